Context: an optimization exercise on an open-source flow, tuned for a short achievable clock period and few clock cycles. The choices shown serve that exercise and are no tape-out recipe. RTL that was checked went through simulation tests only; none was proved equivalent to the original. The runs stand in the order in which they began. Some may have run side by side, so a run need not build on the results above it, and the first need not be the original design. Some runs may be left out. An edit can pass the tests and still lose a function that they never use. Function not checked in run 2: the RTL went through the layout flow alone. Power and IR drop assume default switching activity.

<file path="design/flow/config.mk">
export PLATFORM = sky130hd
export DESIGN_NAME = dawn_cpu
export DESIGN_NICKNAME = dawn_cpu
export VERILOG_FILES = /design/flow/design.v
export SDC_FILE = /design/flow/constraint.sdc
export NUM_CORES = 4
export LEC_CHECK = 0
export CAP_MARGIN = 20
export CORE_MARGIN = 2
export CORE_UTILIZATION = 30
export SLEW_MARGIN = 20
</file>
<file path="design/flow/constraint.sdc">
create_clock -name core_clock -period 10.0 [get_ports {clk_i}]
set_input_delay 2.0000 -clock core_clock [delete_from_list [all_inputs] [get_ports {clk_i}]]
set_output_delay 2.0000 -clock core_clock [all_outputs]
set_load 0.01 [all_outputs]
</file>
<file path="design/flow/design.v">
module F_pipe_reg(
    input wire clk_i,
    input wire rst_n_i,
    input wire F_stall_i,
    input wire F_bubble_i,
    input wire[63:0] f_predPC_i,
    output wire[63:0] F_predPC_o
);
reg[63:0]predPC;
always@(posedge clk_i)begin 
    if(~rst_n_i)begin 
        predPC<=64'b0;
    end
    else if(F_bubble_i)begin 
        predPC<=64'b0;
    end
    else if(~F_stall_i)begin 
        predPC<=f_predPC_i;
    end
end
assign F_predPC_o=predPC;
endmodule
module select_pc(
    input wire[63:0] F_predPC_i,
    input wire[3:0] M_icode_i,
    input wire[3:0] W_icode_i,
    input wire[63:0] M_valA_i,
    input wire[63:0] W_valM_i,
    input wire M_cnd_i,
    output reg[63:0] f_pc_o
);
always@(*)begin 
    if(M_icode_i==4'H7 && ~M_cnd_i)
        f_pc_o=M_valA_i;
    else if(W_icode_i==4'H9)
        f_pc_o=W_valM_i;
    else
        f_pc_o=F_predPC_i;
end
endmodule
module fetch(
    input wire[63:0] PC_i,
    input wire[79:0] imem_data_i, 
    output wire[3:0] icode_o,
    output wire[3:0] ifun_o,
    output wire[3:0] rA_o,
    output wire[3:0] rB_o,
    output wire[63:0] valC_o,
    output wire[63:0] valP_o,
    output wire[63:0] predPC_o, 
    output wire[2:0] stat_o     
);
wire[79:0] instr;
wire need_regids;
wire need_valC;
wire imem_error;
wire instr_valid;
assign imem_error=(PC_i>1023);
assign instr=imem_error==0?imem_data_i:80'b0;
assign icode_o=instr[7:4];
assign ifun_o=instr[3:0];
assign instr_valid=(icode_o<4'hC);
assign need_regids=(icode_o==4'H2)||(icode_o==4'H3)||(icode_o==4'H4)||
(icode_o==4'H5)||(icode_o==4'H6)||(icode_o==4'HA)||(icode_o==4'HB);
assign need_valC=(icode_o==4'H3)||(icode_o==4'H4)||
        (icode_o==4'H5)||(icode_o==4'H7)||(icode_o==4'H8);
assign rA_o=need_regids?{instr[15:12]}:4'hf;
assign rB_o=need_regids?{instr[11:8]}:4'hf;
assign valC_o=need_valC?(need_regids?instr[79:16]:instr[71:8]):64'b0;
assign valP_o=PC_i+1+8*need_valC+need_regids;
assign stat_o=imem_error?{1'b0,2'H2}:
                (!instr_valid)?{1'b0,2'H3}:
                (icode_o==4'H0)?{1'b0,2'H1}:{1'b0,2'H0};
assign predPC_o=(icode_o==4'H7||icode_o==4'H8)?valC_o:valP_o;
endmodule
module fetch_D_pipe_reg(
    input wire clk_i,
    input wire rst_n_i,
    input wire D_stall_i,
    input wire D_bubble_i,
    input wire[2:0] f_stat_i,
    input wire[63:0] f_pc_i,
    input wire[3:0] f_icode_i,
    input wire[3:0] f_ifun_i,
    input wire[3:0] f_rA_i,
    input wire[3:0] f_rB_i,
    input wire[63:0] f_valC_i,
    input wire[63:0] f_valP_i,
    output reg[2:0] D_stat_o,
    output reg[63:0] D_pc_o,
    output reg[3:0] D_icode_o,
    output reg[3:0] D_ifun_o,
    output reg[3:0] D_rA_o,
    output reg[3:0] D_rB_o,
    output reg[63:0] D_valC_o,
    output reg[63:0] D_valP_o
);
always@(posedge clk_i)begin 
    if(~rst_n_i)begin 
        D_stat_o<=2'H0;
        D_pc_o<=64'b0;
        D_icode_o<=4'H1;
        D_ifun_o<=4'b0;
        D_rA_o<=4'HF;
        D_rB_o<=4'HF;
        D_valC_o<=64'b0;
        D_valP_o<=64'b0;
    end
    else if(D_bubble_i)begin 
        D_stat_o<=2'H0;
        D_pc_o<=64'b0;
        D_icode_o<=4'H1;
        D_ifun_o<=4'b0;
        D_rA_o<=4'HF;
        D_rB_o<=4'HF;
        D_valC_o<=64'b0;
        D_valP_o<=64'b0;
    end
    else if(~D_stall_i)begin 
        D_stat_o<=f_stat_i;
        D_pc_o<=f_pc_i;
        D_icode_o<=f_icode_i;
        D_ifun_o<=f_ifun_i;
        D_rA_o<=f_rA_i;
        D_rB_o<=f_rB_i;
        D_valC_o<=f_valC_i;
        D_valP_o<=f_valP_i;
    end
end
endmodule
module decode(
    input wire clk_i,
    input wire rst_n_i,
    input wire decode_stall_i,
    input wire decode_bubble_i,
    input [3:0] D_icode_i,
    input [3:0] D_rA_i,
    input [3:0] D_rB_i,
    input [63:0] D_valP_i,
    input [2:0] D_stat_i,
    input wire[3:0] e_dstE_i,
    input wire[63:0] e_valE_i,
    input wire[3:0] M_dstM_i,
    input wire[63:0] m_valM_i,
    input wire[3:0] M_dstE_i,
    input wire[63:0] M_valE_i,
    input wire[3:0] W_dstM_i,
    input wire[63:0] W_valM_i,
    input wire[3:0] W_dstE_i,
    input wire[63:0] W_valE_i,
    output wire[63:0] d_valA_o,
    output wire[63:0] d_valB_o,
    output wire[3:0] d_dstE_o,
    output wire[3:0] d_dstM_o,
    output wire[3:0] d_srcA_o,
    output wire[3:0] d_srcB_o,
    output wire[2:0] d_stat_o
);
wire[63:0]d_rvalA;
wire[63:0]d_rvalB;
wire[63:0]fwdA_valA_o;
wire[63:0]fwdA_valB_o;
reg [63:0] regfile[14:0];
assign d_srcA_o=(D_icode_i==4'H2 || D_icode_i==4'H4 ||
                D_icode_i==4'H6 ||D_icode_i==4'HA )?D_rA_i:
                (D_icode_i==4'HB || D_icode_i==4'H9)?4'H4:4'HF;
assign d_srcB_o=(D_icode_i==4'H6 ||D_icode_i==4'H4 ||D_icode_i==4'H5)?D_rB_i:
                (D_icode_i==4'H8||D_icode_i==4'HA||D_icode_i==4'HB||D_icode_i==4'H9)?4'H4:4'HF;
assign d_dstE_o=(D_icode_i==4'H2||D_icode_i==4'H3||D_icode_i==4'H6)?D_rB_i:
                (D_icode_i==4'HA||D_icode_i==4'HB||
                D_icode_i==4'H8||D_icode_i==4'H9)?4'H4:4'HF;
assign d_dstM_o=(D_icode_i==4'H5||D_icode_i==4'HB)?D_rA_i:4'HF;
assign d_rvalA=(d_srcA_o==4'HF)?64'b0:regfile[d_srcA_o];
assign d_rvalB=(d_srcB_o==4'HF)?64'b0:regfile[d_srcB_o];
assign fwdA_valA_o=((D_icode_i==4'H8 || D_icode_i==4'H7)?D_valP_i:
                    (d_srcA_o==e_dstE_i)?e_valE_i:
                    (d_srcA_o==M_dstM_i)?m_valM_i:
                    (d_srcA_o==M_dstE_i)?M_valE_i:
                    (d_srcA_o==W_dstM_i)?W_valM_i:
                    (d_srcA_o==W_dstE_i)?W_valE_i:d_rvalA);
assign fwdA_valB_o=(d_srcB_o==e_dstE_i)?e_valE_i:
                    (d_srcB_o==M_dstM_i)?m_valM_i:
                    (d_srcB_o==M_dstE_i)?M_valE_i:
                    (d_srcB_o==W_dstM_i)?W_valM_i:
                    (d_srcB_o==W_dstE_i)?W_valE_i:d_rvalB;
assign d_valA_o=fwdA_valA_o;
assign d_valB_o=fwdA_valB_o;
assign d_stat_o=D_stat_i;
integer i;
always@(posedge clk_i)begin 
    if(~rst_n_i)begin 
        for(i=0;i<15;i=i+1)begin 
            regfile[i]<=64'b0;
        end
    end else begin 
        if(W_dstE_i!=4'HF)begin 
            regfile[W_dstE_i]<=W_valE_i;
        end 
        if(W_dstM_i!=4'HF)begin 
            regfile[W_dstM_i]<=W_valM_i;
        end
    end
end
endmodule
module decode_E_pipe_reg(
    input wire clk_i,
    input wire rst_n_i,
    input wire E_stall_i,
    input wire E_bubble_i,
    input wire[2:0]d_stat_i,
    input wire[63:0]d_pc_i,
    input wire[3:0]d_icode_i,
    input wire[3:0]d_ifun_i,
    input wire[63:0]d_valC_i,
    input wire[63:0]d_valA_i,
    input wire[63:0]d_valB_i,
    input wire[3:0]d_dstE_i,
    input wire[3:0]d_dstM_i,
    input wire[3:0]d_srcA_i,
    input wire[3:0]d_srcB_i,
    output reg[2:0]E_stat_o,
    output reg[63:0]E_pc_o,
    output reg[3:0]E_icode_o,
    output reg[3:0]E_ifun_o,
    output reg[63:0]E_valA_o,
    output reg[63:0]E_valB_o,
    output reg[63:0]E_valC_o,
    output reg[3:0]E_dstE_o,
    output reg[3:0]E_dstM_o,
    output reg[3:0]E_srcA_o,
    output reg[3:0]E_srcB_o
);
always@(posedge clk_i)begin 
    if(~rst_n_i)begin 
        E_stat_o<=3'b0;
        E_pc_o<=64'b0;
        E_icode_o<=4'H1;
        E_ifun_o<=4'b0;
        E_valA_o<=64'b0;
        E_valB_o<=64'b0;
        E_valC_o<=64'b0;
        E_dstE_o<=4'HF;
        E_dstM_o<=4'HF;
        E_srcA_o<=4'HF;
        E_srcB_o<=4'HF;
    end
    else if(E_bubble_i)begin
        E_stat_o<={1'b0,2'H0};
        E_pc_o<=64'b0;
        E_icode_o<=4'H1;
        E_ifun_o<=4'b0;
        E_valA_o<=64'b0;
        E_valB_o<=64'b0;
        E_valC_o<=64'b0;
        E_dstE_o<=4'HF;
        E_dstM_o<=4'HF;
        E_srcA_o<=4'HF;
        E_srcB_o<=4'HF;
    end
    else if(~E_stall_i)begin 
        E_stat_o<=d_stat_i;
        E_pc_o<=d_pc_i;
        E_icode_o<=d_icode_i;
        E_ifun_o<=d_ifun_i;
        E_valA_o<=d_valA_i;
        E_valB_o<=d_valB_i;
        E_valC_o<=d_valC_i;
        E_dstE_o<=d_dstE_i;
        E_dstM_o<=d_dstM_i;
        E_srcA_o<=d_srcA_i;
        E_srcB_o<=d_srcB_i;
    end
end
endmodule
module execute(
    input wire clk_i,
    input wire rst_n_i,
    input wire execute_stall_i,
    input wire execute_bubble_i,
    input wire[3:0] icode_i,
    input wire [3:0] ifun_i,
    input wire[2:0] stat_i,
    input wire[3:0] E_dstE_i,
    input wire signed[63:0]valA_i,
    input wire signed[63:0]valB_i,
    input wire signed[63:0]valC_i,
    input wire[2:0]m_stat_i,
    input wire[2:0]W_stat_i,
    output wire signed[63:0] valE_o,
    output wire[3:0]dstE_o,
    output wire e_cnd_o,
    output wire[2:0] stat_o,
    output wire [2:0]cc_debug
);
wire [63:0] aluA;
wire[63:0] aluB;
wire [3:0] alu_fun;
reg[2:0]new_cc;
reg[2:0]cc;
wire of=cc[0];
wire sf=cc[1];
wire zf=cc[2];
assign aluA=(icode_i==4'H2||icode_i==4'H6)?valA_i:
            (icode_i==4'H3||icode_i==4'H4||icode_i==4'H5)?valC_i: 
            (icode_i==4'H8||icode_i==4'HA)?-8:
            (icode_i==4'H9||icode_i==4'HB)?8:0;
assign aluB=(icode_i==4'H4||icode_i==4'H5||
            icode_i==4'H6||icode_i==4'H8||
            icode_i==4'HA||icode_i==4'H9||
            icode_i==4'HB)?valB_i:
            (icode_i==4'H2||icode_i==4'H3)?0:0;
assign alu_fun=(icode_i==4'H6)?ifun_i:4'H0;
assign valE_o=(alu_fun==4'H1)?(aluB-aluA):
              (alu_fun==4'H2)?(aluB & aluA):
              (alu_fun==4'H3)?(aluB ^ aluA):(aluB+aluA);
always@(*)begin 
    new_cc[2]=(valE_o==0)?1'b1:1'b0;
    new_cc[1]=valE_o[63];
    new_cc[0]=(alu_fun==4'H0)?
                (aluA[63]==aluB[63])&(aluA[63]!=valE_o[63]):
                (alu_fun==4'H1)?
                (~aluA[63]==aluB[63])&(aluB[63]!=valE_o[63]):1'b0;
end
wire set_cc;
assign set_cc=(icode_i==4'H6)&&(m_stat_i==2'H0)&&(W_stat_i==2'H0);
always@(posedge clk_i)begin 
    if(~rst_n_i)
        cc<=3'b100; 
    else if( (~execute_stall_i) && set_cc)
    begin 
        cc<=new_cc;
    end
end
assign e_cnd_o= 
    ((ifun_i==4'h0)||
    (ifun_i==4'h1 && ((sf^of)||zf))||
    (ifun_i==4'h2 &&(sf^of))||
    (ifun_i==4'h3 && zf)||
    (ifun_i==4'h4 && ~zf)||
    (ifun_i==4'h5 && ~(sf ^ of))||
    (ifun_i==4'h6 && (~(sf ^ of)&&~zf)));
assign dstE_o=((icode_i==4'H2)&&!e_cnd_o)?4'HF:E_dstE_i;
assign stat_o=stat_i;
assign cc_debug=cc;
endmodule
module execute_M_pipe_reg(
    input wire clk_i,
    input wire rst_n_i,
    input wire M_stall_i,
    input wire M_bubble_i,
    input wire[2:0]e_stat_i,
    input wire[63:0]e_pc_i,
    input wire[3:0]e_icode_i,
    input wire[3:0]e_ifun_i,
    input wire      e_cnd_i,
    input wire[63:0]e_valE_i,
    input wire[63:0]e_valA_i,
    input wire[3:0]e_dstE_i,
    input wire[3:0]e_dstM_i,
    output reg[2:0]M_stat_o,
    output reg[63:0]M_pc_o, 
    output reg[3:0]M_icode_o,
    output reg[3:0]M_ifun_o,
    output reg      M_cnd_o,
    output reg[63:0]M_valE_o,
    output reg[63:0]M_valA_o,
    output reg[3:0]M_dstE_o,
    output reg[3:0]M_dstM_o
);
always@(posedge clk_i)begin
    if(~rst_n_i)begin 
        M_stat_o<=2'b0;
        M_pc_o<=64'b0;
        M_icode_o<=4'H1;
        M_ifun_o<=4'b0;
        M_cnd_o<=1'b0;
        M_valE_o<=64'b0;
        M_valA_o<=64'b0;
        M_dstE_o<=4'HF;
        M_dstM_o<=4'HF;
    end
    else if(M_bubble_i)begin 
        M_stat_o<=2'H0; 
        M_pc_o<=64'b0;
        M_icode_o<=4'H1;
        M_ifun_o<=4'b0;
        M_cnd_o<=1'b0;
        M_valE_o<=64'b0;
        M_valA_o<=64'b0;
        M_dstE_o<=4'HF;
        M_dstM_o<=4'HF;
    end 
    else if(~M_stall_i)begin 
        M_stat_o<=e_stat_i; 
        M_pc_o<=e_pc_i;
        M_icode_o<=e_icode_i;
        M_ifun_o<=e_ifun_i;
        M_cnd_o<=e_cnd_i;
        M_valE_o<=e_valE_i;
        M_valA_o<=e_valA_i;
        M_dstE_o<=e_dstE_i;
        M_dstM_o<=e_dstM_i;
    end
end
endmodule
module  memory_access(
    input wire[3:0]icode_i,
    input wire[2:0]stat_i,
    input wire[63:0] valA_i,
    input wire[63:0] valE_i,
    input wire[3:0] dstE_i,
    input wire[3:0] dstM_i,
    input wire cnd_i,
    output wire[9:0] dmem_addr_o,
    output wire[63:0] dmem_wdata_o,
    output wire dmem_we_o,
    input wire[63:0] dmem_rdata_i,
    output wire[3:0]icode_o,
    output wire[2:0]stat_o,
    output wire [63:0] valM_o,
    output wire [63:0] valE_o,
    output wire[3:0]dstE_o,
    output wire[3:0]dstM_o,
    output wire[63:0]M_valA_o
);
reg r_en;
reg w_en;
reg[63:0] mem_addr;
wire dmem_error;
always@(*)begin 
    case(icode_i)
        4'H4,4'HA,4'H8:begin 
            r_en=1'b0;w_en=1'b1;mem_addr=valE_i;
            end
        4'H5:begin 
            r_en=1'b1;w_en=1'b0;mem_addr=valE_i;
            end
        4'HB,4'H9:begin 
            r_en=1'b1;w_en=1'b0;mem_addr=valA_i;
            end
        default:begin 
            r_en=1'b0;w_en=1'b0;mem_addr=valE_i;
            end
    endcase
end
assign dmem_error=(r_en|w_en)&&(mem_addr>=1023);
assign dmem_addr_o=mem_addr[9:0];
assign dmem_wdata_o=valA_i;
assign dmem_we_o=w_en&&!dmem_error;
assign icode_o=icode_i;
assign stat_o=(stat_i=={1'b0,2'H3})?{1'b0,2'H3}:
                (stat_i=={1'b0,2'H2})?{1'b0,2'H2}:
                (stat_i=={1'b0,2'H1})?{1'b0,2'H1}:
                dmem_error?{1'b0,2'H2}:{1'b0,2'H0};
assign valE_o=valE_i;
assign valM_o=(r_en&&!dmem_error)?dmem_rdata_i:64'b0;
assign dstE_o=dstE_i;
assign dstM_o=dstM_i;
assign M_valA_o=valA_i;
endmodule
module writeback(
    input wire clk_i,
    input wire rst_n_i,
    input wire stall_i,
    input wire bubble_i,
    input wire [3:0] icode_i,
    input wire [63:0] valE_i,
    input wire [63:0] valM_i,
    input wire [3:0] dstE_i,
    input wire [3:0] dstM_i,
    input wire [2:0] stat_i,
    output wire [63:0] valM_o,
    output wire [63:0] valE_o,
    output wire [3:0] dstE_o,
    output wire [3:0] dstM_o,
    output wire [3:0] icode_o,
    output wire [2:0] stat_o
);
reg[2:0]stat;
reg[3:0]icode;
reg[63:0]valE;
reg[63:0]valM;
reg[3:0]dstE;
reg[3:0]dstM;
always@(posedge clk_i)begin 
    if(~rst_n_i)begin
        stat<=2'H0;
        icode<=4'H1;
        valE<=0;
        valM<=0;
        dstE<=4'HF;
        dstM<=4'HF;
    end else if(bubble_i)begin 
        stat<=2'H0;
        icode<=4'H1;
        valE<=0;
        valM<=0;
        dstE<=4'HF;
        dstM<=4'HF;
    end else if(~stall_i) begin 
        stat<=stat_i;
        icode<=icode_i;
        valE<=valE_i;
        valM<=valM_i;
        dstE<=dstE_i;
        dstM<=dstM_i;
    end
end
assign valE_o=valE;
assign valM_o=valM;
assign dstE_o=dstE;
assign dstM_o=dstM;
assign icode_o=icode;
assign stat_o=stat;
endmodule
module controller(
    input wire[3:0]D_icode_i,
    input wire[3:0]d_srcA_i,
    input wire[3:0]d_srcB_i,
    input wire[3:0]E_icode_i,
    input wire[3:0]E_dstM_i,
    input wire e_Cnd_i,
    input wire[3:0]M_icode_i,
    input wire[2:0]m_stat_i,
    input wire[2:0]W_stat_i,
    output wire F_stall_o,
    output wire D_bubble_o,
    output wire D_stall_o,
    output wire E_bubble_o,
    output wire M_bubble_o,
    output wire W_stall_o  
);
assign F_stall_o=(((E_icode_i==4'H5 || E_icode_i==4'HB)&&
    (E_dstM_i==d_srcA_i || E_dstM_i==d_srcB_i)) ||
    (D_icode_i==4'H9 || E_icode_i==4'H9 || M_icode_i==4'H9));
assign D_stall_o=(E_icode_i==4'H5 || E_icode_i == 4'HB) &&
                    (E_dstM_i==d_srcA_i ||E_dstM_i==d_srcB_i);
assign D_bubble_o=((E_icode_i==4'H7)&&(~e_Cnd_i)) ||
                    ((~((E_icode_i==4'H5 || E_icode_i==4'HB)&& 
                    (E_dstM_i==d_srcA_i || E_dstM_i ==d_srcB_i)) &&
                    (D_icode_i==4'H9 || E_icode_i==4'H9 || M_icode_i==4'H9)));
assign E_bubble_o=(((E_icode_i==4'H7)&& (~e_Cnd_i)) ||
                    ((E_icode_i==4'H5 || E_icode_i==4'HB)&&
                    (E_dstM_i==d_srcA_i || E_dstM_i==d_srcB_i)));
assign M_bubble_o=((m_stat_i==2'H2 || m_stat_i==2'H3 || m_stat_i==2'H1) |
                    (W_stat_i==2'H2 || W_stat_i==2'H3 || W_stat_i==2'H1));
assign W_stall_o=(W_stat_i==2'H2 || W_stat_i==2'H3 || W_stat_i == 2'H1);
endmodule
module dawn_cpu(
    input  wire        clk_i,
    input  wire        rst_n_i,
    output wire [9:0]  imem_addr_o,
    input  wire [79:0] imem_data_i,
    output wire [9:0]  dmem_addr_o,
    output wire [63:0] dmem_wdata_o,
    output wire        dmem_we_o,
    input  wire [63:0] dmem_rdata_i,
    output wire        halted_o,
    output wire [1:0]  stat_o
);
wire F_stall_i;
wire F_bubble_i;
assign F_bubble_i=0;
wire [63:0] F_predPC_o;
wire [63:0] f_predPC_o;
F_pipe_reg f_reg(
    .clk_i(clk_i),
    .rst_n_i(rst_n_i),
    .F_stall_i(F_stall_i),
    .F_bubble_i(F_bubble_i),
    .f_predPC_i(f_predPC_o),
    .F_predPC_o(F_predPC_o)
);
wire [3:0] M_icode_o;
wire [3:0] W_icode_o;
wire [63:0] M_valA_o;
wire [63:0] W_valM_o;
wire [63:0] f_pc_o;
wire M_cnd_o;
select_pc select_pc_module  (
    .F_predPC_i(F_predPC_o),
    .M_icode_i(M_icode_o), 
    .W_icode_i(W_icode_o), 
    .M_valA_i(M_valA_o), 
    .W_valM_i(W_valM_o), 
    .M_cnd_i(M_cnd_o), 
    .f_pc_o(f_pc_o)
);
wire[3:0] f_icode_o;
wire[3:0] f_ifun_o;
wire[3:0] f_rA_o;
wire[3:0] f_rB_o;
wire[63:0] f_valC_o;
wire[63:0] f_valP_o;
wire[2:0] f_stat_o;
fetch fetch_module(
    .PC_i(f_pc_o),
    .imem_data_i(imem_data_i),
    .icode_o(f_icode_o),
    .ifun_o(f_ifun_o),
    .rA_o(f_rA_o),
    .rB_o(f_rB_o),
    .valC_o(f_valC_o),
    .valP_o(f_valP_o) ,
    .predPC_o(f_predPC_o),
    .stat_o(f_stat_o)
);
wire D_stall_i;
wire D_bubble_i;
wire[3:0]D_icode_o;
wire[3:0]D_ifun_o;
wire[63:0]D_valC_o;
wire[63:0]D_valP_o;
wire[63:0]D_pc_o;
wire[2:0]D_stat_o;
wire[3:0]D_rA_o;
wire[3:0]D_rB_o;
fetch_D_pipe_reg  D_reg (
    .clk_i(clk_i),
    .rst_n_i(rst_n_i),
    .D_stall_i(D_stall_i),
    .D_bubble_i(D_bubble_i),
    .f_stat_i(f_stat_o),
    .f_pc_i(f_pc_o),
    .f_icode_i(f_icode_o),
    .f_ifun_i(f_ifun_o),
    .f_rA_i(f_rA_o),
    .f_rB_i(f_rB_o),
    .f_valC_i(f_valC_o),
    .f_valP_i(f_valP_o),
    .D_stat_o(D_stat_o),
    .D_pc_o(D_pc_o),
    .D_icode_o(D_icode_o),
    .D_ifun_o(D_ifun_o),
    .D_rA_o(D_rA_o),
    .D_rB_o(D_rB_o),
    .D_valC_o(D_valC_o),
    .D_valP_o(D_valP_o)
);
wire[3:0] e_dstE_o;
wire[63:0] e_valE_o;
wire[3:0] M_dstM_o;
wire[63:0] m_valM_o;
wire[3:0] M_dstE_o;
wire[63:0] M_valE_o;
wire[3:0] W_dstM_o;
wire[3:0] W_dstE_o;
wire[63:0] W_valE_o;
wire[63:0] d_valA_o;
wire[63:0] d_valB_o;
wire[3:0] d_dstE_o;
wire[3:0] d_dstM_o;
wire[3:0] d_srcA_o;
wire[3:0] d_srcB_o;
wire[2:0] d_stat_o;
decode decode_module(
    .clk_i(clk_i),
    .rst_n_i(rst_n_i),
    .decode_stall_i(D_stall_i),
    .decode_bubble_i(D_bubble_i),
    .D_icode_i(D_icode_o),
    .D_rA_i(D_rA_o),
    .D_rB_i(D_rB_o),
    .D_valP_i(D_valP_o),
    .D_stat_i(D_stat_o),
    .e_dstE_i(e_dstE_o),
    .e_valE_i(e_valE_o),
    .M_dstM_i(M_dstM_o),
    .m_valM_i(m_valM_o),
    .M_dstE_i(M_dstE_o),
    .M_valE_i(M_valE_o),
    .W_dstM_i(W_dstM_o),
    .W_valM_i(W_valM_o),
    .W_dstE_i(W_dstE_o),
    .W_valE_i(W_valE_o),
    .d_valA_o(d_valA_o),
    .d_valB_o(d_valB_o),
    .d_dstE_o(d_dstE_o),
    .d_dstM_o(d_dstM_o),
    .d_srcA_o(d_srcA_o),
    .d_srcB_o(d_srcB_o),
    .d_stat_o(d_stat_o)
);
wire E_stall_i;
assign E_stall_i=0;
wire E_bubble_i;
wire[2:0]E_stat_o;
wire[63:0]E_pc_o;
wire[3:0]E_icode_o;
wire[3:0]E_ifun_o;
wire[63:0]E_valA_o;
wire[63:0]E_valB_o;
wire[63:0]E_valC_o;
wire[3:0]E_dstE_o;
wire[3:0]E_dstM_o;
wire[3:0]E_srcA_o;
wire[3:0]E_srcB_o;
decode_E_pipe_reg  E_reg (
    .clk_i(clk_i),
    .rst_n_i(rst_n_i),
    .E_stall_i(E_stall_i),
    .E_bubble_i(E_bubble_i),
    .d_stat_i(D_stat_o),
    .d_pc_i(D_pc_o),
    .d_icode_i(D_icode_o),
    .d_ifun_i(D_ifun_o),
    .d_valC_i(D_valC_o),
    .d_valA_i(d_valA_o),
    .d_valB_i(d_valB_o),
    .d_dstE_i(d_dstE_o),
    .d_dstM_i(d_dstM_o),
    .d_srcA_i(d_srcA_o),
    .d_srcB_i(d_srcB_o),
    .E_stat_o(E_stat_o),
    .E_pc_o(E_pc_o),
    .E_icode_o(E_icode_o),
    .E_ifun_o(E_ifun_o),
    .E_valA_o(E_valA_o),
    .E_valB_o(E_valB_o),
    .E_valC_o(E_valC_o),
    .E_dstE_o(E_dstE_o),
    .E_dstM_o(E_dstM_o),
    .E_srcA_o(E_srcA_o),
    .E_srcB_o(E_srcB_o)
);
wire[2:0]m_stat_o;
wire[2:0]W_stat_o;
wire[2:0]e_stat_o;
wire e_cnd_o;
wire [2:0]cc_debug_o;
execute execute_module(
    .clk_i(clk_i),
    .rst_n_i(rst_n_i),
    .execute_stall_i(E_stall_i),
    .execute_bubble_i(E_bubble_i),
    .icode_i(E_icode_o),
    .ifun_i(E_ifun_o),
    .stat_i(E_stat_o),
    .E_dstE_i(E_dstE_o),
    .valA_i(E_valA_o),
    .valB_i(E_valB_o),
    .valC_i(E_valC_o),
    .m_stat_i(m_stat_o),
    .W_stat_i(W_stat_o),
    .valE_o(e_valE_o),
    .dstE_o(e_dstE_o),
    .e_cnd_o(e_cnd_o),
    .stat_o(e_stat_o),
    .cc_debug(cc_debug_o)
);
wire   M_stall_i;
assign M_stall_i=0;
wire   M_bubble_i;
wire [2:0]M_stat_o;
wire [63:0]M_pc_o;
wire [3:0]M_ifun_o;
execute_M_pipe_reg  M_reg (
    .clk_i( clk_i),
    .rst_n_i( rst_n_i),
    .M_stall_i( M_stall_i),
    .M_bubble_i( M_bubble_i),
    .e_stat_i(E_stat_o),
    .e_pc_i(E_pc_o),
    .e_icode_i(E_icode_o),
    .e_ifun_i(E_ifun_o),
    .e_cnd_i(e_cnd_o),
    .e_valE_i(e_valE_o),
    .e_valA_i(E_valA_o),
    .e_dstE_i(e_dstE_o),
    .e_dstM_i(E_dstM_o),
    .M_stat_o(M_stat_o),
    .M_pc_o(M_pc_o),
    .M_icode_o(M_icode_o),
    .M_ifun_o(M_ifun_o),
    .M_cnd_o(M_cnd_o),
    .M_valE_o(M_valE_o),
    .M_valA_o(M_valA_o),
    .M_dstE_o(M_dstE_o),
    .M_dstM_o(M_dstM_o)
);
wire [3:0]   m_icode_o;
wire [63:0]   m_valE_o;
wire [63:0]   m_valA_o;
wire [3:0]   m_dstE_o;
wire [3:0]   m_dstM_o;
memory_access memory_module(
    .icode_i(M_icode_o),
    .stat_i(M_stat_o),
    .valA_i(M_valA_o),
    .valE_i(M_valE_o),
    .dstE_i(M_dstE_o),
    .dstM_i(M_dstM_o),
    .cnd_i(M_cnd_o),
    .dmem_addr_o(dmem_addr_o),
    .dmem_wdata_o(dmem_wdata_o),
    .dmem_we_o(dmem_we_o),
    .dmem_rdata_i(dmem_rdata_i),
    .icode_o(m_icode_o),
    .stat_o(m_stat_o),
    .valM_o(m_valM_o),
    .valE_o(m_valE_o),
    .dstE_o(m_dstE_o),
    .dstM_o(m_dstM_o),
    .M_valA_o(m_valA_o)
);
wire W_stall_i;
wire W_bubble_i;
assign W_bubble_i=0;
writeback writeback_module(
    .clk_i(clk_i),
    .rst_n_i(rst_n_i),
    .stall_i(W_stall_i),
    .bubble_i(W_bubble_i),
    .icode_i(m_icode_o),
    .valE_i(m_valE_o),
    .valM_i(m_valM_o),
    .dstE_i(m_dstE_o),
    .dstM_i(m_dstM_o),
    .stat_i(m_stat_o),
    .valM_o(W_valM_o),
    .valE_o(W_valE_o),
    .dstE_o(W_dstE_o),
    .dstM_o(W_dstM_o),
    .icode_o(W_icode_o),
    .stat_o(W_stat_o)
);
controller controller_module(
    .D_icode_i(D_icode_o),
    .d_srcA_i(d_srcA_o),
    .d_srcB_i(d_srcB_o),
    .E_icode_i(E_icode_o),
    .E_dstM_i(E_dstM_o),
    .e_Cnd_i(e_cnd_o),
    .M_icode_i(M_icode_o),
    .m_stat_i(m_stat_o),
    .W_stat_i(W_stat_o),
    .F_stall_o(F_stall_i),
    .D_bubble_o(D_bubble_i),
    .D_stall_o(D_stall_i),
    .E_bubble_o(E_bubble_i),
    .M_bubble_o(M_bubble_i),
    .W_stall_o(W_stall_i)
);
assign imem_addr_o=f_pc_o[9:0];
assign halted_o=(W_stat_o!={1'b0,2'H0});
assign stat_o=W_stat_o[1:0];
endmodule
</file>
<file path="design/flow/run.sh">
#!/bin/bash
# synth_recipe.tcl (not shown) runs the flow's synth.tcl, then flattens the netlist and writes it again
# the make line also repeats each setting of config.mk as NAME=value (left out here)
make -C /OpenROAD-flow-scripts/flow DESIGN_CONFIG=/design/flow/config.mk WORK_HOME=/design/flow/orfs CLKGATE_MAP_FILE= SYNTH_SCRIPT=/design/flow/synth_recipe.tcl finish
</file>
==> impl_metrics.yaml, run 1 <==
outcome:
  status: "timing/DRC/antenna clean"
final_layout:
  syn_to_final_growth_pct: 12.0
  final_common_cell: "nand2_1"
  drive_gt1_frac: 0.0721
  stdcell_count: 16000
  mostFrequentLayoutCells: "1679 x nand2_1, 1024 x edfxtp_1, 978 x a21oi_1, 974 x a22o_1, 864 x nor2_1"
  multi_input_area_um2: 53400
  final_nets: 11500
  nFillCells: 35200
  fin_util: 0.338
  register_area_um2: 44900
power_and_ir_drop:
  power_uw: 23600
  leakage_uw: 0.0409
  vdd_ir_drop_max_v: 0.000257
  power_density_nw_per_um2: 204
route:
  wl_um: 541000
  routedWlPerCell_um: 33.8
  drt_iter0_drc: 16700
  ant_nets: 0
  vias: 104000
  wl_met1_um: 203000
  met3WireLength_um: 71200
  top_layer: "met5"
  drc_errors: 0
  avgViaCountPerCell: 6.50
  dr_wl_met2_um: 225000
  drtPass1Iterations: 9
synth:
  avgSynthCellArea_um2: 8.72
  synthArstFlopShare: 0
  ys_types: 113
  synth_top_family_by_area: "compound AO/OA/AOI/OAI gates"
  seq_area_frac_synth: 0.433
  synth-warning-count: 9
  synth-seq-cells: 1732
  synth_simple_gate_area_frac: 0.178
  synth_xor_area_frac: 0.0102
  synth_fa_ha_area_frac: 0.0161
  syn_area_um2: 104000
  syn_inst: 11900
  ys.flop_type: "edfxtp_1"
  synth-edff-count: 1024
  synth_mux_area_frac: 0.0314
  synth_compound_area_frac: 0.270
floorplanning:
  num_rows: 215
  initial_core_util: 0.302
  io_pins: 234
  die_h_um: 592
  core-area_um2: 344000
  fp.dieW_um: 592
  dieArea_um2: 350000
sta:
  fin_tns_setup_ps: 0
  finalHoldViolations: 0
  period_share: 0.822
  fin_skew_ps: 127
  slew_violations: 0
  slew_headroom: 0.122
  finalCriticalPeriod_ps: 8220
  setup_viol: 0
  rsz0062_at_grt: "no"
  max_freq_mhz: 122
  worst_pin_slew_ps: 1310
critical_path:
  critPathKind: "reg2reg"
  worstSetupStartpointType: "flop"
  critical_path_required_ps: 10810
  crit_arrival_ps: 9030
  cp-end-kind: "flop"
  cp_max_fo: 45
grt:
  grt_usage: 0.294
  grt_max_degree: 206
  grt_pass1_vias: 95400
  grt_first_pass_wirelength_um: 746000
  antenna_found_initial: 56
  grt_overflow_total: 0
run:
  drv_cap: 0
place:
  place_hpwl_um: 340000
  portBuffers: 233
  gp_congestion: 1.03
  dp.cells: 15600
cts:
  cts_resized: 0
  root_buffer: "clkbuf_16"
  hold_buffers: 0
  h-tree-depth: 4
  cts_buffers: 193
  clock_latency_ps: 960
  post_cts_buffers: 0
  clockBufferDepth: 4
  cts.sinks: 1732
  cts_tree: "done"
  clk_pin_slew_ps: 70
hold_path:
  hold_class: "reg2reg"
final timing paths:
check | start | to | slack (ps) | depth (start not counted)
worst max-delay path | E_reg.E_icode_o[3]$_SDFF_PP0_ | execute_module.cc[2]$_SDFFE_PN1P_ | 1780 | 20
worst min-delay path | D_reg.D_valC_o[44]$_SDFFE_PP0N_ | E_reg.E_valC_o[44]$_SDFF_PP0_ | 430 | 1
worst max register to register | E_reg.E_icode_o[3]$_SDFF_PP0_ | execute_module.cc[2]$_SDFFE_PN1P_ | 1780 | 20
worst min register to register | D_reg.D_valC_o[44]$_SDFFE_PP0N_ | E_reg.E_valC_o[44]$_SDFF_PP0_ | 430 | 1
state kept, by name (all words and copies together) (netlist names), 64 cells and up:
| signal | flops |
|---|---|
| decode_module.regfile | 1024 |
| f_reg.predPC | 64 |
| writeback_module.valM | 64 |
| writeback_module.valE | 64 |
| M_reg.M_valA_o | 64 |
| E_reg.E_valA_o | 64 |
| D_reg.D_valP_o | 64 |
| E_reg.E_valC_o | 64 |
| M_reg.M_valE_o | 64 |
| E_reg.E_valB_o | 64 |
| D_reg.D_valC_o | 64 |
synthesized netlist by cell type, types with 27 or more instances:
cell         n  share of area
o21ai_0    308          0.015
a221o_1     31         0.0030
a21o_1      39         0.0028
xor2_1      31         0.0026
nor2_1     899          0.033
mux2_2      27         0.0029
inv_1      156         0.0056
nor4_1      85         0.0051
a32oi_1     66         0.0056
o21bai_1    42         0.0030
and3_1     180          0.011
nand2b_1    41         0.0025
o221ai_1    91         0.0077
nand4_1     61         0.0037
a31oi_1    122         0.0074
or3_1       60         0.0036
o22ai_1     58         0.0035
and2_1      91         0.0055
a311oi_1    50         0.0042
dfxtp_1    708           0.14
buf_1      136         0.0049
clkbuf_1  1266          0.046
nor3_1     168         0.0081
ha_1       130          0.016
o311ai_0   151          0.013
nand2_1   1687          0.061
o31ai_1     28         0.0020
a21oi_1    981          0.047
nand3_1    615          0.030
mux2i_1    293          0.028
nor2b_1     94         0.0057
edfxtp_1  1024           0.30
a211oi_1   251          0.018
a221oi_1   308          0.026
o211ai_1   129         0.0093
a22o_1     974          0.082
o21ai_1     33         0.0016
xnor2_1     88         0.0074
power by group:
| part | internal (uW) | total (uW) | switching, uW |
|---|---|---|---|
| sequential | 8270 | 8960 | 686 |
| combinational | 2010 | 7280 | 5260 |
| clock | 4210 | 7400 | 3180 |
| total | 14500 | 23600 | 9140 |
critical path: stages, from the launching register on:
cell,delay [ps]
dfxtp_1,560
inv_1,200
nand2_1,130
a21oi_1,70
a21oi_4,600
buf_4,690
nor2b_1,160
ha_1,530
or4_1,640
or3_1,470
nor4_1,650
a21boi_0,820
o21ai_0,260
a2bb2oi_1,190
a31oi_1,260
o2111ai_1,150
nor4b_1,750
nand4_1,170
nor4_1,410
nand4_1,150
o21ai_1,170
per-layer routing:
metal | vias up | global-route usage
met3 | 2016 | 0.0854
met4 | 26 | 0.190
li1 | 43200 | -
met1 | 50400 | 0.375
met5 | - | 0.00419
met2 | 8308 | 0.433
logic make-up after synthesis:
family          Yosys count
buf+inv                1606
fa+ha+maj               132
xor+xnor                120
compound gates         3875
other cells               1
flops                  1732
simple gates           4102
mux                     321
cell type report:
cell class,instances,area share
multi-input cells,8614,0.460
flip-flops and latches,1732,0.387
well taps,4557,0.0491
clock buffers,263,0.0465
repair buffers,554,0.0436
clock inverters,86,0.00792
inverters,160,0.00528
diodes,34,0.000733
stage by stage:
stage	worst slack [ps]	instance area, um2	hold WS (ps)
after detailed placement	2140	110000	417
after floorplan	3680	104000	406
after global routing	1850	116000	449
after global placement	2280	110000	415
final	1780	116000	431
after CTS	2090	116000	431
Testbench counts, summed over its fixed seeds: cycles 37,551.
==> inputs of run 2 (changes only) <==
==> design/flow/design.v (replaced) <==
module dawn_cpu(
    input  wire        clk_i,
    input  wire        rst_n_i,
    output wire [9:0]  imem_addr_o,
    input  wire [79:0] imem_data_i,
    output wire [9:0]  dmem_addr_o,
    output wire [63:0] dmem_wdata_o,
    output wire        dmem_we_o,
    input  wire [63:0] dmem_rdata_i,
    output wire        halted_o,
    output wire [1:0]  stat_o
);
localparam [3:0] RNONE = 4'hF;
localparam [3:0] RRSP  = 4'h4;
function cond;
    input [3:0] fn;
    input [2:0] c;       
    begin
        case (fn)
            4'h0: cond = 1'b1;
            4'h1:  cond = (c[1] ^ c[0]) | c[2];
            4'h2:   cond = c[1] ^ c[0];
            4'h3:   cond = c[2];
            4'h4:  cond = ~c[2];
            4'h5:  cond = ~(c[1] ^ c[0]);
            4'h6:   cond = ~(c[1] ^ c[0]) & ~c[2];
            default: cond = 1'b0;
        endcase
    end
endfunction
reg  [9:0]  pc;
reg         pc_bad;              
reg  [10:0] ras [0:3];           
reg  [1:0]  ras_ptr;
reg         fix;                 
reg  [63:0] fix_pc;
reg  [1:0]  fix_rp;
reg         D_valid;
reg  [3:0]  D_icode, D_ifun;
reg  [3:0]  D_srcA, D_srcB, D_dstE, D_dstM;
reg  [63:0] D_valC;
reg  [10:0] D_valP;              
reg  [1:0]  D_stat;
reg         D_predT;
reg  [1:0]  D_rp;
reg  [10:0] D_rpred;
reg         E_valid;
reg  [63:0] E_a;                 
reg  [63:0] E_b;
reg         E_sub;
reg  [1:0]  E_op;                
reg         E_setcc, E_cmov, E_jmp, E_predT, E_mem, E_popret, E_store, E_ret;
reg  [3:0]  E_ifun, E_dstE, E_dstM;
reg  [63:0] E_sd;                
reg  [10:0] E_valP, E_rpred;
reg  [1:0]  E_stat, E_rp;
reg  [2:0]  cc;                  
reg         M_valid;
reg  [63:0] M_valE, M_sd;
reg  [9:0]  M_addr;
reg         M_we, M_ret;
reg  [3:0]  M_dstE, M_dstM;
reg  [10:0] M_rpred;
reg  [1:0]  M_rp;
reg         halted;
reg  [1:0]  stop_code;
reg  [63:0] rf [0:14];
wire [7:0]  b1 = imem_data_i[15:8];
wire [3:0]  f_icode = pc_bad ? 4'H0 : imem_data_i[7:4];
wire [3:0]  f_ifun  = pc_bad ? 4'h0  : imem_data_i[3:0];
wire [63:0] f_valC  = imem_data_i[79:16];
wire [63:0] f_dest  = imem_data_i[71:8];
wire [10:0] pc1  = {1'b0, pc} + 11'd1;
wire [10:0] pc2  = {1'b0, pc} + 11'd2;
wire [10:0] pc9  = {1'b0, pc} + 11'd9;
wire [10:0] pc10 = {1'b0, pc} + 11'd10;
wire [1:0] f_stat = pc_bad ? 2'H2 :
                    (f_icode >= 4'hC) ? 2'H3 :
                    (f_icode == 4'H0) ? 2'H1 : 2'H0;
reg [3:0] f_srcA, f_srcB, f_dstE, f_dstM;
always @(*) begin
    case (f_icode)
        4'H2, 4'H4, 4'H6, 4'HA: f_srcA = b1[7:4];
        4'HB, 4'H9:                      f_srcA = RRSP;
        default:                            f_srcA = RNONE;
    endcase
    case (f_icode)
        4'H4, 4'H5, 4'H6:          f_srcB = b1[3:0];
        4'H8, 4'H9, 4'HA, 4'HB:     f_srcB = RRSP;
        default:                            f_srcB = RNONE;
    endcase
    case (f_icode)
        4'H2, 4'H3, 4'H6:          f_dstE = b1[3:0];
        4'H8, 4'H9, 4'HA, 4'HB:     f_dstE = RRSP;
        default:                            f_dstE = RNONE;
    endcase
    case (f_icode)
        4'H5, 4'HB:                   f_dstM = b1[7:4];
        default:                            f_dstM = RNONE;
    endcase
end
wire D_isop = D_icode == 4'H6;
wire f_resolv = ~(D_valid & D_isop) & ~(E_valid & E_setcc);
wire f_predT  = f_resolv ? cond(f_ifun, cc) : 1'b1;
wire [10:0] ras_top = ras[ras_ptr];
wire [1:0]  f_rp = (f_icode == 4'H8) ? ras_ptr + 2'd1 :
                   (f_icode == 4'H9)  ? ras_ptr - 2'd1 : ras_ptr;
reg [9:0] f_npc;
reg       f_nbad;
always @(*) begin
    case (f_icode)
        4'H7: begin
            if (f_predT) begin f_nbad = |f_dest[63:10]; f_npc = f_dest[9:0]; end
            else         begin f_nbad = pc9[10];        f_npc = pc9[9:0];    end
        end
        4'H8:  begin f_nbad = |f_dest[63:10]; f_npc = f_dest[9:0]; end
        4'H9:   begin f_nbad = ras_top[10];    f_npc = ras_top[9:0]; end
        4'H2, 4'H6, 4'HA, 4'HB:
                 begin f_nbad = pc2[10];        f_npc = pc2[9:0];    end
        4'H3, 4'H4, 4'H5:
                 begin f_nbad = pc10[10];       f_npc = pc10[9:0];   end
        default: begin f_nbad = pc1[10];        f_npc = pc1[9:0];    end
    endcase
end
wire cnd_E = cond(E_ifun, cc);
wire cnd_D = cond(D_ifun, cc);
wire [3:0] E_dstE_eff = (E_cmov & ~cnd_E) ? RNONE : E_dstE;
wire e_redir = E_valid & E_jmp & E_predT & ~cnd_E & ~halted;
wire d_redir = D_valid & (D_icode == 4'H7) & D_predT & ~(E_valid & E_setcc) & ~cnd_D & ~halted;
wire stall   = D_valid & E_valid & (E_dstM != RNONE) &
               ((E_dstM == D_srcA) | (E_dstM == D_srcB));
wire m_retbad = M_valid & M_ret & (dmem_rdata_i != {53'b0, M_rpred});
wire kill_D = e_redir | m_retbad | halted;
wire kill_F = kill_D | d_redir | fix;
wire [63:0] sum;
wire [63:0] e_valE;
wire [63:0] rfA = (D_srcA == RNONE) ? 64'd0 : rf[D_srcA];
wire [63:0] rfB = (D_srcB == RNONE) ? 64'd0 : rf[D_srcB];
wire eA  = E_valid & (E_dstE_eff != RNONE) & (E_dstE_eff == D_srcA);
wire mMA = M_valid & (M_dstM != RNONE) & (M_dstM == D_srcA);
wire mEA = M_valid & (M_dstE != RNONE) & (M_dstE == D_srcA);
wire eB  = E_valid & (E_dstE_eff != RNONE) & (E_dstE_eff == D_srcB);
wire mMB = M_valid & (M_dstM != RNONE) & (M_dstM == D_srcB);
wire mEB = M_valid & (M_dstE != RNONE) & (M_dstE == D_srcB);
wire [63:0] valA = eA ? e_valE : mMA ? dmem_rdata_i : mEA ? M_valE : rfA;
wire [63:0] valB = eB ? e_valE : mMB ? dmem_rdata_i : mEB ? M_valE : rfB;
reg         d_useA, d_useB;
reg  [63:0] d_constA;
always @(*) begin
    d_useA = (D_icode == 4'H2) | (D_icode == 4'H6);
    case (D_icode)
        4'H4, 4'H5, 4'H6, 4'H8, 4'H9, 4'HA, 4'HB: d_useB = 1'b1;
        default: d_useB = 1'b0;
    endcase
    case (D_icode)
        4'H3, 4'H4, 4'H5: d_constA = D_valC;
        4'H8, 4'HA:              d_constA = -64'd8;
        4'H9, 4'HB:                d_constA = 64'd8;
        default:                      d_constA = 64'd0;
    endcase
end
wire        d_sub = D_isop & (D_ifun == 4'H1);
wire [63:0] d_a   = d_useA ? valA : d_constA;
assign sum    = E_b + E_a + {63'd0, E_sub};
assign e_valE = (E_op == 2'd2) ? (E_a & E_b) :
                (E_op == 2'd3) ? (E_a ^ E_b) : sum;
wire   e_zf = ~|e_valE;
wire   e_sf = e_valE[63];
wire   e_of = (E_op[1] == 1'b0) & (E_a[63] == E_b[63]) & (sum[63] != E_b[63]);
wire [63:0] e_addr   = E_popret ? E_b : sum;
wire        e_adrerr = E_mem & ((|e_addr[63:10]) | (&e_addr[9:0]));
wire        e_fault  = (E_stat != 2'H0) | e_adrerr;
wire [1:0]  e_scode  = (E_stat != 2'H0) ? E_stat : 2'H2;
wire        e_go     = E_valid & ~halted & ~m_retbad;
integer i;
always @(posedge clk_i) begin
    if (~rst_n_i) begin
        pc <= 10'd0;
        pc_bad <= 1'b0;
        ras_ptr <= 2'd0;
        for (i = 0; i < 4; i = i + 1) ras[i] <= 11'd0;
        fix <= 1'b0;
        D_valid <= 1'b0;
        E_valid <= 1'b0;
        M_valid <= 1'b0;
        M_we <= 1'b0;
        cc <= 3'b100;
        halted <= 1'b0;
        stop_code <= 2'H0;
        for (i = 0; i < 15; i = i + 1) rf[i] <= 64'd0;
    end else begin
        fix <= m_retbad;
        if (fix) begin
            pc <= fix_pc[9:0]; pc_bad <= |fix_pc[63:10]; ras_ptr <= fix_rp;
        end else if (e_redir) begin
            pc <= E_valP[9:0]; pc_bad <= E_valP[10]; ras_ptr <= E_rp;
        end else if (d_redir) begin
            pc <= D_valP[9:0]; pc_bad <= D_valP[10]; ras_ptr <= D_rp;
        end else if (~stall) begin
            pc <= f_npc; pc_bad <= f_nbad; ras_ptr <= f_rp;
            if (f_icode == 4'H8) ras[ras_ptr + 2'd1] <= pc9;
        end
        D_valid <= stall ? (D_valid & ~kill_D) : ~kill_F;
        E_valid <= D_valid & ~stall & ~kill_D;
        if (e_go & E_setcc) cc <= {e_zf, e_sf, e_of};
        M_valid <= e_go & ~e_fault;
        M_we <= e_go & ~e_fault & E_store;
        if (e_go & e_fault & ~halted) stop_code <= e_scode;
        if (e_go & e_fault) halted <= 1'b1;
        if (M_valid) begin
            if (M_dstE != RNONE) rf[M_dstE] <= M_valE;
            if (M_dstM != RNONE) rf[M_dstM] <= dmem_rdata_i;
        end
    end
end
always @(posedge clk_i) begin
    fix_pc <= dmem_rdata_i;
    fix_rp <= M_rp;
    if (~stall) begin
        D_icode <= f_icode;
        D_ifun  <= f_ifun;
        D_srcA  <= f_srcA;
        D_srcB  <= f_srcB;
        D_dstE  <= f_dstE;
        D_dstM  <= f_dstM;
        D_valC  <= f_valC;
        D_valP  <= pc9;
        D_stat  <= f_stat;
        D_predT <= f_predT;
        D_rp    <= f_rp;
        D_rpred <= ras_top;
    end
    E_a     <= d_sub ? ~d_a : d_a;
    E_b     <= d_useB ? valB : 64'd0;
    E_sub   <= d_sub;
    E_op    <= D_isop ? D_ifun[1:0] : 2'd0;
    E_setcc <= D_isop;
    E_cmov  <= D_icode == 4'H2;
    E_jmp   <= D_icode == 4'H7;
    E_predT <= D_predT;
    E_mem   <= (D_icode == 4'H4) | (D_icode == 4'H5) | (D_icode == 4'H8) |
               (D_icode == 4'H9) | (D_icode == 4'HA) | (D_icode == 4'HB);
    E_popret <= (D_icode == 4'H9) | (D_icode == 4'HB);
    E_store <= (D_icode == 4'H4) | (D_icode == 4'H8) | (D_icode == 4'HA);
    E_ret   <= D_icode == 4'H9;
    E_ifun  <= D_ifun;
    E_dstE  <= D_dstE;
    E_dstM  <= D_dstM;
    E_sd    <= (D_icode == 4'H8) ? {53'd0, D_valP} : valA;
    E_valP  <= D_valP;
    E_rpred <= D_rpred;
    E_stat  <= D_stat;
    E_rp    <= D_rp;
    M_valE  <= e_valE;
    M_sd    <= E_sd;
    M_addr  <= e_addr[9:0];
    M_ret   <= E_ret;
    M_dstE  <= E_dstE_eff;
    M_dstM  <= E_dstM;
    M_rpred <= E_rpred;
    M_rp    <= E_rp;
end
assign imem_addr_o  = pc;
assign dmem_addr_o  = M_addr;
assign dmem_wdata_o = M_sd;
assign dmem_we_o    = M_we;
assign halted_o     = halted;
assign stat_o       = stop_code;
endmodule
--- a/design/flow/config.mk
+++ b/design/flow/config.mk
@@ -5,7 +5,9 @@
 export SDC_FILE = /design/flow/constraint.sdc
 export NUM_CORES = 4
 export LEC_CHECK = 0
+export ABC_CLOCK_PERIOD_IN_PS = 2500
 export CAP_MARGIN = 20
 export CORE_MARGIN = 2
 export CORE_UTILIZATION = 30
+export SETUP_SLACK_MARGIN = 5
 export SLEW_MARGIN = 20
==> run 2 against run 1 <==
Worst hold slack got worse by 120 ps. Clock-buffer cell count down 8. Sequential power is 3.0% lower. Synthesized cell count shrank 42%. Highest routed layer unchanged. Combinational power fell by 52%. First-iteration DRC count shrank 36%. Sequential share of layout area increased by 6.3 points. Power shrank 19%. Non-clock buffer count down 81. Worst setup slack gained 2900 ps. Global-route usage is 5.6 points lower.
==> impl_metrics.yaml, run 2 <==
critical_path:
  critical_path_required_ps: 10460
  worstSetupStartpointType: "input port"
  cp_max_fo: 50
  cp-end-kind: "flop"
  r2r_slack_ps: 4830
  critPathMaxStageDelay_ps: 1010
  slowest_stage: "nor2_4"
  cp_common_cell: "buf_4"
  worst-path-buf-inv: 4
  crit_arrival_ps: 5740
  worst_path_dominant_cell_family: "buffers and inverters"
  crit_chain: "buf_2 > buf_4 > nand4_1 > nor2_4 > nand3b_1 > buf_4 > buf_4"
  critPathKind: "in2reg"
floorplanning:
  dieArea_um2: 299000
  die_h_um: 547
  num_rows: 199
  initial_core_util: 0.301
  io_pins: 234
  fp.dieW_um: 547
  core-area_um2: 294000
grt:
  grt_pass1_vias: 65700
  grt_overflow_total: 0
  grt_max_degree: 129
  grt_usage: 0.238
  antenna_found_initial: 29
  grt_first_pass_wirelength_um: 510000
cts:
  cts_tree: "done"
  cts_buffers: 186
  clockBufferDepth: 4
  root_buffer: "clkbuf_16"
  h-tree-depth: 4
  cts.sinks: 1684
  clock_latency_ps: 900
  clk_pin_slew_ps: 60
  hold_buffers: 0
synth:
  seq_area_frac_synth: 0.515
  ys.flop_type: "edfxtp_1"
  synthDominantCellAreaShare: 0.401
  avgSynthCellArea_um2: 12.8
  synth.most_common_cell: "edfxtp_1"
  synth_area_leaders: "edfxtp_1 40%, mux4_2 17%, dfxtp_1 11%"
  synth_top_area_cell: "edfxtp_1"
  synthTopCellsByCount: "1183 x edfxtp_1, 964 x a22o_1, 727 x clkbuf_1, 651 x mux4_2, 501 x dfxtp_1"
  synthArstFlopShare: 0
  synth-warning-count: 1
  synth-edff-count: 1183
  syn_area_um2: 88500
  ys_types: 98
  synth-seq-cells: 1684
  syn_inst: 6886
sta:
  slew_headroom: 0.0988
  period_share: 0.528
  fin_tns_setup_ps: 0
  fin_skew_ps: 57.4
  worst_pin_slew_ps: 1340
  slew_violations: 0
  setup_viol: 0
  finalHoldViolations: 0
  rsz0062_at_grt: "yes"
  final.setup.worst_slack_ps: 4720
  max_freq_mhz: 189
  finalCriticalPeriod_ps: 5280
route:
  drtPass1Iterations: 7
  ant_nets: 0
  drc_errors: 0
  avgViaCountPerCell: 6.24
  routedWlPerCell_um: 34.2
  wl_um: 370000
  drt_iter0_drc: 10600
  vias: 67300
final_layout:
  mostFrequentLayoutCells: "1183 x edfxtp_1, 964 x a22o_1, 651 x mux4_2, 491 x dfxtp_1, 369 x a21oi_1"
  final_nets: 6924
  drive_gt1_frac: 0.199
  largest_reg_flops: 1024
  final_common_cell: "edfxtp_1"
  stdcell_count: 10800
  syn_to_final_growth_pct: 14.6
  largest-register: "rf"
  nFillCells: 28300
place:
  dp.cells: 10400
  portBuffers: 233
  place_hpwl_um: 229000
  place_ws_ps: 2390
  gp_congestion: 0.976
run:
  drv_cap: 0
power_and_ir_drop:
  leakage_uw: 0.0353
  power_density_nw_per_um2: 189
  vdd_ir_drop_max_v: 0.000127
hold_path:
  hold_class: "reg2reg"
outcome:
  status: "timing/DRC/antenna clean"
run 2: stage by stage:
| stage | cell area (um2) | power [uW] | utilization | hold slack (ps) |
|---|---|---|---|---|
| finish | 101000 | 19100 | 0.345 | 309 |
| global route | 101000 | 19600 | 0.345 | 327 |
| CTS | 101000 | 19000 | 0.344 | 324 |
| detailed placement | 94800 | 12200 | 0.323 | 312 |
| global placement | 94800 | 12100 | 0.323 | 311 |
| floorplan | 88800 | 10600 | - | 310 |
run 2: logic make-up (layout without fill, tap and decap cells):
kind of cell,count (synthesis),in the layout,share of synthesized area
multiplexers,873,873,0.192
AND/OR/NAND/NOR,1215,1215,0.0669
flip-flops,1684,1684,0.515
XOR/XNOR,165,165,0.0163
adder cells (fa/ha/maj),71,71,0.0101
buffers and inverters,963,872,0.0414
other,1,81,0.0000424
AO/OA/AOI/OAI,1914,1914,0.159
run 2: power breakdown:
part / total [uW] / switching, uW / internal [uW] / leakage (uW)
sequential: 8690 / 687 / 8000 / 0.0164
clock: 6940 / 2990 / 3950 / 0.00295
combinational: 3480 / 2130 / 1350 / 0.0159
total: 19100 / 5810 / 13300 / 0.0353
run 2: cell type report:
| class | instances | area, um2 | share of cell area |
|---|---|---|---|
| Antenna cell | 17 | 42.5 | 0.000420 |
| Inverter | 63 | 236 | 0.00233 |
| Clock inverter | 81 | 729 | 0.00720 |
| Sequential cell | 1684 | 45600 | 0.450 |
| Timing Repair Buffer | 473 | 4370 | 0.0431 |
| Tap cell | 3919 | 4900 | 0.0484 |
| Clock buffer | 255 | 5270 | 0.0520 |
| Multi-Input combinational cell | 4302 | 40200 | 0.397 |
run 2: path summary, 6_finish.rpt:
kind | to | startpoint | cells past startpoint
hold reg to reg | M_sd[27]$_DFF_P_ | E_sd[27]$_SDFF_PP0_ | 0
setup / recovery | rf[13][38]$_DFFE_PP_ | rst_n_i | 7
setup reg to reg | E_a[30]$_DFF_P_ | D_srcA[1]$_DFFE_PN_ | 12
hold / removal | M_sd[27]$_DFF_P_ | E_sd[27]$_SDFF_PP0_ | 0
run 2: worst reg2reg max path: stages, from the launching register on:
cell and delay, ps:
edfxtp_1 560, xnor2_1 220, nand4_1 180, nor2_4 150, buf_12 450, a41o_4 600
buf_6 700, nor2b_1 160, a21oi_1 140, o21ai_0 350, mux2i_1 650, xnor2_1 180
o21ai_0 650
run 2: repair_timing:
item                       4_1_cts  5_1_grt
setup endpoints to repair       59      155
pin swaps                        3       10
resized for setup               41       54
setup buffers                    2       16
cloned                           0        1
run 2: layer usage:
metal,up-vias,share of wire,GRT usage
li1,26700,-,-
met1,34200,0.36,0.306
met2,5338,0.43,0.354
met3,1102,0.13,0.0621
met4,10,0.077,0.154
met5,-,0.00017,0
==> inputs of run 3 (changes only) <==
--- a/design/flow/design.v
+++ b/design/flow/design.v
@@ -46,12 +46,16 @@
 reg  [10:0] D_rpred;
 reg         E_valid;
 reg  [63:0] E_a;                 
-reg  [63:0] E_b;
-reg         E_sub;
+reg  [63:0] E_b;                 
+reg         E_fwdA, E_fwdB;      
+reg         E_sub;               
 reg  [1:0]  E_op;                
 reg         E_setcc, E_cmov, E_jmp, E_predT, E_mem, E_popret, E_store, E_ret;
 reg  [3:0]  E_ifun, E_dstE, E_dstM;
 reg  [63:0] E_sd;                
+reg         E_fwdS, E_ldS;       
+reg         E_ldA, E_ldB;        
+reg         E_logic;             
 reg  [10:0] E_valP, E_rpred;
 reg  [1:0]  E_stat, E_rp;
 reg  [2:0]  cc;                  
@@ -62,9 +66,17 @@
 reg  [3:0]  M_dstE, M_dstM;
 reg  [10:0] M_rpred;
 reg  [1:0]  M_rp;
+reg         M_ccp;               
+reg         M_add, M_sub;
+reg         M_a63, M_b63;        
+reg         M_zf;                
 reg         halted;
 reg  [1:0]  stop_code;
 reg  [63:0] rf [0:14];
+wire       m_sf = M_valE[63];
+wire       m_of = M_sub ? ((M_a63 != M_b63) & (M_valE[63] != M_b63)) :
+                  M_add ? ((M_a63 == M_b63) & (M_valE[63] != M_a63)) : 1'b0;
+wire [2:0] cc_base = (M_valid & M_ccp) ? {M_zf, m_sf, m_of} : cc;
 wire [7:0]  b1 = imem_data_i[15:8];
 wire [3:0]  f_icode = pc_bad ? 4'H0 : imem_data_i[7:4];
 wire [3:0]  f_ifun  = pc_bad ? 4'h0  : imem_data_i[3:0];
@@ -81,7 +93,6 @@
 always @(*) begin
     case (f_icode)
         4'H2, 4'H4, 4'H6, 4'HA: f_srcA = b1[7:4];
-        4'HB, 4'H9:                      f_srcA = RRSP;
         default:                            f_srcA = RNONE;
     endcase
     case (f_icode)
@@ -100,8 +111,9 @@
     endcase
 end
 wire D_isop = D_icode == 4'H6;
+wire D_jmp  = D_icode == 4'H7;
 wire f_resolv = ~(D_valid & D_isop) & ~(E_valid & E_setcc);
-wire f_predT  = f_resolv ? cond(f_ifun, cc) : 1'b1;
+wire f_predT  = f_resolv ? cond(f_ifun, cc_base) : 1'b1;
 wire [10:0] ras_top = ras[ras_ptr];
 wire [1:0]  f_rp = (f_icode == 4'H8) ? ras_ptr + 2'd1 :
                    (f_icode == 4'H9)  ? ras_ptr - 2'd1 : ras_ptr;
@@ -122,36 +134,39 @@
         default: begin f_nbad = pc1[10];        f_npc = pc1[9:0];    end
     endcase
 end
-wire cnd_E = cond(E_ifun, cc);
-wire cnd_D = cond(D_ifun, cc);
+wire cnd_E = cond(E_ifun, cc_base);
+wire cnd_D = cond(D_ifun, cc_base);
 wire [3:0] E_dstE_eff = (E_cmov & ~cnd_E) ? RNONE : E_dstE;
+wire d_aluA = (D_icode == 4'H2) | D_isop;
+wire d_stA  = (D_icode == 4'H4) | (D_icode == 4'HA);
+reg  d_useB;
+always @(*) begin
+    case (D_icode)
+        4'H4, 4'H5, 4'H6, 4'H8, 4'H9, 4'HA, 4'HB: d_useB = 1'b1;
+        default: d_useB = 1'b0;
+    endcase
+end
+wire eA = E_valid & (E_dstE_eff != RNONE) & (E_dstE_eff == D_srcA);
+wire eB = E_valid & (E_dstE_eff != RNONE) & (E_dstE_eff == D_srcB);
+wire lA = E_valid & (E_dstM != RNONE) & (E_dstM == D_srcA);
+wire lB = E_valid & (E_dstM != RNONE) & (E_dstM == D_srcB);
+wire d_logic = (D_icode == 4'H2) | (D_isop & D_ifun[1]);
+wire stall   = D_valid & ((lA & d_aluA & ~d_logic) | (lB & d_useB & ~(D_isop & D_ifun[1])));
 wire e_redir = E_valid & E_jmp & E_predT & ~cnd_E & ~halted;
-wire d_redir = D_valid & (D_icode == 4'H7) & D_predT & ~(E_valid & E_setcc) & ~cnd_D & ~halted;
-wire stall   = D_valid & E_valid & (E_dstM != RNONE) &
-               ((E_dstM == D_srcA) | (E_dstM == D_srcB));
+wire d_redir = D_valid & D_jmp & D_predT & ~(E_valid & E_setcc) & ~cnd_D & ~halted;
 wire m_retbad = M_valid & M_ret & (dmem_rdata_i != {53'b0, M_rpred});
 wire kill_D = e_redir | m_retbad | halted;
 wire kill_F = kill_D | d_redir | fix;
-wire [63:0] sum;
-wire [63:0] e_valE;
 wire [63:0] rfA = (D_srcA == RNONE) ? 64'd0 : rf[D_srcA];
 wire [63:0] rfB = (D_srcB == RNONE) ? 64'd0 : rf[D_srcB];
-wire eA  = E_valid & (E_dstE_eff != RNONE) & (E_dstE_eff == D_srcA);
 wire mMA = M_valid & (M_dstM != RNONE) & (M_dstM == D_srcA);
 wire mEA = M_valid & (M_dstE != RNONE) & (M_dstE == D_srcA);
-wire eB  = E_valid & (E_dstE_eff != RNONE) & (E_dstE_eff == D_srcB);
 wire mMB = M_valid & (M_dstM != RNONE) & (M_dstM == D_srcB);
 wire mEB = M_valid & (M_dstE != RNONE) & (M_dstE == D_srcB);
-wire [63:0] valA = eA ? e_valE : mMA ? dmem_rdata_i : mEA ? M_valE : rfA;
-wire [63:0] valB = eB ? e_valE : mMB ? dmem_rdata_i : mEB ? M_valE : rfB;
-reg         d_useA, d_useB;
+wire [63:0] valA = mMA ? dmem_rdata_i : mEA ? M_valE : rfA;
+wire [63:0] valB = mMB ? dmem_rdata_i : mEB ? M_valE : rfB;
 reg  [63:0] d_constA;
 always @(*) begin
-    d_useA = (D_icode == 4'H2) | (D_icode == 4'H6);
-    case (D_icode)
-        4'H4, 4'H5, 4'H6, 4'H8, 4'H9, 4'HA, 4'HB: d_useB = 1'b1;
-        default: d_useB = 1'b0;
-    endcase
     case (D_icode)
         4'H3, 4'H4, 4'H5: d_constA = D_valC;
         4'H8, 4'HA:              d_constA = -64'd8;
@@ -159,19 +174,41 @@
         default:                      d_constA = 64'd0;
     endcase
 end
-wire        d_sub = D_isop & (D_ifun == 4'H1);
-wire [63:0] d_a   = d_useA ? valA : d_constA;
-assign sum    = E_b + E_a + {63'd0, E_sub};
-assign e_valE = (E_op == 2'd2) ? (E_a & E_b) :
-                (E_op == 2'd3) ? (E_a ^ E_b) : sum;
-wire   e_zf = ~|e_valE;
-wire   e_sf = e_valE[63];
-wire   e_of = (E_op[1] == 1'b0) & (E_a[63] == E_b[63]) & (sum[63] != E_b[63]);
-wire [63:0] e_addr   = E_popret ? E_b : sum;
-wire        e_adrerr = E_mem & ((|e_addr[63:10]) | (&e_addr[9:0]));
+wire d_sub = D_isop & (D_ifun == 4'H1);
+wire [63:0] opA = E_fwdA ? M_valE : E_a;
+wire [63:0] opB = E_fwdB ? (M_valE ^ {64{E_sub}}) : E_b;
+wire [63:0] sum = opA + opB;
+wire [63:0] lgA = E_ldA ? dmem_rdata_i : opA;
+wire [63:0] lgB = E_ldB ? dmem_rdata_i : opB;
+wire [63:0] e_lg = (E_op == 2'd2) ? (lgA & lgB) : (E_op == 2'd3) ? (lgA ^ lgB) : lgA;
+wire [63:0] e_valE = E_logic ? e_lg : (sum ^ {64{E_sub}});
+wire [63:0] zx = lgA ^ lgB;
+wire        zf_add = (&(zx[63:1] ~^ (lgA[62:0] | lgB[62:0]))) & ~zx[0];
+wire        e_zf = (E_op == 2'd0) ? zf_add : (E_op == 2'd1) ? &zx :
+                   (E_op == 2'd2) ? ~|(lgA & lgB) : ~|zx;
+function adr_fault;
+    input [63:0] a;
+    input [63:0] b;
+    reg   [10:0] lo;
+    reg   [53:0] hp, ho;
+    begin
+        lo = {1'b0, a[9:0]} + {1'b0, b[9:0]};
+        hp = a[63:10] ^ b[63:10];
+        ho = a[63:10] | b[63:10];
+        adr_fault = ~(&(hp[53:1] ~^ ho[52:0]) & (hp[0] == lo[10])) | (&lo[9:0]);
+    end
+endfunction
+wire        f_add_r = adr_fault(E_a, E_b);
+wire        f_add_m = adr_fault(E_a, M_valE);
+wire        f_pop_r = (|E_b[63:10]) | (&E_b[9:0]);
+wire        f_pop_m = (|M_valE[63:10]) | (&M_valE[9:0]);
+wire        f_add = E_fwdB ? f_add_m : f_add_r;
+wire        f_pop = E_fwdB ? f_pop_m : f_pop_r;
+wire        e_adrerr = E_mem & (E_popret ? f_pop : f_add);
 wire        e_fault  = (E_stat != 2'H0) | e_adrerr;
 wire [1:0]  e_scode  = (E_stat != 2'H0) ? E_stat : 2'H2;
 wire        e_go     = E_valid & ~halted & ~m_retbad;
+wire [63:0] e_sd     = E_ldS ? dmem_rdata_i : E_fwdS ? M_valE : E_sd;
 integer i;
 always @(posedge clk_i) begin
     if (~rst_n_i) begin
@@ -198,15 +235,15 @@
             pc <= D_valP[9:0]; pc_bad <= D_valP[10]; ras_ptr <= D_rp;
         end else if (~stall) begin
             pc <= f_npc; pc_bad <= f_nbad; ras_ptr <= f_rp;
-            if (f_icode == 4'H8) ras[ras_ptr + 2'd1] <= pc9;
         end
+        if (~stall & (f_icode == 4'H8)) ras[ras_ptr + 2'd1] <= pc9;
         D_valid <= stall ? (D_valid & ~kill_D) : ~kill_F;
         E_valid <= D_valid & ~stall & ~kill_D;
-        if (e_go & E_setcc) cc <= {e_zf, e_sf, e_of};
         M_valid <= e_go & ~e_fault;
         M_we <= e_go & ~e_fault & E_store;
         if (e_go & e_fault & ~halted) stop_code <= e_scode;
         if (e_go & e_fault) halted <= 1'b1;
+        if (M_valid & M_ccp) cc <= {M_zf, m_sf, m_of};
         if (M_valid) begin
             if (M_dstE != RNONE) rf[M_dstE] <= M_valE;
             if (M_dstM != RNONE) rf[M_dstM] <= dmem_rdata_i;
@@ -230,13 +267,20 @@
         D_rp    <= f_rp;
         D_rpred <= ras_top;
     end
-    E_a     <= d_sub ? ~d_a : d_a;
-    E_b     <= d_useB ? valB : 64'd0;
+    E_a     <= d_aluA ? valA : d_constA;
+    E_b     <= d_useB ? (valB ^ {64{d_sub}}) : 64'd0;
+    E_fwdA  <= eA & d_aluA;
+    E_ldA   <= lA & d_aluA;
+    E_ldB   <= lB & d_useB;
+    E_logic <= d_logic;
+    E_fwdB  <= eB & ~lB & d_useB;
+    E_fwdS  <= eA & ~lA & d_stA;
+    E_ldS   <= lA & d_stA;
     E_sub   <= d_sub;
     E_op    <= D_isop ? D_ifun[1:0] : 2'd0;
     E_setcc <= D_isop;
     E_cmov  <= D_icode == 4'H2;
-    E_jmp   <= D_icode == 4'H7;
+    E_jmp   <= D_jmp;
     E_predT <= D_predT;
     E_mem   <= (D_icode == 4'H4) | (D_icode == 4'H5) | (D_icode == 4'H8) |
                (D_icode == 4'H9) | (D_icode == 4'HA) | (D_icode == 4'HB);
@@ -252,13 +296,19 @@
     E_stat  <= D_stat;
     E_rp    <= D_rp;
     M_valE  <= e_valE;
-    M_sd    <= E_sd;
-    M_addr  <= e_addr[9:0];
+    M_sd    <= e_sd;
+    M_addr  <= E_popret ? opB[9:0] : sum[9:0];
     M_ret   <= E_ret;
     M_dstE  <= E_dstE_eff;
     M_dstM  <= E_dstM;
     M_rpred <= E_rpred;
     M_rp    <= E_rp;
+    M_ccp   <= E_setcc;
+    M_zf    <= e_zf;
+    M_add   <= E_setcc & (E_op == 2'd0) & ~E_sub;
+    M_sub   <= E_setcc & E_sub;
+    M_a63   <= opA[63];
+    M_b63   <= opB[63] ^ E_sub;    
 end
 assign imem_addr_o  = pc;
 assign dmem_addr_o  = M_addr;
==> design/flow/flow/run.sh (new file) <==
#!/bin/bash
# Standard layout (standard.sh), with timing repair aiming well
# below the clock period and sized port buffers. Each tool's output goes
# to standard.log.
export SETUP_SLACK_MARGIN=7
export BUFFER_PORTS_ARGS="-buffer_cell sky130_fd_sc_hd__buf_4"
bash standard.sh > standard.log 2>&1
==> design/flow/standard.sh (new file) <==
#!/bin/bash
# synth_recipe.tcl (not shown) runs the flow's synth.tcl, then flattens the netlist and writes it again
# the make line also repeats each setting of config.mk as NAME=value (left out here)
make -C /OpenROAD-flow-scripts/flow DESIGN_CONFIG=/design/flow/config.mk WORK_HOME=/design/flow/orfs CLKGATE_MAP_FILE= SYNTH_SCRIPT=/design/flow/synth_recipe.tcl "${@:-finish}"
==> design/flow/config.mk (replaced) <==
export PLATFORM = sky130hd
export DESIGN_NAME = dawn_cpu
export DESIGN_NICKNAME = dawn_cpu
export VERILOG_FILES = /design/flow/design.v
export SDC_FILE = /design/flow/constraint.sdc
export NUM_CORES = 4
export LEC_CHECK = 0
export ABC_CLOCK_PERIOD_IN_PS = 1000
export CAP_MARGIN = 20
export CORE_MARGIN = 2
export CORE_UTILIZATION = 40
export SLEW_MARGIN = 20
export TNS_END_PERCENT = 10
removed: design/flow/run.sh
==> run 3 against run 2 <==
Final area grew 18%. Worst setup slack gained 1400 ps. Global-route usage grew 12 points. First-iteration DRC count grew 32%. Non-clock buffer count grew 332. Routed wire length grew 28%. Via count grew 21%. Cell count grew 11%. Combinational power grew 99%. Critical path type is now reg2reg. Critical endpoint is now M_valE[47]$_DFF_P_. Largest cell class is now multi-input combinational cells. Largest power group unchanged.
==> impl_metrics.yaml, run 3 <==
outcome:
  status: "timing/DRC/antenna clean"
floorplanning:
  die_h_um: 502
  num_rows: 182
  initial_core_util: 0.402
  core-area_um2: 246000
  io_pins: 234
  fp.dieW_um: 502
  dieArea_um2: 252000
place:
  gp_congestion: 1.01
  place_hpwl_um: 286000
  place_ws_ps: 4050
  portBuffers: 233
  post_dp_cell_area_um2: 104000
cts:
  clk_pin_slew_ps: 70
  cts_tree: "done"
  cts.sinks: 1697
  hold_buffers: 0
  h-tree-depth: 4
  cts_buffers: 190
  root_buffer: "clkbuf_16"
  clock_latency_ps: 920
  clockBufferDepth: 3
critical_path:
  worstSetupStartpointType: "flop"
  critPathLaunch: "E_fwdA$_DFF_P_"
  critPathKind: "reg2reg"
  cp_max_fo: 13
  worst_path_dominant_cell_family: "compound AO/OA/AOI/OAI gates"
  cp-end-kind: "flop"
  worst-path-buf-inv: 2
  crit_chain: "buf_8 > mux2_2 > ha_2 > nand2_1 > nor2_2 > nor4_4 > a211o_1 > a2111o_1 > a2111oi_4 > buf_6 > o21ai_4 > and3_4 > o31a_1"
  critical_path_required_ps: 10790
  r2r_start: "E_fwdA$_DFF_P_"
  endpoint: "M_valE[47]$_DFF_P_"
  r2r_slack_ps: 6080
  slowest_stage: "a2111o_1"
  critPathMaxStageDelay_ps: 570
  worst-path-stages: 13
  r2r_end: "M_valE[47]$_DFF_P_"
  worstRegToRegCells: 13
  crit_arrival_ps: 4710
sta:
  slew_headroom: 0.149
  fin_tns_setup_ps: 0
  final.setup.worst_slack_ps: 6080
  fin_skew_ps: 80.6
  finalHoldViolations: 0
  slew_violations: 0
  worst_pin_slew_ps: 1280
  rsz0062_at_grt: "yes"
  finalCriticalPeriod_ps: 3920
  setup_viol: 0
  max_freq_mhz: 255
  period_share: 0.392
grt:
  grt_max_degree: 105
  grt_usage: 0.358
  grt_first_pass_wirelength_um: 626000
  antenna_found_initial: 38
  grt_overflow_total: 0
  grt_pass1_vias: 77200
synth:
  ys.flop_type: "edfxtp_1"
  synth_top_area_cell: "edfxtp_1"
  synth.most_common_cell: "edfxtp_1"
  synth-warning-count: 1
  synthDominantCellAreaShare: 0.359
  syn_inst: 8351
  synth-seq-cells: 1697
  synthTopCellsByCount: "1183 x edfxtp_1, 964 x a22o_1, 838 x clkbuf_1, 651 x mux4_2, 571 x nand2_1"
  ys_types: 85
  synthArstFlopShare: 0
  avgSynthCellArea_um2: 11.9
  synth_area_leaders: "edfxtp_1 36%, mux4_2 15%, dfxtp_1 10%"
  seq_area_frac_synth: 0.462
  synth-edff-count: 1183
  syn_area_um2: 99100
route:
  vias: 81800
  ant_nets: 0
  drc_errors: 0
  drtPass1Iterations: 9
  wl_um: 471000
  routedWlPerCell_um: 39.4
  drt_iter0_drc: 14100
  avgViaCountPerCell: 6.84
final_layout:
  drive_gt1_frac: 0.274
  syn_to_final_growth_pct: 20.3
  final_area_um2: 119000
  mostFrequentLayoutCells: "1183 x edfxtp_1, 964 x a22o_1, 651 x mux4_2, 548 x nand2_1, 506 x buf_4"
  nFillCells: 21500
  multi_input_area_um2: 51800
  largest_reg_flops: 1024
  largest-register: "rf"
  fin_util: 0.484
  final_common_cell: "edfxtp_1"
  register_area_um2: 45900
  final_nets: 8916
power_and_ir_drop:
  power_uw: 22700
  leakage_uw: 0.0441
  power_density_nw_per_um2: 191
  vdd_ir_drop_max_v: 0.000166
hold_path:
  hold_class: "reg2reg"
run:
  drv_cap: 0
## run 3: cell types whose count changed after synthesis, moves of 67 or more
cell,delta
a221o_1,+67
inv_1,+334
xnor2_1,+250
ha_1,+252
nor4_1,+71
nand2_1,+232
clkbuf_1,+111
a21oi_1,-162
o21ai_0,+108
o21ai_1,+67
## run 3: per-stage QoR
stage          instances  hold slack [ps]
6_report           12000              327
5_1_grt            11900              331
3_3_place_gp       11200              313
4_1_cts            11800              326
2_1_floorplan       8414              310
3_5_place_dp       11200              312
## run 3: report_power, final
| group | leakage [uW] | switching [uW] | internal, uW |
|---|---|---|---|
| sequential | 0.0165 | 501 | 8090 |
| combinational | 0.0245 | 4380 | 2540 |
| clock | 0.00308 | 3190 | 4020 |
## run 3: cell type report
type,instances,share of cell area
multi-input cells,5359,0.434
flip-flops and latches,1697,0.385
repair buffers,805,0.0796
clock buffers,249,0.0441
well taps,3312,0.0348
inverters,395,0.0126
clock inverters,108,0.00872
diodes,24,0.000504
repair inverters,1,0.0000735
## run 3: timing repair
item,4_1_cts,5_1_grt
cloned,55,19
setup buffers,190,103
pin swaps,130,111
resized for setup,828,291
setup endpoints to repair,2447,2131
## run 3: worst register-to-register path: stages, from the launching register on
cell,delay (ps)
dfxtp_4,440
buf_8,180
mux2_2,400
ha_2,420
nand2_1,100
nor2_2,170
nor4_4,80
a211o_1,320
a2111o_1,570
a2111oi_4,410
buf_6,210
o21ai_4,80
and3_4,180
o31a_1,250
## run 3: worst min path at each step
stage | from | end | depth (start not counted)
floorplan | E_ret$_DFF_P_ | M_ret$_DFF_P_ | 0
global placement | M_rp[1]$_DFF_P_ | fix_rp[1]$_DFF_P_ | 0
detailed placement | E_rpred[7]$_DFF_P_ | M_rpred[7]$_DFF_P_ | 0
CTS | E_rpred[7]$_DFF_P_ | M_rpred[7]$_DFF_P_ | 0
global route | M_rp[1]$_DFF_P_ | fix_rp[1]$_DFF_P_ | 0
finish | E_rpred[8]$_DFF_P_ | M_rpred[8]$_DFF_P_ | 0
## run 3: cell families (layout without fill, tap and decap cells)
logic type               after synthesis  count (layout)  synth area share
AO/OA/AOI/OAI                       2105            2105             0.157
flip-flops                          1697            1697             0.462
AND/OR/NAND/NOR                     1495            1505            0.0719
buffers and inverters               1368            1558            0.0523
multiplexers                         905             905             0.175
XOR/XNOR                             458             458            0.0405
adder cells (fa/ha/maj)              322             322            0.0409
other                                  1              88         0.0000379
## run 3: routing by layer
layer / vias up / share of wire / global-route usage
li1: 32100 / - / -
met1: 40900 / 0.35 / 0.448
met2: 7053 / 0.42 / 0.514
met3: 1626 / 0.15 / 0.142
met4: 32 / 0.080 / 0.224
met5: - / 0.00070 / 0.00270
Testbench counts for the RTL of run 3, summed over its fixed seeds: cycles 30,644.
==> inputs of run 4 (changes only) <==
--- a/design/flow/design.v
+++ b/design/flow/design.v
@@ -61,6 +61,7 @@
 reg  [2:0]  cc;                  
 reg         M_valid;
 reg  [63:0] M_valE, M_sd;
+reg  [63:0] M_valEn;             
 reg  [9:0]  M_addr;
 reg         M_we, M_ret;
 reg  [3:0]  M_dstE, M_dstM;
@@ -176,7 +177,7 @@
 end
 wire d_sub = D_isop & (D_ifun == 4'H1);
 wire [63:0] opA = E_fwdA ? M_valE : E_a;
-wire [63:0] opB = E_fwdB ? (M_valE ^ {64{E_sub}}) : E_b;
+wire [63:0] opB = ~E_fwdB ? E_b : E_sub ? M_valEn : M_valE;
 wire [63:0] sum = opA + opB;
 wire [63:0] lgA = E_ldA ? dmem_rdata_i : opA;
 wire [63:0] lgB = E_ldB ? dmem_rdata_i : opB;
@@ -296,6 +297,7 @@
     E_stat  <= D_stat;
     E_rp    <= D_rp;
     M_valE  <= e_valE;
+    M_valEn <= ~e_valE;
     M_sd    <= e_sd;
     M_addr  <= E_popret ? opB[9:0] : sum[9:0];
     M_ret   <= E_ret;
==> run 4 against run 3 <==
Still clean on timing, DRC and antenna. Combinational power decreased by 18%. Routed wire length decreased by 1.0%. Power decreased by 3.3%. Largest cell class unchanged.
==> impl_metrics.yaml, run 4 <==
power_and_ir_drop:
  power_uw: 22000
  swShare: 0.337
  leakage_uw: 0.0452
  power_frac_seq: 0.403
  vdd_ir_drop_max_v: 0.000172
  p_sw_uw: 7390
  power_frac_comb: 0.260
  p_clk_frac: 0.337
  internal_power_uw: 14600
  power_density_nw_per_um2: 181
sta:
  rsz0062_at_grt: "yes"
  fin_skew_ps: 51.1
  slew_violations: 0
  finalHoldViolations: 0
  worst_pin_slew_ps: 1170
  slew_headroom: 0.219
  setup_viol: 0
  max_freq_mhz: 257
  fin_tns_setup_ps: 0
  finalCriticalPeriod_ps: 3890
  final.setup.worst_slack_ps: 6110
  period_share: 0.389
route:
  drtPass1Iterations: 8
  wl_um: 467000
  avgViaCountPerCell: 6.71
  drt_iter0_drc: 12800
  ant_nets: 0
  drc_errors: 0
  vias: 81800
  routedWlPerCell_um: 38.3
cts:
  cts.sinks: 1761
  clk_pin_slew_ps: 70
  hold_buffers: 0
  cts_buffers: 193
  clockBufferDepth: 3
  h-tree-depth: 4
  cts_tree: "done"
  clock_latency_ps: 900
  root_buffer: "clkbuf_16"
floorplanning:
  num_rows: 184
  dieArea_um2: 255000
  initial_core_util: 0.401
  io_pins: 234
  die_h_um: 505
  core-area_um2: 251000
  fp.dieW_um: 505
grt:
  antenna_found_initial: 38
  grt_usage: 0.340
  grt_max_degree: 115
  grt_first_pass_wirelength_um: 609000
  grt_pass1_vias: 76200
  grt_overflow_total: 0
synth:
  synth_area_leaders: "edfxtp_1 35%, mux4_2 15%, dfxtp_1 12%"
  ys_types: 82
  synthTopCellsByCount: "1183 x edfxtp_1, 961 x a22o_1, 834 x clkbuf_1, 651 x mux4_2, 621 x nand2_1"
  syn_area_um2: 101000
  ys.flop_type: "edfxtp_1"
  synth-edff-count: 1183
  synth_top_area_cell: "edfxtp_1"
  synthDominantCellAreaShare: 0.353
  synth-seq-cells: 1761
  synth-warning-count: 1
  seq_area_frac_synth: 0.469
  synth.most_common_cell: "edfxtp_1"
  synthArstFlopShare: 0
  avgSynthCellArea_um2: 11.8
  syn_inst: 8537
hold_path:
  hold_end: "M_rpred[7]$_DFF_P_"
  hp-start: "E_rpred[7]$_DFF_P_"
  whs_path_depth: 0
  hold_class: "reg2reg"
critical_path:
  cp-end-kind: "flop"
  critPathKind: "reg2reg"
  cp_max_fo: 13
  r2r_start: "E_sub$_DFF_P_"
  critical_path_required_ps: 10730
  worstRegToRegCells: 17
  r2r_slack_ps: 6110
  r2r_end: "M_valE[48]$_DFF_P_"
  crit_arrival_ps: 4620
  worstSetupStartpointType: "flop"
place:
  post_dp_cell_area_um2: 105000
  gp_congestion: 1.01
  place_hpwl_um: 284000
  portBuffers: 233
  place_ws_ps: 4170
final_layout:
  drive_gt1_frac: 0.268
  final_nets: 9126
  largest_reg_flops: 1024
  largest-register: "rf"
  final_area_um2: 121000
  syn_to_final_growth_pct: 20.5
  final_common_cell: "edfxtp_1"
  mostFrequentLayoutCells: "1183 x edfxtp_1, 961 x a22o_1, 651 x mux4_2, 598 x nand2_1, 531 x dfxtp_1"
outcome:
  status: "timing/DRC/antenna clean"
run:
  drv_cap: 0
-- run 4: metal layers --
metal,share of wire,vias up,global-route usage
met5,0.00018,-,0
met4,0.074,14,0.190
met3,0.15,1417,0.123
met2,0.42,6534,0.490
met1,0.36,41100,0.441
li1,-,32700,-
-- run 4: how the worst max path moves through the flow --
| stage | start | endpoint | cells after the start |
|---|---|---|---|
| 3_5_place_dp | rst_n_i | rf[12][56]$_DFFE_PP_ | 7 |
| 3_3_place_gp | rst_n_i | rf[12][56]$_DFFE_PP_ | 7 |
| 4_1_cts | dmem_rdata_i[42] | M_zf$_DFF_P_ | 11 |
| 5_1_grt | E_sub$_DFF_P_ | M_valE[48]$_DFF_P_ | 16 |
| 2_1_floorplan | rst_n_i | rf[10][0]$_DFFE_PP_ | 5 |
| 6_report | E_sub$_DFF_P_ | M_valE[48]$_DFF_P_ | 17 |
-- run 4: final cells by class --
| type | count | area (um2) |
|---|---|---|
| Antenna cell | 17 | 42.5 |
| Clock buffer | 261 | 5370 |
| Clock inverter | 106 | 1080 |
| Fill cell | 22000 | 130000 |
| Inverter | 441 | 1680 |
| Multi-Input combinational cell | 5447 | 51600 |
| Sequential cell | 1761 | 47200 |
| Tap cell | 3348 | 4190 |
| Timing Repair Buffer | 815 | 9930 |
-- run 4: kinds of logic after synthesis --
logic type / count (synthesis) / share of synthesized area
AOI/OAI and AO/OA: 2209 / 0.159
DFF: 1761 / 0.469
and+or+nand+nor: 1505 / 0.0693
buffers and inverters: 1404 / 0.0531
muxes: 935 / 0.175
xor gates and xnor gates: 397 / 0.0346
adders and majority gates: 325 / 0.0406
other: 1 / 0.0000373
-- run 4: worst max-delay path: stages, from the launching register on --
cell,delay (ps)
dfxtp_4,410
buf_8,160
buf_12,130
buf_16,150
nand2_1,60
o211ai_1,90
o21ai_2,140
inv_1,130
ha_4,310
nand2_2,90
a211oi_2,230
a21oi_4,100
a211o_4,370
a311o_2,520
a21boi_2,210
o21ai_2,100
and3_4,190
or3_1,310
-- run 4: what timing repair did --
action                                  4_1_cts  5_1_grt
setup buffers                               136      161
resized for setup                           531      562
pin swaps                                    79      160
gates cloned                                 62       39
endpoints found under the setup margin     2560     2250
-- run 4: power by group through the flow --
| stage | clock network [uW] | logic, uW | registers, uW |
|---|---|---|---|
| floorplan | 0 | 2870 | 8720 |
| global placement | 0 | 4690 | 8960 |
| detailed placement | 0 | 4700 | 8980 |
| CTS | 7400 | 4990 | 8830 |
| global route | 7680 | 5790 | 8890 |
| finish | 7400 | 5700 | 8850 |
-- run 4: stage by stage --
step,hold WS [ps],instances,utilization
2_1_floorplan,310,8600,-
3_3_place_gp,311,11400,0.419
3_5_place_dp,313,11400,0.419
4_1_cts,325,12000,0.465
5_1_grt,330,12200,0.483
6_report,326,12200,0.483
Testbench counts for the RTL of run 4, summed over its fixed seeds: cycles 30,644.
==> inputs of run 5 (changes only) <==
--- a/design/flow/design.v
+++ b/design/flow/design.v
@@ -40,6 +40,7 @@
 reg  [3:0]  D_srcA, D_srcB, D_dstE, D_dstM;
 reg  [63:0] D_valC;
 reg  [10:0] D_valP;              
+reg  [10:0] D_alt;               
 reg  [1:0]  D_stat;
 reg         D_predT;
 reg  [1:0]  D_rp;
@@ -56,7 +57,7 @@
 reg         E_fwdS, E_ldS;       
 reg         E_ldA, E_ldB;        
 reg         E_logic;             
-reg  [10:0] E_valP, E_rpred;
+reg  [10:0] E_valP, E_rpred, E_alt;
 reg  [1:0]  E_stat, E_rp;
 reg  [2:0]  cc;                  
 reg         M_valid;
@@ -114,7 +115,8 @@
 wire D_isop = D_icode == 4'H6;
 wire D_jmp  = D_icode == 4'H7;
 wire f_resolv = ~(D_valid & D_isop) & ~(E_valid & E_setcc);
-wire f_predT  = f_resolv ? cond(f_ifun, cc_base) : 1'b1;
+wire f_predT  = f_resolv ? cond(f_ifun, cc_base) : (f_ifun != 4'h3);
+wire [10:0] f_alt = f_predT ? pc9 : {|f_dest[63:10], f_dest[9:0]};
 wire [10:0] ras_top = ras[ras_ptr];
 wire [1:0]  f_rp = (f_icode == 4'H8) ? ras_ptr + 2'd1 :
                    (f_icode == 4'H9)  ? ras_ptr - 2'd1 : ras_ptr;
@@ -153,8 +155,8 @@
 wire lB = E_valid & (E_dstM != RNONE) & (E_dstM == D_srcB);
 wire d_logic = (D_icode == 4'H2) | (D_isop & D_ifun[1]);
 wire stall   = D_valid & ((lA & d_aluA & ~d_logic) | (lB & d_useB & ~(D_isop & D_ifun[1])));
-wire e_redir = E_valid & E_jmp & E_predT & ~cnd_E & ~halted;
-wire d_redir = D_valid & D_jmp & D_predT & ~(E_valid & E_setcc) & ~cnd_D & ~halted;
+wire e_redir = E_valid & E_jmp & (E_predT ^ cnd_E) & ~halted;
+wire d_redir = D_valid & D_jmp & ~(E_valid & E_setcc) & (D_predT ^ cnd_D) & ~halted;
 wire m_retbad = M_valid & M_ret & (dmem_rdata_i != {53'b0, M_rpred});
 wire kill_D = e_redir | m_retbad | halted;
 wire kill_F = kill_D | d_redir | fix;
@@ -231,9 +233,9 @@
         if (fix) begin
             pc <= fix_pc[9:0]; pc_bad <= |fix_pc[63:10]; ras_ptr <= fix_rp;
         end else if (e_redir) begin
-            pc <= E_valP[9:0]; pc_bad <= E_valP[10]; ras_ptr <= E_rp;
+            pc <= E_alt[9:0]; pc_bad <= E_alt[10]; ras_ptr <= E_rp;
         end else if (d_redir) begin
-            pc <= D_valP[9:0]; pc_bad <= D_valP[10]; ras_ptr <= D_rp;
+            pc <= D_alt[9:0]; pc_bad <= D_alt[10]; ras_ptr <= D_rp;
         end else if (~stall) begin
             pc <= f_npc; pc_bad <= f_nbad; ras_ptr <= f_rp;
         end
@@ -263,6 +265,7 @@
         D_dstM  <= f_dstM;
         D_valC  <= f_valC;
         D_valP  <= pc9;
+        D_alt   <= f_alt;
         D_stat  <= f_stat;
         D_predT <= f_predT;
         D_rp    <= f_rp;
@@ -282,7 +285,7 @@
     E_setcc <= D_isop;
     E_cmov  <= D_icode == 4'H2;
     E_jmp   <= D_jmp;
-    E_predT <= D_predT;
+    E_predT <= D_predT ^ d_redir;    
     E_mem   <= (D_icode == 4'H4) | (D_icode == 4'H5) | (D_icode == 4'H8) |
                (D_icode == 4'H9) | (D_icode == 4'HA) | (D_icode == 4'HB);
     E_popret <= (D_icode == 4'H9) | (D_icode == 4'HB);
@@ -293,6 +296,7 @@
     E_dstM  <= D_dstM;
     E_sd    <= (D_icode == 4'H8) ? {53'd0, D_valP} : valA;
     E_valP  <= D_valP;
+    E_alt   <= D_alt;
     E_rpred <= D_rpred;
     E_stat  <= D_stat;
     E_rp    <= D_rp;
==> run 5 against run 4 <==
Clock skew grew 25 ps. Area after synthesis rose by 0.53%. Largest cell class unchanged. Global-route usage is 0.26 points lower. Final area rose by 0.54%. Sequential power is 4.0% higher. Via count is 1.1% higher. Non-clock buffer count grew 24. Highest routed layer unchanged. Flip-flop and latch count is 11 higher. Sequential share of layout area barely moved. Still clean on timing, DRC and antenna. Critical endpoint is now M_valE[60]$_DFF_P_. Combinational power up 28%.
==> impl_metrics.yaml, run 5 <==
outcome:
  status: "timing/DRC/antenna clean"
critical_path:
  critical_path_required_ps: 10780
  r2r_start: "E_sub$_DFF_P_"
  cp_max_fo: 14
  critPathKind: "reg2reg"
  critPathLaunch: "E_sub$_DFF_P_"
  slowest_stage: "or4_4"
  worstRegToRegCells: 15
  worst-path-stages: 15
  crit_arrival_ps: 4850
  crit_chain: "buf_12 > buf_16 > o211ai_1 > o21ai_0 > inv_1 > ha_4 > nand4_1 > or4_4 > or4_1 > o32a_1 > and3_4 > o21ai_4 > a31oi_4 > mux2_4 > or2_1"
  r2r_slack_ps: 5930
  worstSetupStartpointType: "flop"
  worst_path_dominant_cell_family: "simple AND/OR/NAND/NOR gates"
  cp-end-kind: "flop"
  critPathMaxStageDelay_ps: 490
  worst-path-buf-inv: 3
route:
  drtPass1Iterations: 9
  wl_um: 475000
  vias: 82700
  routedWlPerCell_um: 38.7
  drt_iter0_drc: 13300
  drc_errors: 0
  ant_nets: 0
  avgViaCountPerCell: 6.74
run:
  drv_cap: 0
grt:
  grt_max_degree: 98
  grt_overflow_total: 0
  grt_pass1_vias: 76400
  antenna_found_initial: 45
  grt_first_pass_wirelength_um: 608000
  grt_usage: 0.337
final_layout:
  final_area_um2: 122000
  final_common_cell: "edfxtp_1"
  final_nets: 9204
  mostFrequentLayoutCells: "1194 x edfxtp_1, 961 x a22o_1, 651 x mux4_2, 570 x nand2_1, 550 x buf_4"
  syn_to_final_growth_pct: 20.5
  drive_gt1_frac: 0.265
  fin_util: 0.484
  largest_reg_flops: 1024
  largest-register: "rf"
  stdcell_count: 12300
cts:
  h-tree-depth: 4
  root_buffer: "clkbuf_16"
  cts_tree: "done"
  clock_latency_ps: 910
  clk_pin_slew_ps: 60
  hold_buffers: 0
  clockBufferDepth: 3
  cts.sinks: 1772
  cts_buffers: 197
sta:
  period_share: 0.407
  setup_viol: 0
  max_freq_mhz: 246
  slew_headroom: 0.0840
  finalCriticalPeriod_ps: 4070
  fin_tns_setup_ps: 0
  final.setup.worst_slack_ps: 5930
  slew_violations: 0
  finalHoldViolations: 0
  fin_skew_ps: 76.3
  rsz0062_at_grt: "yes"
  worst_pin_slew_ps: 1370
place:
  gp_congestion: 1.02
  post_dp_cell_area_um2: 106000
  portBuffers: 233
  dp.cells: 11500
  place_hpwl_um: 290000
  place_ws_ps: 4190
synth:
  synthArstFlopShare: 0
  synthDominantCellAreaShare: 0.355
  synth_area_leaders: "edfxtp_1 35%, mux4_2 15%, dfxtp_1 11%"
  syn_area_um2: 101000
  synth-edff-count: 1194
  ys.flop_type: "edfxtp_1"
  syn_inst: 8588
  synth-warning-count: 1
  synth.most_common_cell: "edfxtp_1"
  avgSynthCellArea_um2: 11.8
  ys_types: 88
  seq_area_frac_synth: 0.469
  synthTopCellsByCount: "1194 x edfxtp_1, 961 x a22o_1, 834 x clkbuf_1, 651 x mux4_2, 588 x nand2_1"
  synth_top_area_cell: "edfxtp_1"
  synth-seq-cells: 1772
hold_path:
  whs_path_depth: 0
  hold_class: "reg2reg"
  hp-start: "E_rpred[1]$_DFF_P_"
floorplanning:
  io_pins: 234
  num_rows: 184
  die_h_um: 507
  initial_core_util: 0.402
  dieArea_um2: 257000
  fp.dieW_um: 507
  core-area_um2: 251000
power_and_ir_drop:
  leakage_uw: 0.0457
  power_density_nw_per_um2: 199
  vdd_ir_drop_max_v: 0.000147
## run 5: cell types whose count changed in the layout (fill, tap and decap cells not counted), sizes merged, moves of 26 or more
cell | previous run | this run
a21oi | 324 | 387
a22oi | 68 | 8
mux2i | 188 | 162
nand2 | 621 | 588
nor2b | 34 | 94
xnor2 | 225 | 323
xor2 | 172 | 85
## run 5: layout make-up
cell class                 count  area [um2]
fill                       22000      130000
timing repair buffer         839        9840
timing repair inverter         2        17.5
antenna                       18        45.0
inverter                     429        1650
clock inverter               104        1290
tap                         3348        4190
sequential                  1772       47500
multi-input combinational   5496       51700
clock buffer                 266        5580
## run 5: worst paths after layout
check                                     endpoint
worst max-delay path            M_valE[60]$_DFF_P_
worst min-delay path            M_rpred[1]$_DFF_P_
worst max register to register  M_valE[60]$_DFF_P_
worst min register to register  M_rpred[1]$_DFF_P_
## run 5: per-layer routing
| layer | part of all wire | up-vias | wire (um) | track usage |
|---|---|---|---|---|
| li1 | - | 32900 | - | - |
| met1 | 0.35 | 41700 | 168000 | 0.429 |
| met2 | 0.43 | 6739 | 202000 | 0.497 |
| met3 | 0.14 | 1438 | 68900 | 0.124 |
| met4 | 0.075 | 30 | 35600 | 0.184 |
| met5 | 0.0014 | - | 659 | 0.00370 |
## run 5: cells by family (layout without fill, tap and decap cells)
kind of cell | Yosys count | in the layout | synth area share
AOI/OAI and AO/OA | 2226 | 2228 | 0.158
DFF | 1772 | 1772 | 0.469
and+or+nand+nor | 1562 | 1572 | 0.0735
buffers and inverters | 1395 | 1640 | 0.0522
muxes | 901 | 901 | 0.171
xor gates and xnor gates | 408 | 408 | 0.0354
adders and majority gates | 323 | 323 | 0.0402
other | 1 | 82 | 0.0000371
## run 5: report_power, final
| group | internal, uW | switching [uW] | total, uW |
|---|---|---|---|
| Combinational | 2600 | 4690 | 7290 |
| Clock | 4440 | 3290 | 7730 |
| Sequential | 8540 | 654 | 9200 |
| Total | 15600 | 8640 | 24200 |
## run 5: timing repair
item / 4_1_cts / 5_1_grt
buffers inserted: 137 / 196
pin swaps: 119 / 76
gates resized for setup: 519 / 482
cloned: 34 / 65
setup endpoints to repair: 2580 / 2467
## run 5: through the flow
step | hold WS, ps | total power (uW)
6_report | 326 | 24200
5_1_grt | 331 | 24700
4_1_cts | 326 | 23400
3_5_place_dp | 312 | 15400
3_3_place_gp | 311 | 15400
2_1_floorplan | 310 | 12700
Testbench counts for the RTL of run 5, summed over its fixed seeds: cycles 30,316.
==> inputs of run 6 (changes only) <==
--- a/design/flow/design.v
+++ b/design/flow/design.v
@@ -48,7 +48,6 @@
 reg         E_valid;
 reg  [63:0] E_a;                 
 reg  [63:0] E_b;                 
-reg         E_fwdA, E_fwdB;      
 reg         E_sub;               
 reg  [1:0]  E_op;                
 reg         E_setcc, E_cmov, E_jmp, E_predT, E_mem, E_popret, E_store, E_ret;
@@ -62,7 +61,7 @@
 reg  [2:0]  cc;                  
 reg         M_valid;
 reg  [63:0] M_valE, M_sd;
-reg  [63:0] M_valEn;             
+reg  [63:0] M_fwdA, M_fwdB;      
 reg  [9:0]  M_addr;
 reg         M_we, M_ret;
 reg  [3:0]  M_dstE, M_dstM;
@@ -154,6 +153,8 @@
 wire lA = E_valid & (E_dstM != RNONE) & (E_dstM == D_srcA);
 wire lB = E_valid & (E_dstM != RNONE) & (E_dstM == D_srcB);
 wire d_logic = (D_icode == 4'H2) | (D_isop & D_ifun[1]);
+wire d_fwdA = eA & d_aluA;
+wire d_fwdB = eB & ~lB & d_useB;
 wire stall   = D_valid & ((lA & d_aluA & ~d_logic) | (lB & d_useB & ~(D_isop & D_ifun[1])));
 wire e_redir = E_valid & E_jmp & (E_predT ^ cnd_E) & ~halted;
 wire d_redir = D_valid & D_jmp & ~(E_valid & E_setcc) & (D_predT ^ cnd_D) & ~halted;
@@ -178,8 +179,8 @@
     endcase
 end
 wire d_sub = D_isop & (D_ifun == 4'H1);
-wire [63:0] opA = E_fwdA ? M_valE : E_a;
-wire [63:0] opB = ~E_fwdB ? E_b : E_sub ? M_valEn : M_valE;
+wire [63:0] opA = E_a | M_fwdA;
+wire [63:0] opB = E_b | M_fwdB;
 wire [63:0] sum = opA + opB;
 wire [63:0] lgA = E_ldA ? dmem_rdata_i : opA;
 wire [63:0] lgB = E_ldB ? dmem_rdata_i : opB;
@@ -201,12 +202,8 @@
         adr_fault = ~(&(hp[53:1] ~^ ho[52:0]) & (hp[0] == lo[10])) | (&lo[9:0]);
     end
 endfunction
-wire        f_add_r = adr_fault(E_a, E_b);
-wire        f_add_m = adr_fault(E_a, M_valE);
-wire        f_pop_r = (|E_b[63:10]) | (&E_b[9:0]);
-wire        f_pop_m = (|M_valE[63:10]) | (&M_valE[9:0]);
-wire        f_add = E_fwdB ? f_add_m : f_add_r;
-wire        f_pop = E_fwdB ? f_pop_m : f_pop_r;
+wire        f_add = adr_fault(opA, opB);
+wire        f_pop = (|opB[63:10]) | (&opB[9:0]);
 wire        e_adrerr = E_mem & (E_popret ? f_pop : f_add);
 wire        e_fault  = (E_stat != 2'H0) | e_adrerr;
 wire [1:0]  e_scode  = (E_stat != 2'H0) ? E_stat : 2'H2;
@@ -271,13 +268,11 @@
         D_rp    <= f_rp;
         D_rpred <= ras_top;
     end
-    E_a     <= d_aluA ? valA : d_constA;
-    E_b     <= d_useB ? (valB ^ {64{d_sub}}) : 64'd0;
-    E_fwdA  <= eA & d_aluA;
+    E_a     <= d_fwdA ? 64'd0 : d_aluA ? valA : d_constA;
+    E_b     <= (d_useB & ~d_fwdB) ? (valB ^ {64{d_sub}}) : 64'd0;
     E_ldA   <= lA & d_aluA;
     E_ldB   <= lB & d_useB;
     E_logic <= d_logic;
-    E_fwdB  <= eB & ~lB & d_useB;
     E_fwdS  <= eA & ~lA & d_stA;
     E_ldS   <= lA & d_stA;
     E_sub   <= d_sub;
@@ -301,7 +296,8 @@
     E_stat  <= D_stat;
     E_rp    <= D_rp;
     M_valE  <= e_valE;
-    M_valEn <= ~e_valE;
+    M_fwdA  <= d_fwdA ? e_valE : 64'd0;
+    M_fwdB  <= d_fwdB ? (e_valE ^ {64{d_sub}}) : 64'd0;
     M_sd    <= e_sd;
     M_addr  <= E_popret ? opB[9:0] : sum[9:0];
     M_ret   <= E_ret;
==> run 6 against run 5 <==
Still clean on timing, DRC and antenna. Via count up 0.98%. Die area down 0.15%. Critical path depth down 7. Fmax up 7.0%. Utilization up 1.6 points. Sequential power up 2%.
==> impl_metrics.yaml, run 6 <==
outcome:
  status: "timing/DRC/antenna clean"
synth:
  ys.flop_type: "edfxtp_1"
  synthArstFlopShare: 0
  syn_area_um2: 101000
  synth-seq-cells: 1834
  seq_area_frac_synth: 0.482
  synth.most_common_cell: "edfxtp_1"
  synth_area_leaders: "edfxtp_1 36%, mux4_2 15%, dfxtp_1 13%"
  synth_top_area_cell: "edfxtp_1"
  syn_inst: 8459
  synthDominantCellAreaShare: 0.355
  ys_types: 95
  synthTopCellsByCount: "1194 x edfxtp_1, 961 x a22o_1, 850 x clkbuf_1, 651 x mux4_2, 640 x dfxtp_1"
  avgSynthCellArea_um2: 11.9
  synth-warning-count: 1
  synth-edff-count: 1194
cts:
  h-tree-depth: 4
  clk_pin_slew_ps: 60
  cts_tree: "done"
  cts.sinks: 1834
  root_buffer: "clkbuf_16"
  clockBufferDepth: 3
  clock_latency_ps: 930
  cts_buffers: 195
place:
  place_hpwl_um: 283000
  gp_congestion: 1.02
  place_ws_ps: 3870
  portBuffers: 233
sta:
  final.setup.worst_slack_ps: 6190
  fin_tns_setup_ps: 0
  slew_headroom: 0.131
  finalCriticalPeriod_ps: 3810
  finalHoldViolations: 0
  worst_pin_slew_ps: 1300
  rsz0062_at_grt: "yes"
  fin_skew_ps: 84.8
  max_freq_mhz: 263
  fin_hold_ws_ps: 327
  slew_violations: 0
  period_share: 0.381
  setup_viol: 0
route:
  vias: 83500
  drt_iter0_drc: 13400
  avgViaCountPerCell: 6.81
  ant_nets: 0
  drtPass1Iterations: 8
  routedWlPerCell_um: 38.9
  wl_um: 477000
  drc_errors: 0
power_and_ir_drop:
  p_clk_frac: 0.320
  p_sw_uw: 8190
  vdd_ir_drop_max_v: 0.000202
  power_density_nw_per_um2: 189
  power_frac_comb: 0.284
  leakage_uw: 0.0464
  swShare: 0.345
  internal_power_uw: 15500
  power_frac_seq: 0.396
floorplanning:
  fp.dieW_um: 506
  initial_core_util: 0.402
  die_h_um: 506
  num_rows: 184
  core-area_um2: 251000
  dieArea_um2: 256000
  io_pins: 234
hold_path:
  hold_class: "reg2reg"
  whs_path_depth: 0
grt:
  grt_usage: 0.342
  grt_max_degree: 101
  grt_pass1_vias: 76500
  antenna_found_initial: 41
  grt_overflow_total: 0
  grt_first_pass_wirelength_um: 614000
final_layout:
  final_nets: 9116
  largest_reg_flops: 1024
  mostFrequentLayoutCells: "1194 x edfxtp_1, 961 x a22o_1, 651 x mux4_2, 646 x buf_4, 599 x dfxtp_1"
  drive_gt1_frac: 0.332
  syn_to_final_growth_pct: 24.6
  largest-register: "rf"
  final_common_cell: "edfxtp_1"
critical_path:
  worstSetupStartpointType: "input port"
  cp-end-kind: "flop"
  worstRegToRegCells: 12
  crit_arrival_ps: 4590
  critPathKind: "in2reg"
  critical_path_required_ps: 10780
  cp_max_fo: 3
run:
  drv_cap: 0
==> run 6: what timing repair did <==
item	CTS	global route
gates cloned	36	51
endpoints found under the setup margin	2631	2063
pin swaps	81	270
hold buffers	0	0
buffers inserted	144	346
gates resized for setup	606	1040
==> run 6: logic make-up after synthesis <==
family | count (synthesis) | synth area share
buffers and inverters | 1334 | 0.0507
adders and majority gates | 247 | 0.0307
and+or+nand+nor | 1704 | 0.0818
muxes | 916 | 0.173
xor gates and xnor gates | 376 | 0.0328
AOI/OAI and AO/OA | 2047 | 0.149
other | 1 | 0.0000372
DFF | 1834 | 0.482
==> run 6: final timing paths <==
| kind | from | end | slack, ps |
|---|---|---|---|
| max reg2reg | M_fwdB[1]$_SDFF_PN0_ | M_valE[37]$_DFF_P_ | 6360 |
| min reg2reg | M_rp[0]$_DFF_P_ | fix_rp[0]$_DFF_P_ | 330 |
| min | M_rp[0]$_DFF_P_ | fix_rp[0]$_DFF_P_ | 330 |
| max | imem_data_i[68] | pc_bad$_SDFFE_PN0N_ | 6190 |
==> run 6: final cells by class <==
type | instances | area [um2]
well taps | 3348 | 4190
inverters | 347 | 1410
repair buffers | 983 | 11300
diodes | 25 | 62.6
multi-input cells | 5363 | 53400
flip-flops and latches | 1834 | 48800
clock inverters | 94 | 1140
fillers | 21400 | 125000
clock buffers | 272 | 5480
==> run 6: per-layer routing <==
| layer | track usage | part of all wire | vias to the layer above |
|---|---|---|---|
| li1 | - | - | 32500 |
| met2 | 0.500 | 0.42 | 7174 |
| met1 | 0.438 | 0.35 | 42100 |
| met4 | 0.225 | 0.083 | 30 |
| met3 | 0.105 | 0.14 | 1697 |
| met5 | 0 | 0.00041 | - |
==> run 6: power groups by stage <==
stage	clock network, uW	logic (uW)	registers [uW]
2_1_floorplan	0	3300	8990
3_3_place_gp	0	4980	9490
3_5_place_dp	0	4990	9520
4_1_cts	7590	5460	9350
5_1_grt	7870	6820	9430
6_report	7600	6750	9390
==> run 6: worst max-delay path, stage by stage <==
cell      delay [ps]
buf_4            120
nor4_4           250
nand4_1          730
or4_4            870
a221oi_4         290
o221ai_2         130
nand4_1          120
a21oi_1           70
==> run 6: metrics by stage <==
step	utilization	instance area, um2	total power (uW)	instances
floorplan	-	101000	12300	8522
global placement	0.419	105000	14500	11300
detailed placement	0.419	105000	14500	11300
CTS	0.465	117000	22400	11800
global route	0.500	126000	24100	12300
finish	0.501	126000	23700	12300
Testbench counts for the RTL of run 6, summed over its fixed seeds: cycles 30,316.
==> inputs of run 7 (changes only) <==
--- a/design/flow/design.v
+++ b/design/flow/design.v
@@ -124,10 +124,10 @@
 always @(*) begin
     case (f_icode)
         4'H7: begin
-            if (f_predT) begin f_nbad = |f_dest[63:10]; f_npc = f_dest[9:0]; end
+            if (f_predT) begin f_nbad = 1'b0;           f_npc = f_dest[9:0]; end
             else         begin f_nbad = pc9[10];        f_npc = pc9[9:0];    end
         end
-        4'H8:  begin f_nbad = |f_dest[63:10]; f_npc = f_dest[9:0]; end
+        4'H8:  begin f_nbad = 1'b0;           f_npc = f_dest[9:0]; end
         4'H9:   begin f_nbad = ras_top[10];    f_npc = ras_top[9:0]; end
         4'H2, 4'H6, 4'HA, 4'HB:
                  begin f_nbad = pc2[10];        f_npc = pc2[9:0];    end
@@ -161,6 +161,11 @@
 wire m_retbad = M_valid & M_ret & (dmem_rdata_i != {53'b0, M_rpred});
 wire kill_D = e_redir | m_retbad | halted;
 wire kill_F = kill_D | d_redir | fix;
+wire f_tgt   = (f_icode == 4'H8) | ((f_icode == 4'H7) & f_predT);
+wire tgt_bad = |f_dest[63:10];
+wire pc_bad_n0 = fix ? |fix_pc[63:10] : e_redir ? E_alt[10] : d_redir ? D_alt[10] :
+                 ~stall ? f_nbad : pc_bad;
+wire pc_bad_n  = pc_bad_n0 | (~fix & ~e_redir & ~d_redir & ~stall & f_tgt & tgt_bad);
 wire [63:0] rfA = (D_srcA == RNONE) ? 64'd0 : rf[D_srcA];
 wire [63:0] rfB = (D_srcB == RNONE) ? 64'd0 : rf[D_srcB];
 wire mMA = M_valid & (M_dstM != RNONE) & (M_dstM == D_srcA);
@@ -227,14 +232,15 @@
         for (i = 0; i < 15; i = i + 1) rf[i] <= 64'd0;
     end else begin
         fix <= m_retbad;
+        pc_bad <= pc_bad_n;
         if (fix) begin
-            pc <= fix_pc[9:0]; pc_bad <= |fix_pc[63:10]; ras_ptr <= fix_rp;
+            pc <= fix_pc[9:0]; ras_ptr <= fix_rp;
         end else if (e_redir) begin
-            pc <= E_alt[9:0]; pc_bad <= E_alt[10]; ras_ptr <= E_rp;
+            pc <= E_alt[9:0]; ras_ptr <= E_rp;
         end else if (d_redir) begin
-            pc <= D_alt[9:0]; pc_bad <= D_alt[10]; ras_ptr <= D_rp;
+            pc <= D_alt[9:0]; ras_ptr <= D_rp;
         end else if (~stall) begin
-            pc <= f_npc; pc_bad <= f_nbad; ras_ptr <= f_rp;
+            pc <= f_npc; ras_ptr <= f_rp;
         end
         if (~stall & (f_icode == 4'H8)) ras[ras_ptr + 2'd1] <= pc9;
         D_valid <= stall ? (D_valid & ~kill_D) : ~kill_F;
--- a/design/flow/config.mk
+++ b/design/flow/config.mk
@@ -10,4 +10,4 @@
 export CORE_MARGIN = 2
 export CORE_UTILIZATION = 40
 export SLEW_MARGIN = 20
-export TNS_END_PERCENT = 10
+export TNS_END_PERCENT = 25
==> run 7 against run 6 <==
Non-clock buffer count increased by 42. Flip-flop and latch count stayed put. Clock skew fell by 6.2 ps. Fmax grew 2.1%. Via count shrank 0.17%. Global-route usage increased by 1.0 points. Largest cell class unchanged. Largest power group unchanged.
==> impl_metrics.yaml, run 7 <==
outcome:
  status: "timing/DRC/antenna clean"
critical_path:
  cp_common_cell: "nor4_4"
  worstRegToRegCells: 10
  endpoint: "M_we$_SDFF_PN0_"
  cp-end-kind: "flop"
  worst-path-stages: 10
  critPathLaunch: "M_fwdB[48]$_SDFF_PN0_"
  crit_arrival_ps: 4580
  critical_path_required_ps: 10860
  critPathMaxStageDelay_ps: 660
  cp_max_fo: 2
  crit_chain: "or2_4 > nor4_4 > nand4_1 > nor4_4 > o31ai_1 > buf_4 > or4_4 > a311oi_4 > and3_4 > and2_4"
  worst-path-buf-inv: 1
  slowest_stage: "or4_4"
  r2r_start: "M_fwdB[48]$_SDFF_PN0_"
  r2r_slack_ps: 6270
  r2r_end: "M_we$_SDFF_PN0_"
  worstSetupStartpointType: "flop"
  critPathKind: "reg2reg"
  worst_path_dominant_cell_family: "simple AND/OR/NAND/NOR gates"
grt:
  gr-usage-met1: 0.441
  gr-usage-met2: 0.507
  antenna_found_initial: 44
  grt_pass1_vias: 77500
  grt_first_pass_wirelength_um: 627000
  met3_usage: 0.139
  grt_overflow_total: 0
  grt_usage: 0.353
  top_usage_layer: "met2"
  grt_max_degree: 78
sta:
  rsz0062_at_grt: "yes"
  slew_violations: 0
  setup_viol: 0
  slew_headroom: 0.0906
  period_share: 0.373
  finalHoldViolations: 0
  worst_pin_slew_ps: 1350
  max_freq_mhz: 268
  fin_tns_setup_ps: 0
  finalCriticalPeriod_ps: 3730
  fin_skew_ps: 78.6
cts:
  clockBufferDepth: 3
  cts_tree: "done"
  h-tree-depth: 4
  clock_latency_ps: 930
  clk_pin_slew_ps: 70
  hold_buffers: 0
  cts_buffers: 198
  root_buffer: "clkbuf_16"
  cts.sinks: 1834
synth:
  syn_area_um2: 100000
  seq_area_frac_synth: 0.486
  synth_area_leaders: "edfxtp_1 36%, mux4_2 15%, dfxtp_1 13%"
  synthArstFlopShare: 0
  synthDominantCellAreaShare: 0.358
  synth_top_area_cell: "edfxtp_1"
  synth-edff-count: 1194
  synth-seq-cells: 1834
  avgSynthCellArea_um2: 12.0
  synthTopCellsByCount: "1194 x edfxtp_1, 961 x a22o_1, 812 x clkbuf_1, 651 x mux4_2, 640 x dfxtp_1"
  ys_types: 84
  ys.flop_type: "edfxtp_1"
  synth.most_common_cell: "edfxtp_1"
  syn_inst: 8378
  synth-warning-count: 1
final_layout:
  final_common_cell: "edfxtp_1"
  stdcell_count: 12200
  final_nets: 9100
  syn_to_final_growth_pct: 28.3
  drive_gt1_frac: 0.360
  largest_reg_flops: 1024
  mostFrequentLayoutCells: "1194 x edfxtp_1, 961 x a22o_1, 651 x mux4_2, 600 x dfxtp_1, 570 x buf_4"
  largest-register: "rf"
place:
  place_hpwl_um: 270000
  portBuffers: 233
  gp_congestion: 1.00
  dp.cells: 11200
route:
  vias: 83400
  drt_iter0_drc: 14100
  avgViaCountPerCell: 6.82
  wl_um: 489000
  routedWlPerCell_um: 40.0
  drc_errors: 0
  drtPass1Iterations: 11
  ant_nets: 0
hold_path:
  hold_class: "reg2reg"
floorplanning:
  fp.dieW_um: 505
  initial_core_util: 0.403
  dieArea_um2: 255000
  core-area_um2: 249000
  die_h_um: 505
  num_rows: 183
  io_pins: 234
run:
  drv_cap: 0
power_and_ir_drop:
  power_uw: 22900
  power_density_nw_per_um2: 178
  leakage_uw: 0.0475
  vdd_ir_drop_max_v: 0.000158
==> run 7: cell types whose count changed in the layout (fill, tap and decap cells not counted), moves of 46 or more <==
cell / change
o21ai_0: +54
nand2_1: +59
a21oi_1: -89
xnor2_1: -46
buf_4: -76
nor2_4: +94
o21a_1: -67
nor2_1: -89
==> run 7: where the power goes <==
part           switching, uW  total (uW)  internal [uW]  leakage, uW
Sequential               702        9290           8590       0.0176
Combinational           3340        5690           2350       0.0264
Clock                   3450        7960           4500      0.00344
Total                   7500       22900          15400       0.0475
==> run 7: worst min-delay path by stage <==
stage | from | end | slack (ps) | cells past startpoint
floorplan | E_ret$_DFF_P_ | M_ret$_DFF_P_ | 310 | 0
finish | E_rpred[7]$_DFF_P_ | M_rpred[7]$_DFF_P_ | 320 | 0
global placement | E_rpred[6]$_DFF_P_ | M_rpred[6]$_DFF_P_ | 310 | 0
global route | E_rpred[9]$_DFF_P_ | M_rpred[9]$_DFF_P_ | 330 | 0
CTS | E_rpred[7]$_DFF_P_ | M_rpred[7]$_DFF_P_ | 330 | 0
detailed placement | M_rp[0]$_DFF_P_ | fix_rp[0]$_DFF_P_ | 310 | 0
==> run 7: stage by stage <==
stage / setup WS [ps] / hold slack, ps / util / cell area (um2)
floorplan: 4140 / 310 / - / 101000
global placement: 4060 / 310 / 0.420 / 104000
detailed placement: 4000 / 312 / 0.420 / 104000
CTS: 6310 / 327 / 0.491 / 122000
global route: 6270 / 331 / 0.517 / 129000
finish: 6270 / 323 / 0.517 / 129000
==> run 7: timing repair <==
item / in CTS / in global routing
gates resized for setup: 1229 / 792
setup buffers: 292 / 209
pin swaps: 268 / 235
setup endpoints to repair: 2577 / 1959
cloned: 86 / 63
==> run 7: metal layers <==
layer  vias up  wire, um
li1      32200         -
met1     41800    168000
met2      7504    202000
met3      1869     77900
met4        47     40700
met5         -      1420
==> run 7: kinds of logic (layout without fill, tap and decap cells) <==
| logic type | after synthesis | in the layout | share of synthesized area |
|---|---|---|---|
| other | 1 | 78 | 0.0000374 |
| DFF | 1834 | 1834 | 0.486 |
| and+or+nand+nor | 1741 | 1753 | 0.0828 |
| xor gates and xnor gates | 401 | 401 | 0.0350 |
| adders and majority gates | 248 | 248 | 0.0310 |
| buffers and inverters | 1312 | 1742 | 0.0498 |
| AOI/OAI and AO/OA | 1918 | 1919 | 0.141 |
| muxes | 923 | 923 | 0.175 |
==> run 7: cell type report <==
cell class | count | area, um2
Inverter | 337 | 1350
Tap cell | 3330 | 4170
Clock buffer | 288 | 5870
Antenna cell | 14 | 35.0
Multi-Input combinational cell | 5308 | 53800
Clock inverter | 88 | 1210
Timing Repair inverter | 4 | 37.5
Sequential cell | 1834 | 48800
Timing Repair Buffer | 1025 | 13300
Fill cell | 20800 | 120000
Testbench counts for the RTL of run 7, summed over its fixed seeds: cycles 30,316.
==> inputs of run 8 (changes only) <==
--- a/design/flow/design.v
+++ b/design/flow/design.v
@@ -78,6 +78,21 @@
 wire       m_of = M_sub ? ((M_a63 != M_b63) & (M_valE[63] != M_b63)) :
                   M_add ? ((M_a63 == M_b63) & (M_valE[63] != M_a63)) : 1'b0;
 wire [2:0] cc_base = (M_valid & M_ccp) ? {M_zf, m_sf, m_of} : cc;
+wire [63:0] opA = E_a | M_fwdA;
+wire [63:0] opB = E_b | M_fwdB;
+wire [63:0] fx = opA ^ opB;
+wire [63:0] fa = opA & opB;
+wire fzf_add = (&(fx[63:1] ~^ (opA[62:0] | opB[62:0]))) & ~fx[0];
+wire e_zf_fast = (E_op == 2'd0) ? fzf_add : (E_op == 2'd1) ? &fx :
+                 (E_op == 2'd2) ? ~|fa : ~|fx;
+wire e_sf_lg = E_op[0] ? fx[63] : fa[63];
+wire e_opq   = E_valid & E_setcc;
+wire e_opok  = ~(E_ldA | E_ldB);
+wire [2:0] cc_e = e_opq ? {e_zf_fast, e_sf_lg, 1'b0} : cc_base;
+function zf_only;
+    input [3:0] fn;
+    zf_only = (fn == 4'h0) | (fn == 4'h3) | (fn == 4'h4);
+endfunction
 wire [7:0]  b1 = imem_data_i[15:8];
 wire [3:0]  f_icode = pc_bad ? 4'H0 : imem_data_i[7:4];
 wire [3:0]  f_ifun  = pc_bad ? 4'h0  : imem_data_i[3:0];
@@ -113,8 +128,8 @@
 end
 wire D_isop = D_icode == 4'H6;
 wire D_jmp  = D_icode == 4'H7;
-wire f_resolv = ~(D_valid & D_isop) & ~(E_valid & E_setcc);
-wire f_predT  = f_resolv ? cond(f_ifun, cc_base) : (f_ifun != 4'h3);
+wire f_resolv = ~(D_valid & D_isop) & (~e_opq | e_opok & (E_op[1] | zf_only(f_ifun)));
+wire f_predT  = f_resolv ? cond(f_ifun, cc_e) : (f_ifun != 4'h3);
 wire [10:0] f_alt = f_predT ? pc9 : {|f_dest[63:10], f_dest[9:0]};
 wire [10:0] ras_top = ras[ras_ptr];
 wire [1:0]  f_rp = (f_icode == 4'H8) ? ras_ptr + 2'd1 :
@@ -137,7 +152,7 @@
     endcase
 end
 wire cnd_E = cond(E_ifun, cc_base);
-wire cnd_D = cond(D_ifun, cc_base);
+wire cnd_D = cond(D_ifun, cc_e);
 wire [3:0] E_dstE_eff = (E_cmov & ~cnd_E) ? RNONE : E_dstE;
 wire d_aluA = (D_icode == 4'H2) | D_isop;
 wire d_stA  = (D_icode == 4'H4) | (D_icode == 4'HA);
@@ -157,7 +172,8 @@
 wire d_fwdB = eB & ~lB & d_useB;
 wire stall   = D_valid & ((lA & d_aluA & ~d_logic) | (lB & d_useB & ~(D_isop & D_ifun[1])));
 wire e_redir = E_valid & E_jmp & (E_predT ^ cnd_E) & ~halted;
-wire d_redir = D_valid & D_jmp & ~(E_valid & E_setcc) & (D_predT ^ cnd_D) & ~halted;
+wire d_redir = D_valid & D_jmp & (~e_opq | e_opok & (E_op[1] | zf_only(D_ifun))) &
+               (D_predT ^ cnd_D) & ~halted;
 wire m_retbad = M_valid & M_ret & (dmem_rdata_i != {53'b0, M_rpred});
 wire kill_D = e_redir | m_retbad | halted;
 wire kill_F = kill_D | d_redir | fix;
@@ -184,8 +200,6 @@
     endcase
 end
 wire d_sub = D_isop & (D_ifun == 4'H1);
-wire [63:0] opA = E_a | M_fwdA;
-wire [63:0] opB = E_b | M_fwdB;
 wire [63:0] sum = opA + opB;
 wire [63:0] lgA = E_ldA ? dmem_rdata_i : opA;
 wire [63:0] lgB = E_ldB ? dmem_rdata_i : opB;
==> run 8 against run 7 <==
Worst hold slack got worse by 6.1 ps. Sequential share of layout area up 0.48 points. Synthesized cell count decreased by 0.51%. Non-clock buffer count fell by 21. Cell count shrank 0.76%. Critical path depth rose by 5. Still clean on timing, DRC and antenna. Sequential power hardly changed. Power increased by 0.36%. Final area decreased by 1.3%.
==> impl_metrics.yaml, run 8 <==
outcome:
  status: "timing/DRC/antenna clean"
cts:
  cts.sinks: 1834
  root_buffer: "clkbuf_16"
  clock_latency_ps: 900
  clockBufferDepth: 3
  h-tree-depth: 4
  clk_pin_slew_ps: 60
  cts_tree: "done"
  cts_buffers: 200
  hold_buffers: 0
floorplanning:
  core-area_um2: 249000
  die_h_um: 505
  initial_core_util: 0.403
  num_rows: 183
  dieArea_um2: 255000
  fp.dieW_um: 505
  io_pins: 234
final_layout:
  largest_reg_flops: 1024
  final_common_cell: "edfxtp_1"
  nFillCells: 21200
  largest-register: "rf"
  mostFrequentLayoutCells: "1194 x edfxtp_1, 961 x a22o_1, 651 x mux4_2, 600 x dfxtp_1, 535 x buf_4"
  syn_to_final_growth_pct: 26.5
  final_nets: 8947
  drive_gt1_frac: 0.348
synth:
  synthTopCellsByCount: "1194 x edfxtp_1, 961 x a22o_1, 855 x clkbuf_1, 651 x mux4_2, 640 x dfxtp_1"
  ys.flop_type: "edfxtp_1"
  seq_area_frac_synth: 0.485
  syn_area_um2: 100000
  synth-warning-count: 1
  synthArstFlopShare: 0
  synth-edff-count: 1194
  syn_inst: 8335
  avgSynthCellArea_um2: 12.0
  synth_area_leaders: "edfxtp_1 36%, mux4_2 15%, dfxtp_1 13%"
  synth.most_common_cell: "edfxtp_1"
  ys_types: 106
  synth_top_area_cell: "edfxtp_1"
  synthDominantCellAreaShare: 0.357
  synth-seq-cells: 1834
hold_path:
  hold_class: "reg2reg"
route:
  vias: 82400
  drc_errors: 0
  drt_iter0_drc: 14100
  routedWlPerCell_um: 41.2
  drtPass1Iterations: 7
  wl_um: 501000
  ant_nets: 0
  avgViaCountPerCell: 6.79
sta:
  period_share: 0.423
  fin_tns_setup_ps: 0
  rsz0062_at_grt: "yes"
  fin_skew_ps: 65.6
  setup_viol: 0
  slew_headroom: 0.0785
  slew_violations: 0
  finalHoldViolations: 0
  worst_pin_slew_ps: 1370
  max_freq_mhz: 236
  finalCriticalPeriod_ps: 4230
grt:
  grt_usage: 0.361
  gr-usage-met2: 0.535
  top_usage_layer: "met2"
  grt_pass1_vias: 76600
  antenna_found_initial: 60
  grt_overflow_total: 0
  grt_max_degree: 129
  grt_first_pass_wirelength_um: 640000
  gr-usage-met1: 0.451
  met3_usage: 0.128
place:
  place_hpwl_um: 290000
  portBuffers: 233
  gp_congestion: 1.02
critical_path:
  slowest_stage: "or4_4"
  critical_path_required_ps: 10780
  crit_chain: "or2_4 > ha_4 > or4_4 > or4_4 > nor3_4 > a21o_1 > a31oi_1 > a21oi_2 > a41o_2 > mux2i_2 > nand3_2 > a211o_4 > o221a_4 > a221oi_2 > nor2_1"
  cp-end-kind: "flop"
  crit_arrival_ps: 5010
  worstSetupStartpointType: "flop"
  critPathKind: "reg2reg"
  cp_max_fo: 5
  worst-path-buf-inv: 0
  critPathMaxStageDelay_ps: 590
  worst_path_dominant_cell_family: "simple AND/OR/NAND/NOR gates"
  cp_common_cell: "or4_4"
power_and_ir_drop:
  power_uw: 23000
  leakage_uw: 0.0463
  vdd_ir_drop_max_v: 0.000166
  power_density_nw_per_um2: 181
run:
  drv_cap: 0
==> run 8: cell types whose count changed after synthesis, moves of 28 or more <==
cell	before	now
or2_2	137	64
inv_1	333	219
or2_1	2	50
a21oi_1	344	316
ha_1	245	197
a21o_1	41	12
clkbuf_1	812	855
nor2_1	568	597
nor4_1	105	140
xor2_1	138	89
xnor2_1	263	391
==> run 8: power breakdown <==
part | total (uW) | switching [uW] | internal [uW]
Clock | 7760 | 3440 | 4320
Combinational | 5980 | 3600 | 2380
Sequential | 9280 | 684 | 8590
Total | 23000 | 7720 | 15300
==> run 8: cell type report <==
class,count,area (um2),share of cell area
Sequential cell,1834,48800,0.384
Multi-Input combinational cell,5342,53400,0.421
Inverter,221,868,0.00684
Tap cell,3330,4170,0.0328
Timing Repair inverter,1,8.76,0.0000690
Clock buffer,281,5650,0.0445
Clock inverter,98,1120,0.00883
Timing Repair Buffer,1004,12900,0.101
Antenna cell,24,60.1,0.000473
==> run 8: what timing repair did <==
| item | CTS | global route |
|---|---|---|
| endpoints found under the hold margin | 0 | 0 |
| buffers inserted | 271 | 181 |
| resized for setup | 1020 | 824 |
| pin swaps | 302 | 223 |
| endpoints found under the setup margin | 2657 | 2364 |
| gates cloned | 100 | 61 |
==> run 8: routing by layer <==
layer | vias to the layer above | wire, um
met2 | 7024 | 212000
li1 | 32100 | -
met5 | - | 431
met4 | 28 | 42500
met1 | 41600 | 172000
met3 | 1722 | 73900
==> run 8: through the flow <==
stage	setup WS, ps	hold WS [ps]	area [um2]	util	std cells
floorplan	3970	310	101000	-	8398
global placement	4010	311	105000	0.420	11100
detailed placement	4050	312	105000	0.420	11100
CTS	5840	302	121000	0.484	11900
global route	5770	323	127000	0.510	12100
finish	5770	317	127000	0.510	12100
==> run 8: final timing paths <==
check | startpoint | endpoint | slack [ps] | cells after the start
worst min register to register | D_rpred[9]$_DFFE_PN_ | E_rpred[9]$_DFF_P_ | 320 | 0
worst min-delay path | D_rpred[9]$_DFFE_PN_ | E_rpred[9]$_DFF_P_ | 320 | 0
worst max-delay path | E_b[12]$_SDFF_PN0_ | flop | 5770 | 15
worst max register to register | E_b[12]$_SDFF_PN0_ | flop | 5770 | 15
==> run 8: worst reg2reg max path: stages (launching register included) <==
cell and delay (ps):
dfxtp_1 300, or2_4 260, ha_4 190, or4_4 600
or4_4 460, nor3_4 270, a21o_1 160, a31oi_1 50
a21oi_2 270, a41o_2 210, mux2i_2 260, nand3_2 120
a211o_4 400, o221a_4 260, a221oi_2 230, nor2_1 90
==> run 8: logic make-up after synthesis <==
logic type	Yosys count	share of synthesized area
AOI/OAI and AO/OA	1854	0.137
xor gates and xnor gates	489	0.0438
adders and majority gates	199	0.0248
buffers and inverters	1244	0.0472
DFF	1834	0.485
muxes	945	0.177
other	1	0.0000374
and+or+nand+nor	1769	0.0847
Testbench counts for the RTL of run 8, summed over its fixed seeds: cycles 30,115.

-- afterwards: timing with drivers on the ports --
How much do the figures lean on ideal ports? The routed layouts below were timed once more, with nothing changed but the port constraints. Step 1: set_driving_cell puts a clkbuf_16 on clk_i and a buf_2 on each other input, an assumption about the parent block. Step 2 moves the port delays by t, midway between the first and last clock arrival at a register: inputs arrive t later, outputs are due t later. That takes back most of the time a late clock gives input paths. a / b / c = ideal ports / drivers / drivers and shift; a / b = the first two.
| run | shift t [ns] | setup slack, ns | worst slew at a driven data input, ns |
|---|---|---|---|
| run 1 | 0.975 | 1.784 / 1.784 / 1.784 | 0.26 |
| run 2 | 0.965 | 4.718 / 4.784 / 3.819 | 0.24 |
| run 3 | 0.972 | 6.084 / 6.084 / 5.274 | 0.46 |
| run 4 | 0.981 | 6.114 / 6.114 / 5.289 | 0.39 |
| run 5 | 0.980 | 5.928 / 5.928 / 5.154 | 0.38 |
| run 6 | 1.002 | 6.193 / 6.219 / 5.217 | 0.52 |
| run 7 | 0.985 | 6.273 / 6.273 / 5.323 | 0.51 |
| run 8 | 0.975 | 5.767 / 5.767 / 5.061 | 0.50 |
After both steps every run listed still meets setup and hold. For run 6, which loses most, drivers alone change the setup slack by +0.026 ns; drivers and shift together by -0.976 ns.
